Background: an optimization exercise with open tools, aiming at a short achievable clock period and few clock cycles. Do not read the settings as production practice.
In this exercise RTL edits were held to simulation tests only and were not proved equivalent to the original.
Order is by start time. A run may have started before the one above it ended, and the first run may already hold edits.
Some runs may be left out. An edit can pass the tests and still lose a function that they never use.
Power figures rest on the tool's default switching activity, not on a simulated workload.

`design.v`:
```
`timescale 1ns / 1ps
module chip8_display (
    input wire clk,
    input wire reset,
    input wire draw,
    input wire clear,
    input wire [5:0] x,
    input wire [4:0] y,
    input wire [7:0] sprite_data,
    output wire [2047:0] pixels,
    output reg collision,
    output reg done
);
    reg [2047:0] display_mem;  
    localparam IDLE   = 3'b000;
    localparam LOAD   = 3'b001;
    localparam UPDATE = 3'b010;
    localparam STORE  = 3'b011;
    localparam NEXT   = 3'b100;
    localparam FINISH = 3'b101;
    reg [2:0] state;
    reg [2:0] byte_index;
    reg       second;
    reg [5:0] x_l;
    reg [4:0] y_l;
    reg [7:0] sprite_l;
    reg [7:0] curr_byte;
    reg [7:0] new_byte;
    reg [7:0] part;
    always @(*) begin
        if (!second)
            part = sprite_l >> x_l[2:0];
        else
            part = sprite_l << (4'd8 - {1'b0, x_l[2:0]});
    end
    always @(posedge clk or posedge reset) begin
        if (reset) begin
            state <= IDLE;
            byte_index <= 0;
            second <= 0;
            collision <= 0;
            done <= 0;
            x_l <= 0;
            y_l <= 0;
            sprite_l <= 0;
            curr_byte <= 0;
            new_byte <= 0;
            display_mem <= 2048'd0;
        end else begin
            done <= 0;
            if (clear)
                display_mem <= 2048'd0;
            case (state)
                IDLE: begin
                    second <= 0;
                    if (draw) begin
                        x_l <= x;
                        y_l <= y;
                        sprite_l <= sprite_data;
                        byte_index <= x[5:3];
                        collision <= 0;
                        state <= LOAD;
                    end
                end
                LOAD: begin
                    curr_byte <= display_mem[{y_l, byte_index, 3'b000} +: 8];
                    state <= UPDATE;
                end
                UPDATE: begin
                    new_byte <= curr_byte ^ part;  
                    if (|(curr_byte & part))  
                        collision <= 1;
                    state <= STORE;
                end
                STORE: begin
                    display_mem[{y_l, byte_index, 3'b000} +: 8] <= new_byte;
                    state <= NEXT;
                end
                NEXT: begin
                    if (!second && x_l[2:0] != 3'd0) begin
                        second <= 1;
                        byte_index <= byte_index + 1;
                        state <= LOAD;
                    end else
                        state <= FINISH;
                end
                FINISH: begin
                    done <= 1;
                    state <= IDLE;
                end
                default: state <= IDLE;
            endcase
        end
    end
    genvar b, j;
    generate
        for (b = 0; b < 256; b = b + 1) begin : g_byte
            for (j = 0; j < 8; j = j + 1) begin : g_bit
                assign pixels[8*b + j] = display_mem[8*b + 7 - j];
            end
        end
    endgenerate
endmodule
`timescale 1ns / 1ps
module chip8_cpu (
    input wire clk,
    input wire reset,
    input wire [7:0] mem_data_out,
    input wire [15:0] key_pressed,
    input wire collision,
    input wire display_done,
    output reg mem_read,
    output reg [11:0] mem_addr_out,
    output reg [7:0] mem_data_in,
    output reg mem_write,
    output reg draw,
    output reg clear,
    output reg [5:0] x,
    output reg [4:0] y,
    output reg [7:0] sprite_data,
    output reg halted
);
    reg [11:0]    pc;
    reg [11:0]    I;
    reg [7:0]     V[0:15];
    reg [15:0]    opcode;
    reg [4:0]     state;
    reg [11:0]    stack[0:15];
    reg [3:0]     sp;
    reg [7:0]     opcode_fh;
    reg [7:0]     opcode_sh;
    reg [7:0]     delay_timer;
    reg [15:0]    lfsr;
    reg [3:0]     i;
    reg [3:0]     draw_row;
    reg           draw_coll;
    reg [7:0]     bcd_val;
    localparam FETCH1 = 0, FETCH1_WAIT = 1, FETCH2 = 2, FETCH2_WAIT = 3;
    localparam LASTFETCH = 4, EXECUTE = 5, LASTFETCH_WAIT = 6;
    localparam STORE = 7, RETRIEVE = 8, RETRIEVE_WAIT = 9;
    localparam DRAW_START = 10, DRAW_INC = 11, DRAW_FETCH = 12;
    localparam RETRIEVE_WAIT1 = 13, DRAW_WAIT = 14, BCD1 = 15, BCD2 = 16, HALT = 17;
    wire [3:0]  X   = opcode[11:8];
    wire [3:0]  Y   = opcode[7:4];
    wire [7:0]  NN  = opcode[7:0];
    wire [11:0] NNN = opcode[11:0];
    wire [7:0]  VX  = V[opcode[11:8]];
    wire [7:0]  VY  = V[opcode[7:4]];
    wire [8:0]  sum = {1'b0, VX} + {1'b0, VY};
    wire [15:0] lfsr_next = {lfsr[14:0], lfsr[15] ^ lfsr[13] ^ lfsr[12] ^ lfsr[10]};
    reg [3:0] key_num;
    integer k;
    always @(*) begin
        key_num = 4'd0;
        for (k = 15; k >= 0; k = k - 1)
            if (key_pressed[k])
                key_num = k[3:0];
    end
    integer r;
    always @(posedge clk or posedge reset) begin
        if(reset) begin
            pc <= 12'h200;
            state <= FETCH1;
            opcode <= 0;
            I <= 12'd0;
            sp <= 4'd0;
            opcode_fh <= 0;
            opcode_sh <= 0;
            mem_read <= 0;
            mem_write <= 0;
            mem_addr_out <= 12'd0;
            mem_data_in <= 8'd0;
            delay_timer <= 0;
            lfsr <= 16'hACE1;
            draw <= 0;
            clear <= 0;
            x <= 0;
            y <= 0;
            draw_row <= 0;
            draw_coll <= 0;
            sprite_data <= 8'd0;
            halted <= 0;
            i <= 0;
            bcd_val <= 0;
            for (r = 0; r < 16; r = r + 1)
                V[r] <= 8'd0;
        end else begin
            mem_read <= 0;
            mem_write <= 0;
            draw <= 0;
            clear <= 0;
            case(state)
                FETCH1: begin
                    mem_addr_out <= pc;
                    mem_read <= 1;
                    state <= FETCH1_WAIT;
                end
                FETCH1_WAIT: state <= FETCH2;
                FETCH2: begin
                    opcode_fh <= mem_data_out;
                    mem_addr_out <= pc + 1;
                    mem_read <= 1;
                    state <= FETCH2_WAIT;
                end
                FETCH2_WAIT: state <= LASTFETCH;
                LASTFETCH: begin
                    opcode_sh <= mem_data_out;
                    state <= LASTFETCH_WAIT;
                end
                LASTFETCH_WAIT: begin
                    opcode <= {opcode_fh, opcode_sh};
                    state <= EXECUTE;
                end
                EXECUTE: begin
                    pc <= pc + 2;
                    state <= FETCH1;
                    case(opcode[15:12])
                        4'h0: begin
                            if (opcode == 16'h00E0)
                                clear <= 1;
                            else if (opcode == 16'h00EE) begin
                                pc <= stack[sp - 4'd1] + 12'd2;
                                sp <= sp - 4'd1;
                            end else if (opcode == 16'h00FD) begin
                                pc <= pc;
                                halted <= 1;
                                state <= HALT;
                            end
                        end
                        4'h1: pc <= NNN;
                        4'h2: begin
                            stack[sp] <= pc;
                            sp <= sp + 4'd1;
                            pc <= NNN;
                        end
                        4'h3: if (VX == NN) pc <= pc + 4;
                        4'h4: if (VX != NN) pc <= pc + 4;
                        4'h5: if (VX == VY) pc <= pc + 4;
                        4'h6: V[X] <= NN;
                        4'h7: V[X] <= VX + NN;
                        4'h8: begin
                            case (opcode[3:0])
                                4'h0: V[X] <= VY;
                                4'h1: V[X] <= VX | VY;
                                4'h2: V[X] <= VX & VY;
                                4'h3: V[X] <= VX ^ VY;
                                4'h4: begin
                                    V[X] <= sum[7:0];
                                    V[15] <= {7'd0, sum[8]};
                                end
                                4'h5: begin
                                    V[X] <= VX - VY;
                                    V[15] <= {7'd0, VX >= VY};
                                end
                                4'h6: begin
                                    V[X] <= VX >> 1;
                                    V[15] <= {7'd0, VX[0]};
                                end
                                4'h7: begin
                                    V[X] <= VY - VX;
                                    V[15] <= {7'd0, VY >= VX};
                                end
                                4'hE: begin
                                    V[X] <= VX << 1;
                                    V[15] <= {7'd0, VX[7]};
                                end
                                default: ;
                            endcase
                        end
                        4'h9: if (VX != VY) pc <= pc + 4;
                        4'hA: I <= NNN;
                        4'hB: pc <= NNN + {4'd0, V[0]};
                        4'hC: begin
                            lfsr <= lfsr_next;
                            V[X] <= lfsr_next[7:0] & NN;
                        end
                        4'hD: begin
                            pc <= pc;
                            draw_row <= 0;
                            draw_coll <= 0;
                            if (opcode[3:0] == 4'd0) begin
                                V[15] <= 8'd0;
                                pc <= pc + 2;
                            end else
                                state <= DRAW_FETCH;
                        end
                        4'hE: begin
                            if (NN == 8'h9E && key_pressed[VX[3:0]]) pc <= pc + 4;
                            if (NN == 8'hA1 && !key_pressed[VX[3:0]]) pc <= pc + 4;
                        end
                        4'hF: begin
                            case (NN)
                                8'h07: V[X] <= delay_timer;
                                8'h0A: begin
                                    if (key_pressed != 16'd0)
                                        V[X] <= {4'd0, key_num};
                                    else begin
                                        pc <= pc;
                                        state <= EXECUTE;
                                    end
                                end
                                8'h15: delay_timer <= VX;
                                8'h1E: I <= I + {4'd0, VX};
                                8'h29: I <= {6'd0, VX[3:0], 2'b00} + {8'd0, VX[3:0]};
                                8'h33: begin
                                    pc <= pc;
                                    mem_addr_out <= I;
                                    mem_data_in <= VX / 100;
                                    mem_write <= 1;
                                    bcd_val <= VX;
                                    state <= BCD1;
                                end
                                8'h55: begin
                                    pc <= pc;
                                    i <= 0;
                                    state <= STORE;
                                end
                                8'h65: begin
                                    pc <= pc;
                                    i <= 0;
                                    state <= RETRIEVE;
                                end
                                default: ;
                            endcase
                        end
                        default: ;
                    endcase
                end
                BCD1: begin
                    mem_addr_out <= I + 12'd1;
                    mem_data_in <= (bcd_val / 10) % 10;
                    mem_write <= 1;
                    state <= BCD2;
                end
                BCD2: begin
                    mem_addr_out <= I + 12'd2;
                    mem_data_in <= bcd_val % 10;
                    mem_write <= 1;
                    pc <= pc + 2;
                    state <= FETCH1;
                end
                DRAW_FETCH: begin
                    mem_addr_out <= I + {8'd0, draw_row};
                    mem_read <= 1;
                    state <= DRAW_WAIT;
                end
                DRAW_WAIT: state <= DRAW_START;
                DRAW_START: begin
                    draw <= 1;
                    x <= VX[5:0];
                    y <= VY[4:0] + {1'b0, draw_row};
                    sprite_data <= mem_data_out;
                    state <= DRAW_INC;
                end
                DRAW_INC: begin
                    if (display_done) begin
                        if (draw_row == opcode[3:0] - 4'd1) begin
                            V[15] <= {7'd0, draw_coll | collision};
                            pc <= pc + 2;
                            state <= FETCH1;
                        end else begin
                            draw_coll <= draw_coll | collision;
                            draw_row <= draw_row + 1;
                            state <= DRAW_FETCH;
                        end
                    end
                end
                STORE: begin
                    mem_addr_out <= I + {8'd0, i};
                    mem_data_in <= V[i];
                    mem_write <= 1;
                    if (i == X) begin
                        pc <= pc + 2;
                        state <= FETCH1;
                    end else begin
                        i <= i + 1;
                        state <= STORE;
                    end
                end
                RETRIEVE: begin
                    mem_addr_out <= I + {8'd0, i};
                    mem_read <= 1;
                    state <= RETRIEVE_WAIT1;
                end
                RETRIEVE_WAIT1: state <= RETRIEVE_WAIT;
                RETRIEVE_WAIT: begin
                    V[i] <= mem_data_out;
                    if (i == X) begin
                        pc <= pc + 2;
                        state <= FETCH1;
                    end else begin
                        i <= i + 1;
                        state <= RETRIEVE;
                    end
                end
                HALT: state <= HALT;
                default: state <= FETCH1;
            endcase
        end
    end
endmodule
`timescale 1ns / 1ps
module chip8_top(
    input wire clk,reset,
    input wire [15:0] key_pressed,
    input wire [7:0] mem_rdata,
    output wire [2047:0] display,
    output wire halted,
    output wire [11:0] mem_addr,
    output wire mem_re,
    output wire mem_we,
    output wire [7:0] mem_wdata
    );
    wire [7:0] sprite_data;
    wire [5:0] x;
    wire [4:0] y;
    wire draw, clear;
    wire collision, display_done;
    chip8_cpu cpu(.clk(clk),.reset(reset),.mem_data_out(mem_rdata),.key_pressed(key_pressed),
                  .collision(collision),.display_done(display_done),
                  .mem_read(mem_re),.mem_addr_out(mem_addr),.mem_data_in(mem_wdata),.mem_write(mem_we),
                  .draw(draw),.clear(clear),.x(x),.y(y),.sprite_data(sprite_data),.halted(halted));
    chip8_display display_module(.clk(clk),.reset(reset),.draw(draw),.clear(clear),.x(x),.y(y),
                  .sprite_data(sprite_data),.pixels(display),.collision(collision),.done(display_done));
endmodule
```
`run.sh`:
```
#!/bin/bash
# synth_recipe.tcl (not shown) runs the flow's synth.tcl, then flattens the netlist and writes it again
# the make line also repeats each setting of config.mk as NAME=value (left out here)
make -C /OpenROAD-flow-scripts/flow DESIGN_CONFIG=/design/flow/config.mk WORK_HOME=/design/flow/orfs CLKGATE_MAP_FILE= SYNTH_SCRIPT=/design/flow/synth_recipe.tcl finish
```
`config.mk`:
```
export PLATFORM = sky130hd
export DESIGN_NAME = chip8_top
export DESIGN_NICKNAME = chip8_top
export VERILOG_FILES = /design/flow/design.v
export SDC_FILE = /design/flow/constraint.sdc
export NUM_CORES = 4
export LEC_CHECK = 0
export CAP_MARGIN = 20
export CORE_AREA = 10 10 730 730
export DIE_AREA = 0 0 740 740
export SLEW_MARGIN = 20
```
`constraint.sdc`:
```
create_clock -name core_clock -period 11.0 [get_ports {clk}]
set_input_delay 2.2000 -clock core_clock [delete_from_list [all_inputs] [get_ports {clk}]]
set_output_delay 2.2000 -clock core_clock [all_outputs]
set_load 0.01 [all_outputs]
```
==> results of run 1 <==
-- cell families (layout without fill, tap and decap cells) --
logic type | after synthesis | after routing | synth area share [%]
buffers and inverters | 1221 | 3059 | 3.55
DFF | 2559 | 2559 | 48.2
adders and majority gates | 113 | 113 | 1.10
muxes | 918 | 918 | 13.3
xor gates and xnor gates | 78 | 78 | 0.507
and+or+nand+nor | 5548 | 5548 | 20.3
AOI/OAI and AO/OA | 3061 | 3061 | 13.0
other | 0 | 234 | 0
-- registers in the layout, summed over array words and instances (netlist names), 12 cells and up --
name / cells
cpu.stack: 192
cpu.V: 128
cpu.I: 12
display_module.display_mem: 2048
cpu.lfsr: 16
cpu.opcode: 16
cpu.mem_addr_out: 12
cpu.pc: 12
-- area by class of cell --
| type | instances | area, um2 |
|---|---|---|
| clock buffer | 443 | 8880 |
| timing repair buffer | 2407 | 23700 |
| tap | 6916 | 8650 |
| fill | 52000 | 342000 |
| inverter | 93 | 353 |
| clock inverter | 116 | 1630 |
| multi-input combinational | 9718 | 65600 |
| sequential | 2559 | 65100 |
| antenna | 234 | 586 |
-- per-stage QoR --
step	std cells	area (um2)	power, mW	util [%]	setup WS [ns]
CTS	22200	174000	33.7	33.6	4.77
floorplan	13500	135000	17.9	-	-29.59
finish	22500	174000	33.9	33.8	4.61
global route	22400	174000	34.9	33.7	4.58
global placement	21700	163000	23.0	31.6	4.54
detailed placement	21700	163000	23.0	31.6	4.82
-- cells in the final DEF, fill, tap and decap left out, types with 225 or more instances in the layout --
cell type,n
buf_4,292
nand2_1,2476
diode_2,234
nand2b_1,2028
dfrtp_1,2340
clkbuf_16,311
a21oi_1,225
mux4_2,681
nor2_1,408
o21ai_0,2175
clkdlybuf4s50_1,2080
-- critical path, cell delays in order (launching register included) --
cell and delay [ns]:
dfrtp_2 0.50, buf_4 0.31, buf_4 0.50, nor2b_1 0.44, a221oi_1 0.19, a211o_1 0.39, a31oi_4 0.15, buf_4 0.39
inv_1 0.35, ha_1 0.32, a21oi_1 0.26, o22ai_1 0.15, a21oi_1 0.22, o221ai_1 0.17, a221o_1 0.29, a221oi_1 0.77
a21oi_2 0.43, mux2_2 0.39
-- how the worst max path moves through the flow --
stage / startpoint / cells past startpoint / end / slack (ns)
finish: cpu.opcode[8]$_DFFE_PP0P_ / 17 / cpu.V[5][3]$_DFFE_PP0P_ / 4.61
global route: display_module.byte_index[0]$_DFFE_PP0P_ / 8 / display_module.curr_byte[1]$_DFFE_PP0P_ / 4.58
CTS: display_module.byte_index[0]$_DFFE_PP0P_ / 8 / display_module.curr_byte[0]$_DFFE_PP0P_ / 4.77
detailed placement: display_module.byte_index[0]$_DFFE_PP0P_ / 8 / display_module.curr_byte[0]$_DFFE_PP0P_ / 4.82
global placement: display_module.byte_index[0]$_DFFE_PP0P_ / 8 / display_module.display_mem[72]$_DFF_PP0_ / 4.54
floorplan: reset / 4 / cpu.stack[1][0]$_DFFE_PP_ / -29.59
-- power by group --
| part | switching [mW] | leakage (nW) | total [mW] | internal (mW) |
|---|---|---|---|---|
| Combinational | 8.17 | 26.1 | 11.8 | 3.60 |
| Clock | 4.63 | 5.13 | 10.8 | 6.14 |
| Sequential | 1.32 | 34.3 | 11.4 | 10.0 |
| Total | 14.1 | 65.5 | 33.9 | 19.8 |
-- per-layer routing --
metal  routed length (um)  part of all wire [%]  vias up
met5                  649                 0.076        -
met3               104000                    12     1705
met1               324000                    38    61800
met4                61400                   7.2       96
met2               364000                    43     7807
li1                     -                     -    50400
==> impl_metrics.tcl, run 1 <==
set metrics [dict create \
    gr-max-usage-layer "met2" \
    whs_path_depth 2 \
    use_met1_pct 36.8 \
    rr_worst_depth 17 \
    die_h_um 740 \
    drv_cap 0 \
    core_um2 517000 \
    grt_pass1_wl_um 1130000 \
    synth_area_um2 135000 \
    initial_utilization_pct 26.1 \
    place_congestion 1.04 \
    nNetsFinal 15200 \
    synthTopCellsByCount "nand2_1 (2492), dfrtp_1 (2358), o21ai_0 (2176)" \
    setup_violations 0 \
    antenna_found_initial 156 \
    fmax_mhz 156 \
    synth.most_common_cell "nand2_1" \
    via_count 122000 \
    drtPass1Iterations 6 \
    postSynthCellCount 13500 \
    ys_seq_area_share_pct 48.2 \
    synth.avg_cell_area_um2 9.98 \
    worstMarginPinSlew_ns 1.38 \
    cp_max_fo 45 \
    dieArea_um2 548000 \
    drt_iter0_drc 16800 \
    final_min_period_over_clock_period_pct 58.1 \
    slew_headroom_pct 8.13 \
    ios 2097 \
    hp-start "cpu.opcode_fh[4]$_DFFE_PP0P_" \
    overflow 0 \
    synth-async-reset-ratio_pct 92.5 \
    netlist.area_leader.share_pct 43.8 \
    cts_tree "yes" \
    use_met3_pct 12.1 \
    drt_wl_total_um 854000 \
    cts_sinks 2559 \
    hold_class "flop to flop" \
    ys.flop_type "dfrtp_1" \
    numPortBuffers 2096 \
    finClkSkew_ns 0.126 \
    grt_pass1_vias 114000 \
    fin_setup_tns_ns 0 \
    worstSetupPathType "flop to flop" \
    grt_util_met2_pct 44.0 \
    cts_hold_buf 0 \
    r2r-start "cpu.opcode[8]$_DFFE_PP0P_" \
    ir_drop_mv 0.178 \
    power.density_nw_per_um2 194 \
    yosysWarnings 4 \
    hold_viol_final 0 \
    wl_per_cell_um 38.0 \
    clk_latency_ns 1.01 \
    synth.distinct_cells 125 \
    synth_area_leaders "dfrtp_1 (44%), mux4_2 (11%), nand2b_1 (9.4%)" \
    cts_root_buf "clkbuf_16" \
    required_ns 11.80 \
    grt_max_degree 272 \
    area_delta_synth_final_pct 29.4 \
    dpl.hpwl_um 658000 \
    cts_max_level 5 \
    outcome "finished clean" \
    num_rows 264 \
    clk_pin_slew_ns 0.06 \
    leakage_nw 65.5 \
    numCtsBuffers 309 \
    drc 0 \
    regToRegSetupSlack_ns 4.61 \
    worstSetupEndpointType "flop" \
    worstSetupStartpointType "flop" \
    via_per_inst 5.42 \
    final_antenna_net_count 0 \
    synth_area_leader_cell "dfrtp_1" \
    r2r-end "cpu.V[5][3]$_DFFE_PP0P_" \
    synth-edff-count 192 \
    holdPathEnd "cpu.opcode_fh[4]$_DFFE_PP0P_" \
    grt_usage_pct 29.9 \
    chipWidth_um 740 \
    ys_ff_latch 2559 \
    layout-drive-gt1-share_pct 12.8 \
    crit_arrival_ns 7.19 \
    clk_path_buf_depth 4 \
    period_minus_slack_ns 6.39 \
    rsz0062_at_grt "no" \
    hold_ws_ns 0.476 \
    cts_setup_buffers 0 \
    synth_fp_nets 13600 \
    cts_resized 0 \
    final_max_slew_viol_count 0 \
]
Testbench counts, summed over its fixed seeds: cycles 463,959.
==> run 2: changes to the inputs <==
==> design.v (replaced) <==
`timescale 1ns / 1ps
module chip8_display (
    input  wire        clk,
    input  wire        reset,
    input  wire        srst,           
    input  wire        clear,
    input  wire        start,
    input  wire [5:0]  x,
    input  wire [4:0]  y,
    input  wire        row_v,
    input  wire        row_n,          
    input  wire [7:0]  spr,
    output wire [2047:0] pixels,
    output reg         hit_v,
    output wire        hit
);
    reg [2047:0] fb;
    reg [63:0]   xdec;
    reg [31:0]   ysel;
    reg [31:0]   rowact;        
    reg [63:0]   hitrow;
    reg [63:0] mask;
    integer j, k;
    always @(*) begin
        for (j = 0; j < 64; j = j + 1) begin
            mask[j] = 1'b0;
            for (k = 0; k < 8; k = k + 1)
                mask[j] = mask[j] | (xdec[(j - k) & 63] & spr[7 - k]);
        end
    end
    reg [63:0] oldrow;
    integer r;
    always @(*) begin
        oldrow = 64'd0;
        for (r = 0; r < 32; r = r + 1)
            oldrow = oldrow | ({64{rowact[r]}} & fb[64*r +: 64]);
    end
    assign hit = |hitrow;
    wire [31:0] ysel_n = start ? (32'd1 << y) : row_v ? {ysel[30:0], ysel[31]} : ysel;
    always @(posedge clk) begin
        if (srst)
            hit_v <= 1'b0;
        else
            hit_v <= row_v;
    end
    always @(posedge clk) begin
        begin
            ysel <= ysel_n;
            rowact <= row_n ? ysel_n : 32'd0;
            if (start)
                xdec <= 64'd1 << x;
            hitrow <= oldrow & mask;
        end
    end
    genvar g;
    generate
        for (g = 0; g < 32; g = g + 1) begin : g_row
            always @(posedge clk) begin
                if (srst || clear)
                    fb[64*g +: 64] <= 64'd0;
                else if (rowact[g])
                    fb[64*g +: 64] <= fb[64*g +: 64] ^ mask;
            end
        end
    endgenerate
    assign pixels = fb;
endmodule
`timescale 1ns / 1ps
module chip8_cpu (
    input  wire        clk,
    input  wire        reset,
    input  wire        srst,           
    input  wire [7:0]  mem_rdata,
    input  wire [15:0] key_pressed,
    output reg  [11:0] mem_addr,
    output reg         mem_re,
    output reg         mem_we,
    output reg  [7:0]  mem_wdata,
    output reg         halted,
    output reg         fb_clear,
    output reg         d_start,
    output reg  [5:0]  d_x,
    output reg  [4:0]  d_y,
    output wire        row_v,          
    output wire        row_n,          
    output wire [7:0]  spr,
    input  wire        hit_v,
    input  wire        hit
);
    localparam K_NONE = 2'd0, K_FETCH = 2'd1, K_SPR = 2'd2, K_LDV = 2'd3;
    localparam D_SPR = 2'd0, D_LDV = 2'd1, D_STV = 2'd2, D_BCD = 2'd3;
    localparam PD_VF  = 0;     
    localparam PD_KEY = 1;     
    localparam PD_DAT = 2;     
    localparam PD_B   = 3;     
    localparam PD_JMP = 4;     
    localparam PD_HLT = 5;     
    localparam PDW    = 6;
    function [PDW-1:0] predecode(input [15:0] w);
        reg [3:0] o, x, y, n;
        reg alu8f;
        begin
            o = w[15:12]; x = w[11:8]; y = w[7:4]; n = w[3:0];
            alu8f = (o == 4'h8) && (n == 4'h4 || n == 4'h5 || n == 4'h6 || n == 4'h7 || n == 4'hE);
            predecode[PD_VF]  = (x == 4'hF) || (y == 4'hF) || alu8f || (o == 4'hD) ||
                                (w == 16'h00E0) || (w == 16'h00FD);
            predecode[PD_KEY] = (o == 4'hF) && (w[7:0] == 8'h0A);
            predecode[PD_DAT] = ((o == 4'hD) && (n != 4'd0)) ||
                                ((o == 4'hF) && (w[7:0] == 8'h33 || w[7:0] == 8'h55 || w[7:0] == 8'h65));
            predecode[PD_B]   = (o == 4'hB);
            predecode[PD_JMP] = (o == 4'h1) || (o == 4'h2) || (w == 16'h00EE);
            predecode[PD_HLT] = (w == 16'h00FD);
        end
    endfunction
    reg [11:0] I;
    reg [7:0]  V [0:15];
    reg [11:0] stack [0:15];
    reg [3:0]  sp;
    reg [7:0]  delay_r;
    reg [15:0] lfsr;
    reg        skip;           
    reg [11:0] fa;             
    reg [11:0] mfa;            
    reg        hb_v;           
    reg [7:0]  hb;
    reg [15:0] iq  [0:2];
    reg [11:0] iqa [0:2];      
    reg [PDW-1:0] iqd [0:2];   
    reg [1:0]  iqn;
    reg [11:0] fr [0:15];      
    reg [3:0]  fsp;
    reg [11:0] ftop;           
    reg [11:0] ftop1;          
    reg        redir_q;        
    reg [1:0]  iss_k, ret_k;   
    reg [3:0]  iss_i, ret_i;
    reg [7:0]  hx, hy;
    reg [15:0] keys;
    reg        no_key;
    reg        d_act;
    reg [1:0]  d_op;
    reg [11:0] d_addr;
    reg [3:0]  d_cnt;
    reg [3:0]  d_k;
    reg [6:0]  bcd_r;          
    reg [3:0]  bcd_o;          
    reg        vfbusy;
    reg        coll;
    reg [3:0]  h_left;
    wire [15:0] opw = iq[0];
    wire [PDW-1:0] pd = iqd[0];
    wire [3:0]  op  = opw[15:12];
    wire [3:0]  X   = opw[11:8];
    wire [3:0]  N   = opw[3:0];
    wire [7:0]  NN  = opw[7:0];
    wire [11:0] NNN = opw[11:0];
    wire [11:0] epc = iqa[0];
    wire is_cls  = (opw == 16'h00E0);
    wire is_ret  = (opw == 16'h00EE);
    wire is_f    = (op == 4'hF);
    wire is_bcd  = is_f && NN == 8'h33;
    wire is_stv  = is_f && NN == 8'h55;
    wire is_ldv  = is_f && NN == 8'h65;
    reg [3:0] key_num;
    integer kk;
    always @(*) begin
        key_num = 4'd0;
        for (kk = 15; kk >= 0; kk = kk - 1)
            if (keys[kk])
                key_num = kk[3:0];
    end
    wire have     = (iqn != 2'd0);
    wire ldv_busy = (iss_k == K_LDV) || (ret_k == K_LDV);
    wire dbusy    = d_act || ldv_busy;
    wire fire_skip = have && skip && !halted;
    wire fire_exec = have && !skip && !halted && !dbusy && !(vfbusy && pd[PD_VF]) &&
                     !(no_key && pd[PD_KEY]);
    wire pop       = fire_skip || fire_exec;
    wire [8:0]  sum  = {1'b0, hx} + {1'b0, hy};
    wire [8:0]  dxy  = {1'b0, hx} - {1'b0, hy};
    wire [8:0]  dyx  = {1'b0, hy} - {1'b0, hx};
    wire [15:0] lfsr_next = {lfsr[14:0], lfsr[15] ^ lfsr[13] ^ lfsr[12] ^ lfsr[10]};
    reg       weA, weF;        
    reg [7:0] res;
    reg       flag;
    always @(*) begin
        weA  = 1'b0;
        weF  = 1'b0;
        res  = NN;
        flag = 1'b0;
        case (op)
            4'h6: weA = 1'b1;
            4'h7: begin weA = 1'b1; res = hx + NN; end
            4'h8: begin
                case (N)
                    4'h0: begin weA = 1'b1; res = hy; end
                    4'h1: begin weA = 1'b1; res = hx | hy; end
                    4'h2: begin weA = 1'b1; res = hx & hy; end
                    4'h3: begin weA = 1'b1; res = hx ^ hy; end
                    4'h4: begin weA = 1'b1; weF = 1'b1; res = sum[7:0]; flag = sum[8]; end
                    4'h5: begin weA = 1'b1; weF = 1'b1; res = dxy[7:0]; flag = !dxy[8]; end
                    4'h6: begin weA = 1'b1; weF = 1'b1; res = {1'b0, hx[7:1]}; flag = hx[0]; end
                    4'h7: begin weA = 1'b1; weF = 1'b1; res = dyx[7:0]; flag = !dyx[8]; end
                    4'hE: begin weA = 1'b1; weF = 1'b1; res = {hx[6:0], 1'b0}; flag = hx[7]; end
                    default: ;
                endcase
            end
            4'hC: begin weA = 1'b1; res = lfsr_next[7:0] & NN; end
            4'hD: weF = (N == 4'd0);
            4'hF: begin
                if (NN == 8'h07) begin weA = 1'b1; res = delay_r; end
                if (NN == 8'h0A) begin weA = 1'b1; res = {4'd0, key_num}; end
            end
            default: ;
        endcase
    end
    reg do_skip;
    always @(*) begin
        case (op)
            4'h3: do_skip = (hx == NN);
            4'h4: do_skip = (hx != NN);
            4'h5: do_skip = (hx == hy);
            4'h9: do_skip = (hx != hy);
            4'hE: do_skip = (NN == 8'h9E &&  keys[hx[3:0]]) ||
                            (NN == 8'hA1 && !keys[hx[3:0]]);
            default: do_skip = 1'b0;
        endcase
    end
    wire [11:0] epc2    = epc + 12'd2;
    wire [11:0] btgt    = NNN + {4'd0, V[0]};
    wire        redirect = (fire_skip && pd[PD_JMP]) || (fire_exec && pd[PD_B]);
    wire [11:0] target  = skip ? epc2 : btgt;
    wire start_dat = fire_exec && pd[PD_DAT];
    wire start_drw = start_dat && (op == 4'hD);
    wire start_ldv = start_dat && is_ldv;
    wire start_stv = start_dat && is_stv;
    wire       wA   = fire_exec && weA;
    wire       wC   = hit_v && (h_left == 4'd1);       
    wire       wF   = (fire_exec && weF) || wC;
    wire       fval = wC ? (coll | hit) : flag;
    wire       cval = coll | hit;
    wire       wL   = (ret_k == K_LDV);
    wire          rf    = (ret_k == K_FETCH);
    assign row_v = (ret_k == K_SPR);
    assign row_n = (iss_k == K_SPR);
    assign spr   = mem_rdata;
    wire          m_hi  = rf && !hb_v;
    wire          m_lo  = rf &&  hb_v;
    wire [15:0]   pw    = {hb, mem_rdata};
    wire [PDW-1:0] pwd  = predecode(pw);
    wire          pcall = (hb[7:4] == 4'h2);
    wire          pret  = (hb == 8'h00) && (mem_rdata == 8'hEE);
    wire          m_jmp = m_lo && ((hb[7:4] == 4'h1) || pcall || pret);
    wire [11:0]   jtgt  = {hb[3:0], mem_rdata};
    wire [11:0]   ptgt  = pret ? ftop : jtgt;
    wire [11:0]   ptgt1 = pret ? ftop1 : jtgt + 12'd1;
    wire          push  = m_lo;
    reg  [2:0]    fdist;       
    wire          f_ok  = ({2'd0, iqn, 1'b0} + {1'b0, fdist}) < 4'd5;
    wire          port_free = !start_dat && !d_act && !redirect && !halted &&
                              !(fire_exec && pd[PD_HLT]);
    wire          jmp_iss = m_jmp && port_free;
    wire          issue_f = port_free && !m_jmp && f_ok;
    wire [1:0]    iqb = pop ? iqn - 2'd1 : iqn;
    function [7:0] fwd(input [3:0] i, input full);
        begin
            if (wL && ret_i == i)
                fwd = mem_rdata;
            else if (full && wF && i == 4'hF)
                fwd = {7'd0, fval};
            else if (!full && wC && i == 4'hF)
                fwd = {7'd0, cval};
            else if (full && wA && X == i)
                fwd = res;
            else
                fwd = V[i];
        end
    endfunction
    wire [1:0] nsel = (!pop && iqn != 2'd0) ? 2'd0 : (pop && iqn >= 2'd2) ? 2'd1 : 2'd2;
    wire [7:0] x0 = fwd(iq[0][11:8], 1'b0), y0 = fwd(iq[0][7:4], 1'b0);
    wire [7:0] x1 = fwd(iq[1][11:8], 1'b1), y1 = fwd(iq[1][7:4], 1'b1);
    wire [7:0] x2 = fwd(pw[11:8], 1'b1),    y2 = fwd(pw[7:4], 1'b1);
    wire [7:0] hx_n = (nsel == 2'd0) ? x0 : (nsel == 2'd1) ? x1 : x2;
    wire [7:0] hy_n = (nsel == 2'd0) ? y0 : (nsel == 2'd1) ? y1 : y2;
    wire [1:0] bh  = (hx >= 8'd200) ? 2'd2 : (hx >= 8'd100) ? 2'd1 : 2'd0;
    wire [7:0] bhr = hx - (bh == 2'd2 ? 8'd200 : bh == 2'd1 ? 8'd100 : 8'd0);
    integer r;
    always @(posedge clk) begin
        for (r = 0; r < 16; r = r + 1) begin
            if (srst)
                V[r] <= 8'd0;
            else if (wL && ret_i == r[3:0])
                V[r] <= mem_rdata;
            else if (wF && r == 15)
                V[r] <= {7'd0, fval};
            else if (wA && X == r[3:0])
                V[r] <= res;
        end
        hx <= hx_n;
        hy <= hy_n;
        ret_i <= iss_i;
        if (start_ldv)
            iss_i <= 4'd0;
        else
            iss_i <= d_k;
        if (m_hi) hb <= mem_rdata;
        for (r = 0; r < 3; r = r + 1) begin
            if (push && iqb == r[1:0]) begin
                iq[r]  <= pw;
                iqa[r] <= fa;
                iqd[r] <= pwd;
            end else if (pop) begin
                iq[r]  <= (r < 2) ? iq[r + 1]  : 16'd0;
                iqa[r] <= (r < 2) ? iqa[r + 1] : 12'd0;
                iqd[r] <= (r < 2) ? iqd[r + 1] : {PDW{1'b0}};
            end
        end
        if (redir_q) begin
            for (r = 0; r < 16; r = r + 1) fr[r] <= stack[r];
            ftop  <= stack[sp - 4'd1] + 12'd2;
            ftop1 <= stack[sp - 4'd1] + 12'd3;
        end else if (push && m_jmp && pcall) begin
            fr[fsp] <= fa;
            ftop  <= fa + 12'd2;
            ftop1 <= fa + 12'd3;
        end else if (push && m_jmp && pret) begin
            ftop  <= fr[fsp - 4'd2] + 12'd2;
            ftop1 <= fr[fsp - 4'd2] + 12'd3;
        end
        if (fire_exec && op == 4'h2)
            stack[sp] <= epc;
        if (start_dat)
            bcd_r <= bhr[6:0];
        if (d_act && d_k == 4'd1)
            bcd_o <= bcd_r % 7'd10;
    end
    always @(posedge clk or posedge reset) begin
        if (reset) begin
            mfa <= 12'h200;
            fdist <= 3'd0;
            iss_k <= K_NONE;
            mem_addr <= 12'd0; mem_re <= 1'b0; mem_we <= 1'b0;
            halted <= 1'b0;
        end else begin
            if (redirect)
                fdist <= 3'd1;
            else if (push && m_jmp)
                fdist <= jmp_iss ? 3'd1 : 3'd0;
            else
                fdist <= fdist + {2'd0, issue_f} - {1'b0, push, 1'b0};
            if (redirect)
                mfa <= target + 12'd1;
            else if (push && m_jmp)
                mfa <= jmp_iss ? ptgt1 : ptgt;
            else if (issue_f)
                mfa <= mfa + 12'd1;
            if (fire_exec && pd[PD_HLT])
                halted <= 1'b1;
            mem_re <= 1'b0;
            mem_we <= 1'b0;
            iss_k <= K_NONE;
            if (start_dat) begin
                mem_addr <= I;
                if (start_drw || start_ldv) begin
                    mem_re <= 1'b1; iss_k <= start_drw ? K_SPR : K_LDV;
                end else
                    mem_we <= 1'b1;
            end else if (d_act) begin
                mem_addr <= d_addr;
                case (d_op)
                    D_SPR: begin mem_re <= 1'b1; iss_k <= K_SPR; end
                    D_LDV: begin mem_re <= 1'b1; iss_k <= K_LDV; end
                    default: mem_we <= 1'b1;
                endcase
            end else if (redirect) begin
                mem_addr <= target;
                mem_re <= 1'b1; iss_k <= K_FETCH;
            end else if (jmp_iss) begin
                mem_addr <= ptgt;
                mem_re <= 1'b1; iss_k <= K_FETCH;
            end else if (issue_f) begin
                mem_addr <= mfa;
                mem_re <= 1'b1; iss_k <= K_FETCH;
            end
        end
    end
    always @(posedge clk) begin
        if (srst) begin
            fa <= 12'h200;
            redir_q <= 1'b0;
            hb_v <= 1'b0;
            iqn <= 2'd0;
            fsp <= 4'd0;
            I <= 12'd0;
            sp <= 4'd0;
            delay_r <= 8'd0;
            lfsr <= 16'hACE1;
            skip <= 1'b0;
            ret_k <= K_NONE;
            d_act <= 1'b0; d_op <= D_SPR; d_addr <= 12'd0; d_cnt <= 4'd0; d_k <= 4'd0;
            vfbusy <= 1'b0; coll <= 1'b0; h_left <= 4'd0;
            mem_wdata <= 8'd0;
            keys <= 16'd0;
            no_key <= 1'b1;
            fb_clear <= 1'b0; d_start <= 1'b0; d_x <= 6'd0; d_y <= 5'd0;
        end else begin
            fb_clear <= 1'b0;
            d_start <= 1'b0;
            keys <= key_pressed;
            no_key <= (key_pressed == 16'd0);
            ret_k <= (redirect || m_jmp) && iss_k == K_FETCH ? K_NONE : iss_k;
            if (hit_v) begin
                coll <= coll | hit;
                h_left <= h_left - 4'd1;
                if (h_left == 4'd1)
                    vfbusy <= 1'b0;
            end
            redir_q <= redirect;
            if (redir_q)
                fsp <= sp;
            if (redirect) begin
                iqn <= 2'd0;
                hb_v <= 1'b0;
                fa <= target;
            end else begin
                iqn <= iqb + {1'b0, push};
                if (m_hi) hb_v <= 1'b1;
                if (push) begin
                    hb_v <= 1'b0;
                    if (m_jmp) begin
                        fa <= ptgt;
                        if (pcall)
                            fsp <= fsp + 4'd1;
                        if (pret)
                            fsp <= fsp - 4'd1;
                    end else
                        fa <= fa + 12'd2;
                end
            end
            if (fire_skip)
                skip <= 1'b0;
            if (fire_exec) begin
                skip <= do_skip;
                case (op)
                    4'h0: begin
                        if (is_cls) fb_clear <= 1'b1;
                        if (is_ret) sp <= sp - 4'd1;
                    end
                    4'h2: sp <= sp + 4'd1;
                    4'hA: I <= NNN;
                    4'hC: lfsr <= lfsr_next;
                    4'hD: begin
                        if (N != 4'd0) begin
                            vfbusy <= 1'b1;
                            coll <= 1'b0;
                            h_left <= N;
                            d_start <= 1'b1;
                            d_x <= hx[5:0];
                            d_y <= hy[4:0];
                        end
                    end
                    4'hF: begin
                        case (NN)
                            8'h15: delay_r <= hx;
                            8'h1E: I <= I + {4'd0, hx};
                            8'h29: I <= {6'd0, hx[3:0], 2'b00} + {8'd0, hx[3:0]};
                            default: ;
                        endcase
                    end
                    default: ;
                endcase
            end
            if (start_dat) begin
                d_addr <= I + 12'd1;
                d_k <= 4'd1;
                if (start_drw) begin
                    d_op <= D_SPR; d_cnt <= N - 4'd1; d_act <= (N != 4'd1);
                end else if (start_ldv) begin
                    d_op <= D_LDV; d_cnt <= X; d_act <= (X != 4'd0);
                end else if (start_stv) begin
                    mem_wdata <= V[0];
                    d_op <= D_STV; d_cnt <= X; d_act <= (X != 4'd0);
                end else begin
                    mem_wdata <= {6'd0, bh};
                    d_op <= D_BCD; d_cnt <= 4'd2; d_act <= 1'b1;
                end
            end else if (d_act) begin
                d_addr <= d_addr + 12'd1;
                d_k <= d_k + 4'd1;
                d_cnt <= d_cnt - 4'd1;
                if (d_cnt == 4'd1) d_act <= 1'b0;
                if (d_op == D_STV)
                    mem_wdata <= V[d_k];
                else if (d_op == D_BCD)
                    mem_wdata <= (d_k == 4'd1) ? {4'd0, bcd_r / 7'd10} : {4'd0, bcd_o};
            end
        end
    end
endmodule
`timescale 1ns / 1ps
module chip8_top(
    input wire clk,reset,
    input wire [15:0] key_pressed,
    input wire [7:0] mem_rdata,
    output wire [2047:0] display,
    output wire halted,
    output wire [11:0] mem_addr,
    output wire mem_re,
    output wire mem_we,
    output wire [7:0] mem_wdata
    );
    wire       fb_clear, d_start, row_v, row_n, hit_v, hit;
    reg srst;
    always @(posedge clk or posedge reset) begin
        if (reset)
            srst <= 1'b1;
        else
            srst <= 1'b0;
    end
    wire [5:0] d_x;
    wire [4:0] d_y;
    wire [7:0] spr;
    chip8_cpu cpu(.clk(clk), .reset(reset), .srst(srst), .mem_rdata(mem_rdata), .key_pressed(key_pressed),
                  .mem_addr(mem_addr), .mem_re(mem_re), .mem_we(mem_we), .mem_wdata(mem_wdata),
                  .halted(halted), .fb_clear(fb_clear), .d_start(d_start), .d_x(d_x), .d_y(d_y),
                  .row_v(row_v), .row_n(row_n), .spr(spr), .hit_v(hit_v), .hit(hit));
    chip8_display display_module(.clk(clk), .reset(reset), .srst(srst), .clear(fb_clear), .start(d_start),
                  .x(d_x), .y(d_y), .row_v(row_v), .row_n(row_n), .spr(spr), .pixels(display),
                  .hit_v(hit_v), .hit(hit));
endmodule
==> flow/run.sh (new file) <==
#!/bin/bash
# The standard layout, run whole, with the timing repair asked for more
# setup slack than the 11 ns clock needs (the design's paths are far shorter),
# so that it sizes and buffers every path the achieved period depends on.
set -euo pipefail
bash standard.sh SETUP_SLACK_MARGIN=7.1 TNS_END_PERCENT=100 finish > standard_flow.log 2>&1
==> standard.sh (new file) <==
#!/bin/bash
# synth_recipe.tcl (not shown) runs the flow's synth.tcl, then flattens the netlist and writes it again
# the make line also repeats each setting of config.mk as NAME=value (left out here)
make -C /OpenROAD-flow-scripts/flow DESIGN_CONFIG=/design/flow/config.mk WORK_HOME=/design/flow/orfs CLKGATE_MAP_FILE= SYNTH_SCRIPT=/design/flow/synth_recipe.tcl "${@:-finish}"
removed: run.sh
==> run 2 against run 1 <==
Compared with the run above: global-route usage increased by 11 points; register-to-register slack improved by 2.4 ns; flip-flop and latch count increased by 526; still clean on timing, DRC and antenna; hold slack got worse by 0.15 ns; routed wire length increased by 37%; power increased by 24%; critical path type unchanged.
==> impl_metrics.tcl, run 2 <==
set metrics [dict create \
    initial_utilization_pct 29.0 \
    regToRegSetupSlack_ns 6.98 \
    p_clk_share_pct 30.7 \
    ios 2097 \
    synth_top_family_by_area "simple AND/OR/NAND/NOR gates" \
    drt_wl_total_um 1170000 \
    final_min_period_over_clock_period_pct 36.6 \
    antenna_found_initial 69 \
    cp_max_fo 3 \
    required_ns 11.90 \
    worstSetupEndpointType "flop" \
    synth_area_leader_cell "dfxtp_1" \
    final_util_pct 37.7 \
    synth_area_leaders "dfxtp_1 (33%), xor2_1 (12%), edfxtp_1 (12%)" \
    final_max_slew_viol_count 0 \
    largest_registers "display_module.fb: 2048 flops, cpu.fr: 192 flops, cpu.stack: 192 flops" \
    cts_max_level 5 \
    final_common_cell "nand2_1" \
    yosysWarnings 7 \
    grt_max_degree 230 \
    synthTopCellsByCount "nand2_1 (2720), nor2_1 (2500), dfxtp_1 (2459)" \
    power.density_nw_per_um2 217 \
    numCtsBuffers 368 \
    leakage_nw 73.6 \
    fmax_mhz 249 \
    synth.distinct_cells 102 \
    pre_cts_ws_ns 5.00 \
    dieArea_um2 548000 \
    worstSetupPathType "flop to flop" \
    crit_arrival_ns 4.93 \
    via_per_inst 5.84 \
    p_switching_mw 17.3 \
    synth.most_common_cell "nand2_1" \
    ys_ff_latch 3085 \
    drt_iter0_drc 24900 \
    area_delta_synth_final_pct 30.1 \
    synthSimpleGateAreaFrac_pct 17.2 \
    internal_power_mw 24.9 \
    nNetsFinal 18500 \
    synth-compound-area-share_pct 14.3 \
    period_minus_slack_ns 4.02 \
    numPortBuffers 2096 \
    hold_viol_final 0 \
    layout.cells.non_filler 25600 \
    core_um2 517000 \
    p_sw_share_pct 41.1 \
    num_rows 264 \
    fin_area_um2 195000 \
    setup_ws_ns 6.98 \
    via_count 150000 \
    drtPass1Iterations 11 \
    hp-start "cpu.iss_i[3]$_SDFF_PP0_" \
    ir_drop_mv 0.163 \
    grt_usage_pct 40.5 \
    r2r-end "cpu.hy[0]$_DFF_P_" \
    drc 0 \
    overflow 0 \
    grt_pass1_wl_um 1470000 \
    netlist.area_leader.share_pct 32.9 \
    die_h_um 740 \
    wl_per_cell_um 45.6 \
    clk_pin_slew_ns 0.07 \
    worstMarginPinSlew_ns 1.31 \
    synth-xor-area-share_pct 13.1 \
    cts_sinks 3085 \
    rr_worst_depth 11 \
    dpl.hpwl_um 891000 \
    largest_register_ffs 2048 \
    place_congestion 1.06 \
    grt_pass1_vias 134000 \
    rsz0062_at_grt "yes" \
    setup_violations 0 \
    synth-async-reset-ratio_pct 1.07 \
    synth.avg_cell_area_um2 8.94 \
    ys_seq_area_share_pct 45.3 \
    synth_fp_nets 16900 \
    placed_area_um2 178000 \
    worstSetupStartpointType "flop" \
    ys.flop_type "dfxtp_1" \
    clk_latency_ns 1.05 \
    synthMuxAreaShare_pct 4.90 \
    synth_area_um2 150000 \
    r2r-start "display_module.hitrow[35]$_DFF_P_" \
    postSynthCellCount 16800 \
    outcome "finished clean" \
    top_register "display_module.fb" \
    hold_ws_ns 0.324 \
    cts_hold_buf 0 \
    whs_path_depth 0 \
    holdPathEnd "cpu.ret_i[3]$_DFF_P_" \
    cts_root_buf "clkbuf_16" \
    cts_tree "yes" \
    slew_headroom_pct 12.6 \
    yosys.area_share.adder_pct 1.00 \
    finClkSkew_ns 0.0901 \
    final_cell_mix "nand2_1 (2709), nor2_1 (2473), xor2_1 (2113)" \
    power_mw 42.2 \
    final_antenna_net_count 0 \
    synth-edff-count 593 \
    dp_cells 24700 \
    pwr-share-comb_pct 32.5 \
    fin_setup_tns_ns 0 \
    pwr-share-seq_pct 36.7 \
    drv_cap 0 \
    layout-drive-gt1-share_pct 27.9 \
    hold_class "flop to flop" \
    chipWidth_um 740 \
    clk_path_buf_depth 4 \
]
run 2: power by group through the flow:
stage	registers (mW)	logic [mW]	clock network, mW
CTS	15.4	13.1	13.0
detailed placement	15.4	12.8	0
global route	15.6	14.1	13.4
finish	15.5	13.7	13.0
floorplan	14.9	5.11	0
global placement	15.4	12.7	0
run 2: layout make-up:
cell class                      count  area (um2)
Timing Repair Buffer             2780       25700
Tap cell                         6916        8650
Clock inverter                    146        1910
Sequential cell                  3085       70500
Fill cell                       52200      322000
Inverter                          115         472
Multi-Input combinational cell  12000       76900
Antenna cell                       24        60.1
Timing Repair inverter              2        12.5
Clock buffer                      530       10600
run 2: repair_timing:
item                                   4_1_cts  5_1_grt
gates resized for setup                  12300      142
setup endpoints to repair                 4786     1196
setup buffers                              168       32
gates cloned                                 2        7
pin swaps                                   17       18
endpoints found under the hold margin        0        0
run 2: kinds of logic (layout without fill, tap and decap cells):
kind of cell	after synthesis	in the layout
other	1	25
xor gates and xnor gates	2235	2235
adders and majority gates	115	115
AOI/OAI and AO/OA	2920	2921
buffers and inverters	1632	3573
and+or+nand+nor	6229	6230
DFF	3085	3085
muxes	535	535
run 2: worst max-delay path by stage:
| stage | to | from |
|---|---|---|
| final | cpu.hy[0]$_DFF_P_ | display_module.hitrow[35]$_DFF_P_ |
| after global routing | cpu.hy[0]$_DFF_P_ | display_module.hitrow[35]$_DFF_P_ |
| after CTS | cpu.hy[0]$_DFF_P_ | display_module.hitrow[36]$_DFF_P_ |
| after detailed placement | cpu.mem_addr[3]$_DFFE_PP0P_ | mem_rdata[7] |
| after global placement | cpu.mem_addr[3]$_DFFE_PP0P_ | mem_rdata[7] |
| after floorplan | cpu.fdist[2]$_DFF_PP0_ | mem_rdata[0] |
run 2: worst max-delay path, cell delays in order (launching register included):
cell and delay [ns]:
dfxtp_2 0.33, nor4_4 0.84, nand4_1 0.71, nor4_4 0.60, nand4_1 0.17, buf_6 0.24
o21ai_4 0.14, a31oi_4 0.08, buf_6 0.18, a221o_1 0.32, a211oi_2 0.20, o22ai_1 0.11
run 2: layer usage:
metal	vias up	wire length, um	global-route usage [%]
met1	75100	416000	46.6
met3	2412	212000	27.1
met4	36	107000	28.0
li1	61200	-	-
met5	-	859	0.606
met2	11100	434000	53.0
Testbench counts for the RTL of run 2, summed over its fixed seeds: cycles 117,177.
==> run 3: changes to the inputs <==
--- a/design.v
+++ b/design.v
@@ -170,5 +170,5 @@
                 key_num = kk[3:0];
     end
-    wire have     = (iqn != 2'd0);
+    reg  have;                 
     wire ldv_busy = (iss_k == K_LDV) || (ret_k == K_LDV);
     wire dbusy    = d_act || ldv_busy;
@@ -391,4 +391,5 @@
             hb_v <= 1'b0;
             iqn <= 2'd0;
+            have <= 1'b0;
             fsp <= 4'd0;
             I <= 12'd0;
@@ -421,8 +422,10 @@
             if (redirect) begin
                 iqn <= 2'd0;
+                have <= 1'b0;
                 hb_v <= 1'b0;
                 fa <= target;
             end else begin
                 iqn <= iqb + {1'b0, push};
+                have <= push || (iqn > {1'b0, pop});
                 if (m_hi) hb_v <= 1'b1;
                 if (push) begin
--- a/flow/run.sh
+++ b/flow/run.sh
@@ -4,3 +4,3 @@
 # so that it sizes and buffers every path the achieved period depends on.
 set -euo pipefail
-bash standard.sh SETUP_SLACK_MARGIN=7.1 TNS_END_PERCENT=100 finish > standard_flow.log 2>&1
+bash standard.sh SETUP_SLACK_MARGIN=7.5 TNS_END_PERCENT=100 finish > standard_flow.log 2>&1
--- a/config.mk
+++ b/config.mk
@@ -6,6 +6,6 @@
 export NUM_CORES = 4
 export LEC_CHECK = 0
-export CAP_MARGIN = 20
+export CAP_MARGIN = 30
 export CORE_AREA = 10 10 730 730
 export DIE_AREA = 0 0 740 740
-export SLEW_MARGIN = 20
+export SLEW_MARGIN = 45
==> run 3 against run 2 <==
Compared with the run above: still clean on timing, DRC and antenna; fmax rose by 3.3%; sequential power fell by 19%; sequential share of layout area fell by 4.4 points; first-iteration DRC count fell by 6.8%; via count rose by 6.5%; worst setup slack improved by 0.13 ns; routed wire length fell by 0.83%; final area rose by 18%; largest power group is now the clock network.
==> impl_metrics.tcl, run 3 <==
set metrics [dict create \
    wl_per_cell_um 41.6 \
    layout.cells.non_filler 27900 \
    pre_cts_ws_ns 5.45 \
    final_util_pct 44.7 \
    ios 2097 \
    drtPass1Iterations 8 \
    hold_ws_ns 0.324 \
    cts_max_level 5 \
    worstSetupEndpointType "output port" \
    synth_area_leader_cell "dfxtp_1" \
    initial_utilization_pct 29.0 \
    synth.avg_cell_area_um2 8.94 \
    outcome "finished clean" \
    synth.most_common_cell "nand2_1" \
    ys_seq_area_share_pct 45.3 \
    top_register "display_module.fb" \
    grt_pass1_wl_um 1480000 \
    synth.distinct_cells 105 \
    clk_latency_ns 1.05 \
    grt_usage_pct 39.9 \
    hold_class "flop to flop" \
    multi_input_area_um2 83200 \
    final_antenna_net_count 0 \
    hold_viol_final 0 \
    worstSetupPathType "flop to output port" \
    rsz0062_at_grt "yes" \
    via_per_inst 5.72 \
    power_mw 33.3 \
    cpLargestDelayFamily "flip-flops" \
    die_h_um 740 \
    synth_area_leaders "dfxtp_1 (33%), xor2_1 (12%), edfxtp_1 (12%)" \
    setup_violations 0 \
    setup_ws_ns 7.10 \
    clk_path_buf_depth 4 \
    fmax_mhz 257 \
    overflow 0 \
    drt_wl_total_um 1160000 \
    regArea_um2 73500 \
    ys_ff_latch 3086 \
    p_switching_mw 11.3 \
    crit_chain "buf_6" \
    layout-drive-gt1-share_pct 49.2 \
    cp_max_fo 2 \
    via_count 160000 \
    worstMarginPinSlew_ns 0.995 \
    cts_root_buf "clkbuf_16" \
    crit_slowest_cell "dfrtp_2" \
    worstSetupStartpointType "flop" \
    clk_pin_slew_ns 0.06 \
    dieArea_um2 548000 \
    area_delta_synth_final_pct 53.9 \
    final_common_cell "buf_4" \
    num_rows 264 \
    drc 0 \
    nNetsFinal 20800 \
    critPathMaxStageDelay_ns 0.49 \
    slew_headroom_pct 33.6 \
    largest_registers "display_module.fb: 2048 flops, cpu.fr: 192 flops, cpu.stack: 192 flops" \
    internal_power_mw 22.0 \
    crit_buf_inv 1 \
    numPortBuffers 2096 \
    placed_area_um2 184000 \
    finClkSkew_ns 0.123 \
    period_minus_slack_ns 3.90 \
    fin_area_um2 231000 \
    numCtsBuffers 367 \
    chipWidth_um 740 \
    power.density_nw_per_um2 144 \
    largest_register_ffs 2048 \
    n_fill_cell 48500 \
    ir_drop_mv 0.150 \
    pwr-share-comb_pct 23.0 \
    dp_cells 24800 \
    postSynthCellCount 16800 \
    synth-edff-count 593 \
    synth_area_um2 150000 \
    required_ns 8.80 \
    core_um2 517000 \
    p_clk_share_pct 39.1 \
    grt_pass1_vias 146000 \
    synth-async-reset-ratio_pct 1.07 \
    fin_setup_tns_ns 0 \
    final_max_slew_viol_count 0 \
    place_congestion 1.07 \
    drv_cap 0 \
    grt_max_degree 137 \
    yosysWarnings 7 \
    p_sw_share_pct 33.9 \
    pwr-share-seq_pct 37.9 \
    antenna_found_initial 71 \
    drt_iter0_drc 23300 \
    crit_arrival_ns 1.70 \
    final_min_period_over_clock_period_pct 35.4 \
    cts_tree "yes" \
    ys.flop_type "dfxtp_1" \
    synth_fp_nets 16900 \
    netlist.area_leader.share_pct 32.8 \
    synthTopCellsByCount "nand2_1 (2701), nor2_1 (2538), dfxtp_1 (2460)" \
    cts_sinks 3086 \
    final_cell_mix "buf_4 (2621), nor2_1 (2485), xor2_1 (2114)" \
    leakage_nw 88.5 \
    dpl.hpwl_um 853000 \
]
==> run 3: cell types whose count changed after synthesis, sizes merged, moves of 14 or more <==
cell    before   now
a221oi     355   332
o22ai       74    89
o21ai      263   227
nand2     2720  2701
nor2      2502  2538
mux2       240   284
a22o       301   315
buf        359   336
clkbuf    1158  1178
inv        110   127
o221ai      31    17
==> run 3: per-layer routing <==
| metal | share of wire, % | vias to the layer above | GRT usage [%] |
|---|---|---|---|
| met5 | 0.094 | - | 1.15 |
| met4 | 8.8 | 32 | 27.4 |
| met3 | 16 | 2594 | 23.1 |
| met2 | 38 | 11300 | 53.2 |
| met1 | 37 | 80000 | 47.4 |
| li1 | - | 65700 | - |
==> run 3: final timing paths <==
path | endpoint | depth (start not counted) | from | slack [ns]
max | mem_addr[5] | 1 | cpu.mem_addr[5]$_DFFE_PP0P_ | 7.10
min | cpu.ret_i[2]$_DFF_P_ | 0 | cpu.iss_i[2]$_SDFF_PP0_ | 0.32
max reg2reg | cpu.hx[0]$_DFF_P_ | 10 | cpu.iq[1][8]$_DFFE_PP_ | 7.14
min reg2reg | cpu.ret_i[2]$_DFF_P_ | 0 | cpu.iss_i[2]$_SDFF_PP0_ | 0.32
max in group asynchronous | cpu.mem_addr[3]$_DFFE_PP0P_ | 3 | reset | 8.89
min in group asynchronous | cpu.mfa[8]$_DFFE_PP0P_ | 3 | reset | 1.67
==> run 3: cell families (layout without fill, tap and decap cells) <==
family	Yosys count	after routing	synth area share, %
other	1	34	0.00250
and+or+nand+nor	6225	6227	17.1
adders and majority gates	115	115	1.00
muxes	584	584	5.23
xor gates and xnor gates	2227	2227	13.0
buffers and inverters	1645	5801	4.17
AOI/OAI and AO/OA	2891	2894	14.2
DFF	3086	3086	45.3
==> run 3: final cells by class <==
class                   instances  area share (%)
clock inverters               145           0.866
flip-flops and latches       3086            31.8
diodes                         33          0.0358
clock buffers                 520            4.58
multi-input cells           12000            36.1
repair buffers               5005            22.6
well taps                    6916            3.75
inverters                     131           0.244
==> run 3: repair_timing <==
item | 4_1_cts | 5_1_grt
setup endpoints to repair | 5049 | 3137
gates resized for setup | 16200 | 297
cloned | 20 | 12
hold buffers | 0 | 0
setup buffers | 2168 | 146
pin swaps | 58 | 83
==> run 3: power by group through the flow <==
stage	logic [mW]	registers, mW	clock network, mW
3_5_place_dp	5.79	13.1	0
6_report	7.68	12.6	13.0
5_1_grt	7.80	12.6	13.5
3_3_place_gp	5.65	13.2	0
2_1_floorplan	3.04	12.8	0
4_1_cts	7.07	12.6	13.1
Testbench counts for the RTL of run 3, summed over its fixed seeds: cycles 117,177.
==> run 4: changes to the inputs <==
--- a/design.v
+++ b/design.v
@@ -133,4 +133,23 @@
     reg [11:0] ftop1;          
     reg        redir_q;        
+    localparam CI = 6;
+    localparam NC = 1 << CI;
+    localparam TW = 11 - CI;
+    reg [15:0]   c_data [0:NC-1];
+    reg [TW-1:0] c_tag  [0:NC-1];
+    reg [NC-1:0] c_val;
+    reg          f_v;
+    reg [CI-1:0] f_idx;
+    reg [TW-1:0] f_tag;
+    reg [15:0]   f_data;
+    reg          l0_h, l1_h;    
+    reg [15:0]   l0_d, l1_d;
+    reg          fa_same;       
+    reg          fa_adv;        
+    reg          halt_i;        
+    reg          wa_w;          
+    reg [11:0]   wa;            
+    reg          inv_q;         
+    reg [11:0]   inv_a;         
     reg [1:0]  iss_k, ret_k;   
     reg [3:0]  iss_i, ret_i;
@@ -173,6 +192,6 @@
     wire ldv_busy = (iss_k == K_LDV) || (ret_k == K_LDV);
     wire dbusy    = d_act || ldv_busy;
-    wire fire_skip = have && skip && !halted;
-    wire fire_exec = have && !skip && !halted && !dbusy && !(vfbusy && pd[PD_VF]) &&
+    wire fire_skip = have && skip && !halt_i;
+    wire fire_exec = have && !skip && !halt_i && !dbusy && !(vfbusy && pd[PD_VF]) &&
                      !(no_key && pd[PD_KEY]);
     wire pop       = fire_skip || fire_exec;
@@ -245,18 +264,22 @@
     assign row_n = (iss_k == K_SPR);
     assign spr   = mem_rdata;
-    wire          m_hi  = rf && !hb_v;
-    wire          m_lo  = rf &&  hb_v;
-    wire [15:0]   pw    = {hb, mem_rdata};
+    wire          c_av  = (fa_same && l0_h) || (fa_adv && l1_h);
+    wire [15:0]   cw    = fa_same ? l0_d : l1_d;
+    wire          c_use = c_av && (iqn != 2'd3);
+    wire          m_hi  = rf && !hb_v && !c_use;
+    wire          m_lo  = rf &&  hb_v && !c_use;
+    wire [15:0]   pw    = c_use ? cw : {hb, mem_rdata};
     wire [PDW-1:0] pwd  = predecode(pw);
-    wire          pcall = (hb[7:4] == 4'h2);
-    wire          pret  = (hb == 8'h00) && (mem_rdata == 8'hEE);
-    wire          m_jmp = m_lo && ((hb[7:4] == 4'h1) || pcall || pret);
-    wire [11:0]   jtgt  = {hb[3:0], mem_rdata};
-    wire [11:0]   ptgt  = pret ? ftop : jtgt;
-    wire [11:0]   ptgt1 = pret ? ftop1 : jtgt + 12'd1;
-    wire          push  = m_lo;
-    reg  [2:0]    fdist;       
-    wire          f_ok  = ({2'd0, iqn, 1'b0} + {1'b0, fdist}) < 4'd5;
-    wire          port_free = !start_dat && !d_act && !redirect && !halted &&
+    wire          push  = m_lo || c_use;
+    wire          pcall = (pw[15:12] == 4'h2);
+    wire          pret  = (pw == 16'h00EE);
+    wire          pjmp  = (pw[15:12] == 4'h1) || pcall || pret;
+    wire [11:0]   fa2   = fa + 12'd2;
+    wire          m_jmp = push && (pjmp || c_use);
+    wire [11:0]   ptgt  = !pjmp ? fa2 : pret ? ftop : pw[11:0];
+    wire [11:0]   ptgt1 = !pjmp ? fa + 12'd3 : pret ? ftop1 : pw[11:0] + 12'd1;
+    reg  [2:0]    fdist;
+    wire          f_ok  = ({2'd0, iqn, 1'b0} + {1'b0, fdist}) < 4'd6;
+    wire          port_free = !start_dat && !d_act && !redirect && !halt_i &&
                               !(fire_exec && pd[PD_HLT]);
     wire          jmp_iss = m_jmp && port_free;
@@ -285,4 +308,25 @@
     wire [1:0] bh  = (hx >= 8'd200) ? 2'd2 : (hx >= 8'd100) ? 2'd1 : 2'd0;
     wire [7:0] bhr = hx - (bh == 2'd2 ? 8'd200 : bh == 2'd1 ? 8'd100 : 8'd0);
+    wire [11:0]   fa2l  = fa + 12'd2;
+    wire [CI-1:0] i0 = fa[CI:1], i1 = fa2l[CI:1];
+    wire          lk0 = !fa[0] && c_val[i0] && (c_tag[i0] == fa[11:CI+1]);
+    wire          lk1 = !fa[0] && c_val[i1] && (c_tag[i1] == fa2l[11:CI+1]);
+    wire          wr0 = (wa_w && (wa[11:1] == fa[11:1])) ||
+                        (inv_q && (inv_a[11:1] == fa[11:1]));
+    wire          wr1 = (wa_w && (wa[11:1] == fa2l[11:1])) ||
+                        (inv_q && (inv_a[11:1] == fa2l[11:1]));
+    wire [CI-1:0] wi  = wa[CI:1];
+    wire          w_inv = wa_w && ((c_tag[wi] == wa[11:CI+1]) ||
+                          (f_v && f_idx == wi && f_tag == wa[11:CI+1]));
+    always @(posedge clk) begin
+        if (f_v) begin
+            c_data[f_idx] <= f_data;
+            c_tag[f_idx]  <= f_tag;
+        end
+        l0_h <= lk0 && !wr0;
+        l1_h <= lk1 && !wr1;
+        l0_d <= c_data[i0];
+        l1_d <= c_data[i1];
+    end
     integer r;
     always @(posedge clk) begin
@@ -320,9 +364,9 @@
             ftop  <= stack[sp - 4'd1] + 12'd2;
             ftop1 <= stack[sp - 4'd1] + 12'd3;
-        end else if (push && m_jmp && pcall) begin
+        end else if (push && pjmp && pcall) begin
             fr[fsp] <= fa;
             ftop  <= fa + 12'd2;
             ftop1 <= fa + 12'd3;
-        end else if (push && m_jmp && pret) begin
+        end else if (push && pjmp && pret) begin
             ftop  <= fr[fsp - 4'd2] + 12'd2;
             ftop1 <= fr[fsp - 4'd2] + 12'd3;
@@ -387,4 +431,11 @@
     always @(posedge clk) begin
         if (srst) begin
+            c_val <= {NC{1'b0}};
+            f_v <= 1'b0;
+            wa_w <= 1'b0;
+            halt_i <= 1'b0;
+            inv_q <= 1'b0;
+            fa_same <= 1'b0;
+            fa_adv <= 1'b0;
             fa <= 12'h200;
             redir_q <= 1'b0;
@@ -418,4 +469,22 @@
             end
             redir_q <= redirect;
+            f_v <= m_lo && !fa[0];
+            f_idx <= fa[CI:1];
+            f_tag <= fa[11:CI+1];
+            f_data <= pw;
+            if (f_v) c_val[f_idx] <= 1'b1;
+            inv_q <= w_inv;
+            inv_a <= wa;
+            if (inv_q) c_val[inv_a[CI:1]] <= 1'b0;
+            fa_same <= !redirect && !push;
+            if (fire_exec && pd[PD_HLT])
+                halt_i <= 1'b1;
+            wa_w <= start_dat ? (start_stv || (!start_drw && !start_ldv)) :
+                    d_act && (d_op == D_STV || d_op == D_BCD);
+            if (start_dat)
+                wa <= I;
+            else if (d_act)
+                wa <= d_addr;
+            fa_adv  <= !redirect && push && !pjmp;
             if (redir_q)
                 fsp <= sp;
@@ -431,12 +500,12 @@
                 if (push) begin
                     hb_v <= 1'b0;
-                    if (m_jmp) begin
+                    if (m_jmp)
                         fa <= ptgt;
-                        if (pcall)
-                            fsp <= fsp + 4'd1;
-                        if (pret)
-                            fsp <= fsp - 4'd1;
-                    end else
-                        fa <= fa + 12'd2;
+                    else
+                        fa <= fa2;
+                    if (pjmp && pcall)
+                        fsp <= fsp + 4'd1;
+                    if (pjmp && pret)
+                        fsp <= fsp - 4'd1;
                 end
             end
==> run 4 against run 3 <==
Compared with the run above: area after synthesis increased by 49%; clock power increased by 43%; synthesized cell count grew 22%; via count is 33% higher; count of clock-buffer cells in the layout increased by 230; fmax shrank 5.2%.
==> impl_metrics.tcl, run 4 <==
set metrics [dict create \
    outcome "finished clean" \
    cts_sinks 4595 \
    cts_root_buf "clkbuf_16" \
    p_clk_share_pct 33.7 \
    layout-drive-gt1-share_pct 48.8 \
    grt_pass1_wl_um 1960000 \
    numCtsBuffers 533 \
    internal_power_mw 35.7 \
    pre_cts_ws_ns 5.00 \
    antenna_found_initial 147 \
    finClkSkew_ns 0.0951 \
    grt_usage_pct 53.4 \
    synth_area_um2 223000 \
    synth.distinct_cells 110 \
    core_um2 517000 \
    netlist.area_leader.share_pct 26.7 \
    nNetsFinal 24700 \
    drt_wl_total_um 1530000 \
    slew_headroom_pct 27.2 \
    leakage_nw 116 \
    crit_chain "buf_6" \
    clk_pin_slew_ns 0.06 \
    worstSetupStartpointType "flop" \
    fin_setup_tns_ns 0 \
    required_ns 8.80 \
    worstMarginPinSlew_ns 1.09 \
    ios 2097 \
    crit_arrival_ns 1.91 \
    hold_viol_final 0 \
    drt_iter0_drc 36700 \
    num_rows 264 \
    final_min_period_over_clock_period_pct 37.3 \
    setup_violations 0 \
    grt_max_degree 169 \
    largest_registers "display_module.fb: 2048 flops, cpu.c_data: 1024 flops, cpu.c_tag: 320 flops" \
    synth_fp_nets 20600 \
    die_h_um 740 \
    final_common_cell "buf_4" \
    final_cell_mix "buf_4 (2876), nor2_1 (2475), xor2_1 (2169)" \
    drv_cap 0 \
    period_minus_slack_ns 4.11 \
    final_max_slew_viol_count 0 \
    area_delta_synth_final_pct 41.5 \
    synthTopCellsByCount "nand2_1 (2771), nor2_1 (2587), dfxtp_1 (2576)" \
    ir_drop_mv 0.206 \
    grt_pass1_vias 191000 \
    synth-edff-count 1986 \
    final_antenna_net_count 0 \
    numPortBuffers 2096 \
    ys.flop_type "dfxtp_1" \
    via_count 213000 \
    fin_area_um2 316000 \
    placed_area_um2 258000 \
    critPathMaxStageDelay_ns 0.61 \
    worstSetupPathType "flop to output port" \
    dpl.hpwl_um 1090000 \
    clk_latency_ns 1.19 \
    via_per_inst 6.64 \
    cts_max_level 6 \
    ys_seq_area_share_pct 50.2 \
    initial_utilization_pct 43.2 \
    fmax_mhz 243 \
    crit_slowest_cell "dfxtp_4" \
    hold_class "flop to flop" \
    chipWidth_um 740 \
    synth_area_leader_cell "edfxtp_1" \
    pwr-share-seq_pct 36.9 \
    setup_ws_ns 6.89 \
    largest_register_ffs 2048 \
    final_util_pct 61.1 \
    dieArea_um2 548000 \
    power.density_nw_per_um2 174 \
    yosysWarnings 7 \
    rsz0062_at_grt "yes" \
    drc 0 \
    synth.avg_cell_area_um2 10.9 \
    cts_tree "yes" \
    overflow 0 \
    cpLargestDelayFamily "flip-flops" \
    postSynthCellCount 20400 \
    clk_path_buf_depth 4 \
    top_register "display_module.fb" \
    crit_buf_inv 1 \
    p_switching_mw 19.4 \
    place_congestion 1.11 \
    pwr-share-comb_pct 29.4 \
    drtPass1Iterations 8 \
    ys_ff_latch 4595 \
    p_sw_share_pct 35.2 \
    synth_area_leaders "edfxtp_1 (27%), dfxtp_1 (23%), mux4_2 (11%)" \
    synth.most_common_cell "nand2_1" \
    cp_max_fo 2 \
    synth-async-reset-ratio_pct 0.718 \
    wl_per_cell_um 47.9 \
    worstSetupEndpointType "output port" \
]
-- run 4: cell count changes after synthesis, moves of 49 or more --
cell      delta
edfxtp_1  +1393
mux4_2     +992
clkbuf_1   +237
o21ai_0    +123
dfxtp_1    +116
a21oi_1     +92
a211oi_1    +79
buf_2       +74
nand2_1     +70
xor2_1      +63
nand3_1     +61
nor2_1      +49
-- run 4: power by group through the flow --
stage,combinational [mW],sequential [mW],clock (mW)
5_1_grt,16.2,20.3,19.2
4_1_cts,14.7,20.2,18.4
6_report,16.2,20.3,18.6
3_3_place_gp,11.5,21.1,0
2_1_floorplan,6.32,20.2,0
3_5_place_dp,11.7,21.0,0
-- run 4: repair_timing --
action                     in CTS  in global routing
hold buffers                    0                  0
setup buffers                2246                205
gates resized for setup     16200                457
pin swaps                      96                148
setup endpoints to repair    5087               3730
cloned                         51                 23
-- run 4: through the flow --
| step | instances | hold WS (ns) | total power [mW] |
|---|---|---|---|
| 2_1_floorplan | 20400 | 0.310 | 26.5 |
| 3_3_place_gp | 28300 | 0.312 | 32.6 |
| 3_5_place_dp | 28400 | 0.314 | 32.7 |
| 4_1_cts | 31700 | 0.328 | 53.4 |
| 5_1_grt | 31900 | 0.336 | 55.6 |
| 6_report | 32000 | 0.327 | 55.0 |
-- run 4: cell type report --
cell class,instances,area [um2]
timing repair inverter,2,18.8
timing repair buffer,5423,57300
clock buffer,750,15000
multi-input combinational,13900,113000
fill,41200,201000
tap,6916,8650
sequential,4595,118000
antenna,82,205
clock inverter,212,2880
inverter,160,689
-- run 4: path summary, 6_finish.rpt --
path,from,end,slack [ns],cells past startpoint
max in group asynchronous,reset,cpu.mem_addr[6]$_DFFE_PP0P_,9.04,3
min in group asynchronous,reset,cpu.mem_we$_DFF_PP0_,1.47,3
min reg2reg,cpu.iss_i[2]$_SDFF_PP0_,cpu.ret_i[2]$_DFF_P_,0.33,0
min,cpu.iss_i[2]$_SDFF_PP0_,cpu.ret_i[2]$_DFF_P_,0.33,0
max reg2reg,cpu.hx[0]$_DFF_P_,cpu.hy[6]$_DFF_P_,7.17,14
max,display_module.fb[420]$_SDFFE_PP0P_,display[420],6.89,1
-- run 4: kinds of logic after synthesis --
kind of cell	share of synthesized area, %
AO/OA/AOI/OAI	10.6
XOR/XNOR	9.13
adder cells (fa/ha/maj)	0.748
buffers and inverters	3.48
flip-flops	50.2
multiplexers	13.5
other	0.00168
AND/OR/NAND/NOR	12.3
-- run 4: metal layers --
metal / vias to the layer above / share of wire [%] / routed length (um) / track usage [%]
li1: 82500 / - / - / -
met1: 108000 / 33 / 510000 / 60.4
met2: 18100 / 38 / 580000 / 69.6
met3: 4129 / 18 / 280000 / 34.9
met4: 76 / 10 / 158000 / 42.0
met5: - / 0.33 / 5130 / 5.69
Testbench counts for the RTL of run 4, summed over its fixed seeds: cycles 110,756.

[separate check: timing with driven ports]
No port has a modelled driver above. Below, the same layouts with a new extraction and two added sets of constraints.
Step 1: set_driving_cell puts a clkbuf_16 on clk and a buf_2 on each other input, an assumption about the parent block.
Step 2 also shifts input and output timing later by t, the mid clock arrival at the registers, as if the neighbouring blocks saw the same clock.
a / b / c = ideal / step 1 / step 2; a / b = the first two.
run | t (ns) | setup slack, ns | clock arrival spread, ns | slew at the worst register clock pin (ns)
run 1 | 1.059 | 4.607 / 4.607 / 4.607 | 0.127 / 0.128 | 0.07 / 0.07
run 2 | 1.171 | 6.977 / 6.948 / 5.991 | 0.099 / 0.099 | 0.09 / 0.09
run 3 | 1.144 | 7.105 / 6.948 / 5.986 | 0.125 / 0.124 | 0.07 / 0.07
run 4 | 1.291 | 6.892 / 6.745 / 5.894 | 0.098 / 0.099 | 0.07 / 0.07
After both steps setup and hold are still met in every run listed. The setup slack of run 3, which loses most, moves by -0.157 ns with the drivers and by -1.119 ns with both steps.
